This is an optimization exercise on Yosys and OpenROAD, whose aim is small area, not a production implementation. At most, simulation tests tie the RTL to the original design; equivalence was not proved. Runs are listed by start time; runs that overlapped did not see each other's results, and the first one shown may already differ from the original design. Not every run is shown, and edits may drop behaviour that the tests do not exercise. The RTL of run 11 was laid out without a check of its function. Power and IR drop assume default switching activity. The flow treats the clock pin as an ideal source, which a real chip does not have.

$ cat design/flow/config.mk
export PLATFORM = sky130hd
export DESIGN_NAME = morph_open
export DESIGN_NICKNAME = morph_open
export VERILOG_FILES = /design/flow/design.v
export SDC_FILE = /design/flow/constraint.sdc
export NUM_CORES = 4
export LEC_CHECK = 0
export CAP_MARGIN = 20
export CORE_MARGIN = 2
export CORE_UTILIZATION = 40
export SLEW_MARGIN = 20
$ cat design/flow/run.sh
#!/bin/bash
# synth_recipe.tcl (not shown) runs the flow's synth.tcl, then flattens the netlist and writes it again
# the make line also repeats each setting of config.mk as NAME=value (left out here)
make -C /OpenROAD-flow-scripts/flow DESIGN_CONFIG=/design/flow/config.mk WORK_HOME=/design/flow/orfs CLKGATE_MAP_FILE= SYNTH_SCRIPT=/design/flow/synth_recipe.tcl finish
$ cat design/flow/design.v
`timescale 1ns / 1ps
module morph_open #(
    parameter IMG_H = 83
)
(
    input clk,
    input mask,
    input de_in,
    input h_sync_in,
    input v_sync_in,
    output de_out,
    output h_sync_out,
    output v_sync_out,
    output [23:0] open_out
);
localparam integer LSYNC = 4 * IMG_H + 9;                      
localparam integer LM    = 4 * IMG_H + 6;                       
localparam integer LDE   = 6 * IMG_H + 11;                      
reg [LDE-1:0]   s_de;
reg [LSYNC:0]   s_hs;
reg [LSYNC:0]   s_vs;
reg [LM-1:0]    s_m;
reg             e_r;
reg [LM-1:0]    s_e;
reg             d_r;
reg  ev;
reg  z1, z2;      
integer r, c, t;
always @(*) begin
    ev = 1'b1;
    z1 = 1'b0;
    z2 = 1'b0;
    for (r = 0; r < 5; r = r + 1)
        for (c = 0; c < 5; c = c + 1) begin
            t  = 1 + c + IMG_H * r;
            ev = ev & s_de[t];
            z2 = z2 | (z1 & ~s_m[t]);
            z1 = z1 | ~s_m[t];
        end
end
reg  dv;
reg  dor;
always @(*) begin
    dv  = 1'b1;
    dor = 1'b0;
    for (r = 0; r < 5; r = r + 1)
        for (c = 0; c < 5; c = c + 1) begin
            t   = 2 + c + IMG_H * r;
            dor = dor | s_e[t-1];
            dv  = dv & s_de[170 + t];
        end
end
always @(posedge clk) begin
    s_de <= {s_de[LDE-2:0], de_in};
    s_hs <= {s_hs[LSYNC-1:0], h_sync_in};
    s_vs <= {s_vs[LSYNC-1:0], v_sync_in};
    s_m  <= {s_m[LM-2:0], mask};
    e_r  <= ev & ~z2;
    s_e  <= {s_e[LM-2:0], e_r};
    d_r  <= dv & dor;
end
assign de_out     = s_de[LSYNC];
assign h_sync_out = s_hs[LSYNC];
assign v_sync_out = s_vs[LSYNC];
assign open_out   = {24{d_r}};
endmodule
$ cat design/flow/constraint.sdc
create_clock -name core_clock -period 5.0 [get_ports {clk}]
set_input_delay 1.0000 -clock core_clock [delete_from_list [all_inputs] [get_ports {clk}]]
set_output_delay 1.0000 -clock core_clock [all_outputs]
set_load 0.01 [all_outputs]
==> impl_metrics.py, run 1 <==
metrics = {
    "run_status": {
        "status": "complete, no violations",
    },
    "final_layout": {
        "nets": 2138,
        "multi_input_area_um2": 458,
        "layout-drive-gt1-share_pct": 11.8,
        "final_common_cell": "dfxtp_1",
        "register_area_mm2": 0.0375,
        "antenna_cells": 0,
        "n_fill_cell": 7805,
        "layout_common_cells": "1871 x dfxtp_1, 160 x clkbuf_16, 35 x clkinv_2",
        "syn_to_final_growth_pct": 18.9,
    },
    "clocking": {
        "clockRootBuffer": "clkbuf_16",
        "cts_inserted_buffers": 159,
        "post_cts_buffers": 0,
        "cts_resized": 0,
        "cts_tree": "yes",
        "cts.sinks": 1871,
        "cts_max_level": 4,
        "cts_hold_buf": 0,
        "clk_latency_ns": 0.73,
        "cts.clk_slew.worst_paths_ns": 0.06,
        "cts.path.max_buffers": 3,
    },
    "global_routing": {
        "grt.overflow.total": 0,
        "grt_pass1_vias": 13400,
        "grt_pass1_wl_um": 66200,
        "grt.busiest_layer": "met1",
        "grt_max_degree": 25,
        "antenna_found_initial": 1,
        "grt_use_met2_pct": 10.4,
        "use_met3_pct": 3.01,
        "use_met1_pct": 11.7,
        "grtUsageTotal_pct": 8.18,
    },
    "floorplanning": {
        "dieArea_mm2": 0.0977,
        "pin_count": 32,
        "num_rows": 113,
        "fp.dieW_um": 313,
        "initial_utilization_pct": 40.2,
        "die_y_um": 313,
        "core_area_mm2": 0.0947,
    },
    "sta": {
        "setup_viol": 0,
        "finalHoldViolCount": 0,
        "fmax_mhz": 322,
        "drv_slew": 0,
        "fin_setup_tns_ns": 0,
        "worst_slew_pin_slew_ns": 0.615,
        "rsz0062_at_grt": "false",
        "finalClockSkew_ns": 0.0313,
        "relSlewSlack_pct": 58.9,
        "fin_crit_ns": 3.11,
        "fin_crit_sh_pct": 62.1,
    },
    "route": {
        "post_drt_wl_per_cell_um": 10.9,
        "drc": 0,
        "dr.pass1.iters": 4,
        "ant_nets": 0,
        "drt-total-wl_um": 38300,
        "drt_iter0_markers": 596,
        "vias": 12800,
        "via_per_inst": 3.64,
    },
    "worst_setup_path": {
        "crit_required_ns": 4.00,
        "worstSetupStartpointType": "flop",
        "slowest_delay_ns": 0.71,
        "crit_fanout": 24,
        "cp_slowest_cell": "dfxtp_1",
        "crit_arrival_ns": 2.11,
        "crit_chain": "clkdlybuf4s50_1",
        "crit_type": "reg -> out",
        "crit_family": "flip-flops",
        "cp_num_buf_inv": 1,
        "cp-end-kind": "output pin",
    },
    "yosys": {
        "synth.distinct_cells": 27,
        "syn_inst": 1965,
        "yosysSeqAreaShare_pct": 98.3,
        "synth_edf_count": 0,
        "ys_top_cells_by_area": "dfxtp_1 98%, buf_4 0.47%, nand4_1 0.21%",
        "ys.flop_type": "dfxtp_1",
        "syn-cell-area_mm2": 0.0381,
        "synthArstFlopShare_pct": 0,
        "synth_top_area_cell": "dfxtp_1",
        "yosys_warnings": 1,
        "synthesis.nets": 1970,
        "synth_top_area_share_pct": 98.3,
        "syn_avg_cell_area_um2": 19.4,
        "synth.ff_latch_count": 1871,
    },
    "worst_hold_path": {
        "hp-class": "reg -> reg",
    },
    "placement": {
        "dp_hpwl_um": 17000,
        "numPortBuffers": 31,
        "place.gp.congestion": 0.685,
    },
    "flow_run": {
        "maxCapViolCount": 0,
    },
}
[per-stage QoR]
stage	hold slack [ns]	std cells	worst slack, ns	util, %	area, µm²
finish	0.296	3529	1.89	47.8	45300
global route	0.303	3529	1.74	47.8	45300
CTS	0.297	3529	1.80	47.8	45300
detailed placement	0.312	3237	2.61	42.0	39800
global placement	0.311	3237	2.68	42.0	39800
floorplan	0.310	1965	3.12	-	38100
[logic make-up (layout without fill, tap and decap cells)]
kind of cell / count (synthesis) / count (layout) / share of synthesized area [%]
flip-flops: 1871 / 1871 / 98.3
AND/OR/NAND/NOR: 49 / 49 / 0.785
buffers and inverters: 24 / 323 / 0.473
AO/OA/AOI/OAI: 19 / 19 / 0.365
adder cells (fa/ha/maj): 2 / 2 / 0.0526
[cells in the mapped netlist, types with 2 or more instances]
master	number
and4_1	2
o2111ai_1	2
buf_4	24
nor4_1	8
nand4_1	13
nor3_1	2
and3_1	6
nand3_1	3
o21ai_0	2
nand2_1	9
o211ai_1	4
maj3_1	2
dfxtp_1	1871
a21oi_1	4
[final cells by class]
cell class | count | area share [%]
clock buffer | 224 | 10.1
clock inverter | 68 | 1.97
multi-input combinational | 70 | 1.01
sequential | 1871 | 82.7
tap | 1265 | 3.50
timing repair buffer | 31 | 0.685
[sequential cells by signal (all words and copies together) (netlist names)]
register	count
s_vs	342
s_m	338
e_r	1
s_e	338
s_de	509
s_hs	342
d_r	1
[final timing paths]
kind                            cells past startpoint  slack, ns           end  startpoint
worst max-delay path                                1       1.89  open_out[19]         d_r
worst min register to register                      0       0.30      s_m[302]    s_m[301]
worst max register to register                      6       3.39           e_r      s_m[2]
worst min-delay path                                0       0.30      s_m[302]    s_m[301]
[routing by layer]
layer  vias up  wire (µm)
met3       130       1900
met4         0       1450
met2       218      14400
met5         -          0
met1      6006      20500
li1       6482          -
Power of run 1 is not shown: the default activity estimate is doubtful for this run.
==> inputs of run 2 (changes only) <==
--- a/design/flow/config.mk
+++ b/design/flow/config.mk
@@ -7,5 +7,9 @@
 export LEC_CHECK = 0
 export CAP_MARGIN = 20
 export CORE_MARGIN = 2
-export CORE_UTILIZATION = 40
+export CORE_UTILIZATION = 80
+export CTS_BUF_LIST = sky130_fd_sc_hd__clkbuf_4 sky130_fd_sc_hd__clkbuf_8
+export CTS_CLUSTER_DIAMETER = 60
+export CTS_CLUSTER_SIZE = 30
+export PLACE_DENSITY = 0.85
 export SLEW_MARGIN = 20
==> run 2 against run 1 <==
Compared with the run above:
- the run now fails in detailed placement (3_5_place_dp)
- synthesized cell count did not move
- synthesized area did not move
==> impl_metrics.py, run 2 <==
metrics = {
    "placement": {
        "numPortBuffers": 31,
        "place.gp.congestion": 0.700,
    },
    "yosys": {
        "yosys.area_share.xor_xnor_pct": 0,
        "synth-compound-area-share_pct": 0.365,
        "synth.distinct_cells": 27,
        "synthArstFlopShare_pct": 0,
        "synth.ff_latch_count": 1871,
        "syn-cell-area_mm2": 0.0381,
        "post_synth_and_or_nand_nor_area_fraction_pct": 0.785,
        "syn_avg_cell_area_um2": 19.4,
        "synth_mux_area_share_pct": 0,
        "synthesis.nets": 1970,
        "ys_top_cells_by_area": "dfxtp_1 98%, buf_4 0.47%, nand4_1 0.21%",
        "synthAdderAreaFrac_pct": 0.0526,
        "ys_top_cells_by_count": "1871 x dfxtp_1, 24 x buf_4, 13 x nand4_1",
        "yosys_warnings": 1,
        "synth_top_area_cell": "dfxtp_1",
        "synth_top_area_share_pct": 98.3,
        "synth_edf_count": 0,
        "yosysSeqAreaShare_pct": 98.3,
        "syn_inst": 1965,
        "yosysMostFrequentCell": "dfxtp_1",
        "synth_top_family_by_area": "simple AND/OR/NAND/NOR gates",
        "ys.flop_type": "dfxtp_1",
    },
    "floorplanning": {
        "pin_count": 32,
        "fp.dieW_um": 222,
        "die_y_um": 222,
        "initial_utilization_pct": 81.5,
        "num_rows": 79,
    },
    "run_status": {
        "first-error": "Error: detail_place.tcl, 38 bad optional access",
        "stop_stage": "detailed placement (3_5_place_dp)",
        "status": "stopped before the end",
    },
}
## run 2: worst min path at each step
stage          startpoint        end  slack [ns]  cells past startpoint
2_1_floorplan    s_de[99]  s_de[100]        0.31                      0
3_3_place_gp    s_de[165]  s_de[166]        0.31                      0
## run 2: per-stage QoR
step / instances / hold WS, ns / setup slack [ns] / power, µW / instance area (µm²)
floorplan: 1965 / 0.310 / 3.12 / 15300 / 38100
global placement: 2579 / 0.310 / 2.69 / 15300 / 39000
## run 2: cells by family after synthesis
family / after synthesis
flops: 1871
simple gates: 49
buf+inv: 24
compound gates: 19
fa+ha+maj: 2
## run 2: power by group through the flow
stage	registers, µW	logic (µW)	clock network, µW
floorplan	15300	2.24	0
global placement	15300	5.37	0
==> inputs of run 3 (changes only) <==
==> design/flow/config.mk (replaced) <==
export PLATFORM = sky130hd
export DESIGN_NAME = morph_open
export DESIGN_NICKNAME = morph_open
export VERILOG_FILES = /design/flow/design.v
export SDC_FILE = /design/flow/constraint.sdc
export NUM_CORES = 4
export LEC_CHECK = 0
export CAP_MARGIN = 20
export CORE_MARGIN = 2
export CORE_UTILIZATION = 70
export CTS_BUF_LIST = sky130_fd_sc_hd__clkbuf_8
export PLACE_DENSITY = 0.75
export SLEW_MARGIN = 20
==> run 3 against run 2 <==
Compared with the run above:
- the run now finishes clean
- synthesized area is the same
- synthesized cell count is the same
==> impl_metrics.py, run 3 <==
metrics = {
    "run_status": {
        "status": "complete, no violations",
    },
    "worst_setup_path": {
        "crit_arrival_ns": 2.20,
        "cp_slowest_cell": "dfxtp_1",
        "slowest_delay_ns": 0.73,
        "crit_type": "reg -> out",
        "worstSetupStartpointType": "flop",
        "crit_family": "flip-flops",
        "crit_chain": "clkdlybuf4s50_1",
        "cp-end-kind": "output pin",
        "cp_num_buf_inv": 1,
        "crit_required_ns": 4.00,
        "crit_fanout": 24,
    },
    "route": {
        "drc": 0,
        "ant_nets": 0,
        "via_per_inst": 4.23,
        "dr.pass1.iters": 4,
        "drt-total-wl_um": 40800,
        "post_drt_wl_per_cell_um": 13.1,
        "vias": 13100,
        "drt_iter0_markers": 500,
    },
    "yosys": {
        "syn-cell-area_mm2": 0.0381,
        "synth_edf_count": 0,
        "synth_top_area_share_pct": 98.3,
        "syn_avg_cell_area_um2": 19.4,
        "yosysMostFrequentCell": "dfxtp_1",
        "synthAdderAreaFrac_pct": 0.0526,
        "ys_top_cells_by_area": "dfxtp_1 98%, buf_4 0.47%, nand4_1 0.21%",
        "ys_top_cells_by_count": "1871 x dfxtp_1, 24 x buf_4, 13 x nand4_1",
        "synth_top_family_by_area": "simple AND/OR/NAND/NOR gates",
        "synth_top_area_cell": "dfxtp_1",
        "synth.ff_latch_count": 1871,
        "synth_mux_area_share_pct": 0,
        "ys.flop_type": "dfxtp_1",
        "yosys_warnings": 1,
        "synth.distinct_cells": 27,
        "post_synth_and_or_nand_nor_area_fraction_pct": 0.785,
        "synthesis.nets": 1970,
        "synth-compound-area-share_pct": 0.365,
        "syn_inst": 1965,
        "yosysSeqAreaShare_pct": 98.3,
        "yosys.area_share.xor_xnor_pct": 0,
        "synthArstFlopShare_pct": 0,
    },
    "sta": {
        "relSlewSlack_pct": 57.4,
        "fin_crit_ns": 3.20,
        "worst_slew_pin_slew_ns": 0.638,
        "fin_crit_sh_pct": 64.0,
        "fin_setup_tns_ns": 0,
        "rsz0062_at_grt": "false",
        "finalHoldViolCount": 0,
        "finalClockSkew_ns": 0.0262,
        "setup_viol": 0,
        "drv_slew": 0,
        "fmax_mhz": 312,
    },
    "clocking": {
        "cts.path.max_buffers": 3,
        "cts_inserted_buffers": 238,
        "cts.sinks": 1871,
        "post_cts_buffers": 0,
        "clockRootBuffer": "clkbuf_8",
        "cts.clk_slew.worst_paths_ns": 0.07,
        "cts_resized": 0,
        "cts_hold_buf": 0,
        "cts_tree": "yes",
        "clk_latency_ns": 0.82,
        "cts_max_level": 4,
    },
    "final_layout": {
        "layout-drive-gt1-share_pct": 14.4,
        "final_cell_area_mm2": 0.0440,
        "final_common_cell": "dfxtp_1",
        "syn_to_final_growth_pct": 15.6,
        "final_util_pct": 81.8,
        "reg_top3": "s_de: 509 flops, s_hs: 342 flops, s_vs: 342 flops",
        "nets": 2217,
        "layout_common_cells": "1871 x dfxtp_1, 320 x clkbuf_8, 95 x inv_1",
        "largest_reg_flops": 509,
        "antenna_cells": 0,
        "registers.top_by_ff_count": "s_de",
    },
    "global_routing": {
        "grt_pass1_vias": 14500,
        "grt.overflow.total": 0,
        "grt_max_degree": 25,
        "grt_pass1_wl_um": 70800,
        "antenna_found_initial": 0,
        "grtUsageTotal_pct": 15.7,
    },
    "flow_run": {
        "maxCapViolCount": 0,
    },
    "floorplanning": {
        "dieArea_mm2": 0.0563,
        "fp.dieW_um": 237,
        "die_y_um": 237,
        "num_rows": 85,
        "core_area_mm2": 0.0538,
        "initial_utilization_pct": 70.8,
        "pin_count": 32,
    },
    "placement": {
        "placed_cell_area_mm2": 0.0391,
        "place.gp.congestion": 0.720,
        "dp_hpwl_um": 17200,
        "numPortBuffers": 31,
    },
    "worst_hold_path": {
        "hp-class": "reg -> reg",
    },
}
run 3: cell counts after synthesis:
No cell type changed its count.
run 3: cell type report:
type / instances / area, µm²
clock buffer: 320 / 4400
clock inverter: 118 / 536
fill: 2506 / 9780
multi-input combinational: 70 / 458
sequential: 1871 / 37500
tap: 696 / 871
timing repair buffer: 31 / 310
run 3: kinds of logic after synthesis:
group,after synthesis
flip-flops,1871
AND/OR/NAND/NOR,49
buffers and inverters,24
AO/OA/AOI/OAI,19
adder cells (fa/ha/maj),2
run 3: path summary, 6_finish.rpt:
kind | startpoint | end | slack (ns) | cells after the start
worst max-delay path | d_r | open_out[7] | 1.80 | 1
worst min-delay path | s_m[76] | s_m[77] | 0.30 | 0
worst max register to register | s_m[2] | e_r | 3.36 | 6
worst min register to register | s_m[76] | s_m[77] | 0.30 | 0
run 3: per-layer routing:
| metal | track usage (%) | wire [µm] | vias up |
|---|---|---|---|
| met5 | 0 | 0 | - |
| met4 | 8.56 | 935 | 0 |
| met3 | 5.41 | 1670 | 79 |
| met2 | 21.5 | 17200 | 208 |
| met1 | 22.0 | 21000 | 6162 |
| li1 | - | - | 6686 |
run 3: metrics by stage:
| stage | worst slack [ns] | hold WS [ns] | std cells |
|---|---|---|---|
| final | 1.80 | 0.304 | 3106 |
| after global routing | 1.61 | 0.310 | 3106 |
| after CTS | 1.65 | 0.309 | 3106 |
| after detailed placement | 2.63 | 0.312 | 2668 |
| after global placement | 2.69 | 0.310 | 2668 |
| after floorplan | 3.12 | 0.310 | 1965 |
Power of run 3 is not shown: the default activity estimate is doubtful for this run.
==> inputs of run 4 (changes only) <==
==> design/flow/flow/run.sh (new file) <==
#!/bin/bash
# The standard layout, with a leaner clock tree (no dummy loads, larger sink
# clusters, clkbuf_16 only) and the smallest buffer on each port.
set -euo pipefail
export CTS_ARGS="-sink_clustering_enable -repair_clock_nets -dont_use_dummy_load -sink_clustering_size 32 -sink_clustering_max_diameter 100 -buf_list sky130_fd_sc_hd__clkbuf_16"
export BUFFER_PORTS_ARGS="-buffer_cell sky130_fd_sc_hd__buf_1"
bash standard.sh > standard.log 2>&1
==> design/flow/standard.sh (new file) <==
#!/bin/bash
# synth_recipe.tcl (not shown) runs the flow's synth.tcl, then flattens the netlist and writes it again
# the make line also repeats each setting of config.mk as NAME=value (left out here)
make -C /OpenROAD-flow-scripts/flow DESIGN_CONFIG=/design/flow/config.mk WORK_HOME=/design/flow/orfs CLKGATE_MAP_FILE= SYNTH_SCRIPT=/design/flow/synth_recipe.tcl "${@:-finish}"
--- a/design/flow/config.mk
+++ b/design/flow/config.mk
@@ -7,7 +7,6 @@
 export LEC_CHECK = 0
 export CAP_MARGIN = 20
 export CORE_MARGIN = 2
-export CORE_UTILIZATION = 70
-export CTS_BUF_LIST = sky130_fd_sc_hd__clkbuf_8
-export PLACE_DENSITY = 0.75
+export CORE_UTILIZATION = 82
+export PLACE_DENSITY = 0.86
 export SLEW_MARGIN = 20
removed: design/flow/run.sh
==> run 4 against run 3 <==
Compared with the run above:
- synthesized cell count unchanged
- synthesized area unchanged
- the run now fails in detailed placement (3_5_place_dp)
==> impl_metrics.py, run 4 <==
metrics = {
    "floorplanning": {
        "die_y_um": 220,
        "initial_utilization_pct": 83.6,
        "pin_count": 32,
        "fp.dieW_um": 220,
        "num_rows": 78,
    },
    "yosys": {
        "yosys_warnings": 1,
        "synth_edf_count": 0,
        "syn-cell-area_mm2": 0.0381,
        "ys_top_cells_by_count": "1871 x dfxtp_1, 24 x buf_4, 13 x nand4_1",
        "synth_top_area_cell": "dfxtp_1",
        "ys.flop_type": "dfxtp_1",
        "yosysMostFrequentCell": "dfxtp_1",
        "synthesis.nets": 1970,
        "syn_inst": 1965,
        "synth.ff_latch_count": 1871,
        "synthArstFlopShare_pct": 0,
        "yosysSeqAreaShare_pct": 98.3,
        "synth_top_area_share_pct": 98.3,
        "ys_top_cells_by_area": "dfxtp_1 98%, buf_4 0.47%, nand4_1 0.21%",
        "synth.distinct_cells": 27,
        "syn_avg_cell_area_um2": 19.4,
    },
    "placement": {
        "place.gp.congestion": 0.703,
        "numPortBuffers": 31,
    },
    "run_status": {
        "first-error": "Error: detail_place.tcl, 38 bad optional access",
        "status": "stopped before the end",
        "stop_stage": "detailed placement (3_5_place_dp)",
    },
}
run 4: worst max-delay path by stage:
stage                   end  slack (ns)  cells past startpoint
3_3_place_gp   open_out[13]        3.14                      1
2_1_floorplan   open_out[0]        3.12                      1
run 4: cells by family after synthesis:
kind of cell               share of synthesized area (%)
buffers and inverters                              0.473
DFF                                                 98.3
and+or+nand+nor                                    0.785
adders and majority gates                         0.0526
AOI/OAI and AO/OA                                  0.365
run 4: power by group through the flow:
stage          Combinational [µW]  Clock, µW  Sequential, µW
2_1_floorplan                2.24          0           15300
3_3_place_gp                 3.40          0           15300
run 4: stage by stage:
step | instance area [µm²] | total power, µW
3_3_place_gp | 38800 | 15300
2_1_floorplan | 38100 | 15300
==> inputs of run 5 (changes only) <==
==> design/flow/flow/run.sh (replaced) <==
#!/bin/bash
# The standard layout, with a leaner clock tree (no dummy loads, larger sink
# clusters, clkbuf_16 only) and the smallest buffer on each port.
set -euo pipefail
export CTS_ARGS="-sink_clustering_enable -repair_clock_nets -dont_use_dummy_load -sink_clustering_size 30 -sink_clustering_max_diameter 100 -buf_list sky130_fd_sc_hd__clkbuf_16"
export BUFFER_PORTS_ARGS="-buffer_cell sky130_fd_sc_hd__buf_1"
bash standard.sh > standard.log 2>&1
--- a/design/flow/config.mk
+++ b/design/flow/config.mk
@@ -7,6 +7,6 @@
 export LEC_CHECK = 0
 export CAP_MARGIN = 20
 export CORE_MARGIN = 2
-export CORE_UTILIZATION = 82
-export PLACE_DENSITY = 0.86
+export CORE_UTILIZATION = 85
+export PLACE_DENSITY = 0.9
 export SLEW_MARGIN = 20
==> run 5 against run 4 <==
Compared with the run above:
- the flow again stops in detailed placement (3_5_place_dp)
- synthesized area unchanged
- synthesized cell count is the same
==> impl_metrics.py, run 5 <==
metrics = {
    "run_status": {
        "status": "stopped before the end",
        "stop_stage": "detailed placement (3_5_place_dp)",
        "first-error": "Error: detail_place.tcl, 38 bad optional access",
    },
    "placement": {
        "numPortBuffers": 31,
        "place.gp.congestion": 0.702,
    },
    "yosys": {
        "ys_top_cells_by_count": "1871 x dfxtp_1, 24 x buf_4, 13 x nand4_1",
        "yosys_warnings": 1,
        "syn_inst": 1965,
        "synthesis.nets": 1970,
        "yosysSeqAreaShare_pct": 98.3,
        "ys.flop_type": "dfxtp_1",
        "synthArstFlopShare_pct": 0,
        "ys_top_cells_by_area": "dfxtp_1 98%, buf_4 0.47%, nand4_1 0.21%",
        "synth.ff_latch_count": 1871,
        "syn_avg_cell_area_um2": 19.4,
        "synth_top_area_share_pct": 98.3,
        "synth_top_area_cell": "dfxtp_1",
        "yosysMostFrequentCell": "dfxtp_1",
        "synth_edf_count": 0,
        "synth.distinct_cells": 27,
        "syn-cell-area_mm2": 0.0381,
    },
    "floorplanning": {
        "pin_count": 32,
        "num_rows": 77,
        "die_y_um": 216,
        "fp.dieW_um": 216,
        "initial_utilization_pct": 86.1,
    },
}
run 5: cell counts after synthesis:
No cell type changed its count.
run 5: cells by family after synthesis:
family | share of synthesized area, %
flip-flops | 98.3
AND/OR/NAND/NOR | 0.785
buffers and inverters | 0.473
AO/OA/AOI/OAI | 0.365
adder cells (fa/ha/maj) | 0.0526
run 5: how the worst max path moves through the flow:
stage,start,endpoint
floorplan,d_r,open_out[0]
global placement,d_r,open_out[17]
run 5: power by group through the flow:
stage	combinational (µW)	sequential [µW]	clock, µW
after global placement	3.38	15300	0
after floorplan	2.24	15300	0
run 5: stage by stage:
step              setup WS, ns  cell area (µm²)
floorplan                 3.12            38100
global placement          3.14            38800
==> inputs of run 6 (changes only) <==
==> design/flow/flow/run.sh (replaced) <==
#!/bin/bash
# The standard layout, with a leaner clock tree (no dummy loads, larger sink
# clusters, clkbuf_16 only) and the smallest buffer on each port.
set -euo pipefail
export CTS_ARGS="-sink_clustering_enable -repair_clock_nets -dont_use_dummy_load -sink_clustering_size 30 -sink_clustering_max_diameter 100 -buf_list {sky130_fd_sc_hd__buf_12 sky130_fd_sc_hd__clkbuf_16} -root_buf sky130_fd_sc_hd__clkbuf_16 -tree_buf sky130_fd_sc_hd__clkbuf_16 -sink_clustering_buffer sky130_fd_sc_hd__buf_12"
export BUFFER_PORTS_ARGS="-buffer_cell sky130_fd_sc_hd__buf_1"
bash standard.sh > standard.log 2>&1
--- a/design/flow/config.mk
+++ b/design/flow/config.mk
@@ -7,6 +7,6 @@
 export LEC_CHECK = 0
 export CAP_MARGIN = 20
 export CORE_MARGIN = 2
-export CORE_UTILIZATION = 85
-export PLACE_DENSITY = 0.9
+export CORE_UTILIZATION = 75
+export PLACE_DENSITY = 0.8
 export SLEW_MARGIN = 20
==> run 6 against run 5 <==
Compared with the run above:
- the flow stops in clock tree synthesis (4_1_cts)
- synthesized area is the same
- synthesized cell count unchanged
==> impl_metrics.py, run 6 <==
metrics = {
    "yosys": {
        "ys_top_cells_by_area": "dfxtp_1 98%, buf_4 0.47%, nand4_1 0.21%",
        "synthArstFlopShare_pct": 0,
        "syn_inst": 1965,
        "ys_top_cells_by_count": "1871 x dfxtp_1, 24 x buf_4, 13 x nand4_1",
        "synthesis.nets": 1970,
        "yosysSeqAreaShare_pct": 98.3,
        "ys.flop_type": "dfxtp_1",
        "syn_avg_cell_area_um2": 19.4,
        "synth.ff_latch_count": 1871,
        "syn-cell-area_mm2": 0.0381,
        "yosys_warnings": 1,
        "synth_edf_count": 0,
        "synth_top_area_share_pct": 98.3,
        "synth.distinct_cells": 27,
        "synth_top_area_cell": "dfxtp_1",
        "yosysMostFrequentCell": "dfxtp_1",
    },
    "run_status": {
        "first-error": "[ERROR DPL-0033] detailed placement checks failed during check placement.",
        "status": "stopped before the end",
        "stop_stage": "clock tree synthesis (4_1_cts)",
    },
    "placement": {
        "placed_cell_area_mm2": 0.0389,
        "dp_hpwl_um": 19000,
        "numPortBuffers": 31,
        "place.gp.congestion": 0.727,
    },
    "floorplanning": {
        "die_y_um": 229,
        "initial_utilization_pct": 75.9,
        "fp.dieW_um": 229,
        "num_rows": 82,
        "pin_count": 32,
    },
    "clocking": {
        "cts.path.max_buffers": 3,
        "cts_resized": 0,
        "clockRootBuffer": "clkbuf_16",
        "cts_max_level": 3,
        "cts_inserted_buffers": 72,
        "cts.sinks": 1871,
        "cts_hold_buf": 0,
        "post_cts_buffers": 0,
    },
}
## run 6: power by group through the flow
| stage | Clock (µW) | Sequential [µW] | Combinational (µW) |
|---|---|---|---|
| after detailed placement | 0 | 15300 | 3.99 |
| after global placement | 0 | 15300 | 3.43 |
| after floorplan | 0 | 15300 | 2.24 |
## run 6: cells by family after synthesis
family / after synthesis / share of synthesized area (%)
AND/OR/NAND/NOR: 49 / 0.785
flip-flops: 1871 / 98.3
adder cells (fa/ha/maj): 2 / 0.0526
buffers and inverters: 24 / 0.473
AO/OA/AOI/OAI: 19 / 0.365
## run 6: worst max-delay path by stage
stage / endpoint / slack (ns) / depth (start not counted)
detailed placement: open_out[20] / 3.10 / 1
global placement: open_out[13] / 3.14 / 1
floorplan: open_out[0] / 3.12 / 1
## run 6: metrics by stage
step / hold slack [ns] / instances / worst slack, ns / power (µW) / utilization [%]
after floorplan: 0.310 / 1965 / 3.12 / 15300 / -
after global placement: 0.310 / 2644 / 3.14 / 15300 / 77.5
after detailed placement: 0.312 / 2644 / 3.10 / 15400 / 77.5
==> inputs of run 7 (changes only) <==
==> design/flow/flow/run.sh (replaced) <==
#!/bin/bash
# The standard layout, with a leaner clock tree (no dummy loads, larger sink
# clusters, clkbuf_16 only) and the smallest buffer on each port.
set -euo pipefail
export CTS_ARGS="-sink_clustering_enable -repair_clock_nets -dont_use_dummy_load -sink_clustering_size 26 -sink_clustering_max_diameter 60 -buf_list sky130_fd_sc_hd__buf_12"
export BUFFER_PORTS_ARGS="-buffer_cell sky130_fd_sc_hd__buf_1"
bash standard.sh > standard.log 2>&1
==> run 7 against run 6 <==
Compared with the run above:
- the flow again stops in clock tree synthesis (4_1_cts)
- synthesized area unchanged
- synthesized cell count unchanged
==> impl_metrics.py, run 7 <==
metrics = {
    "yosys": {
        "synth.ff_latch_count": 1871,
        "yosysMostFrequentCell": "dfxtp_1",
        "synthArstFlopShare_pct": 0,
        "syn_inst": 1965,
        "synthAdderAreaFrac_pct": 0.0526,
        "yosys_warnings": 1,
        "synth_top_area_share_pct": 98.3,
        "syn_avg_cell_area_um2": 19.4,
        "syn-cell-area_mm2": 0.0381,
        "synth_top_family_by_area": "simple AND/OR/NAND/NOR gates",
        "ys_top_cells_by_count": "1871 x dfxtp_1, 24 x buf_4, 13 x nand4_1",
        "post_synth_and_or_nand_nor_area_fraction_pct": 0.785,
        "synth-compound-area-share_pct": 0.365,
        "synthesis.nets": 1970,
        "yosysSeqAreaShare_pct": 98.3,
        "synth_edf_count": 0,
        "ys.flop_type": "dfxtp_1",
        "synth_mux_area_share_pct": 0,
        "synth.distinct_cells": 27,
        "yosys.area_share.xor_xnor_pct": 0,
        "ys_top_cells_by_area": "dfxtp_1 98%, buf_4 0.47%, nand4_1 0.21%",
        "synth_top_area_cell": "dfxtp_1",
    },
    "clocking": {
        "cts.path.max_buffers": 3,
        "clockRootBuffer": "buf_12",
        "cts_inserted_buffers": 81,
        "cts_hold_buf": 0,
        "cts_max_level": 3,
        "cts_resized": 0,
        "post_cts_buffers": 0,
        "cts.sinks": 1871,
    },
    "floorplanning": {
        "die_y_um": 229,
        "pin_count": 32,
        "num_rows": 82,
        "fp.dieW_um": 229,
        "initial_utilization_pct": 75.9,
    },
    "run_status": {
        "first-error": "[ERROR DPL-0033] detailed placement checks failed during check placement.",
        "status": "stopped before the end",
        "stop_stage": "clock tree synthesis (4_1_cts)",
    },
    "placement": {
        "place.gp.congestion": 0.727,
        "numPortBuffers": 31,
        "dp_hpwl_um": 19000,
        "place_ws_ns": 3.10,
        "placed_cell_area_mm2": 0.0389,
    },
}
## run 7: how the worst max path moves through the flow
| stage | start | to | slack, ns | cells past startpoint |
|---|---|---|---|---|
| global placement | d_r | open_out[13] | 3.14 | 1 |
| detailed placement | d_r | open_out[20] | 3.10 | 1 |
| floorplan | d_r | open_out[0] | 3.12 | 1 |
## run 7: cell families after synthesis
group                    count (synthesis)
adder cells (fa/ha/maj)                  2
flip-flops                            1871
AND/OR/NAND/NOR                         49
buffers and inverters                   24
AO/OA/AOI/OAI                           19
## run 7: metrics by stage
| step | hold WS, ns | util, % | cells |
|---|---|---|---|
| 3_5_place_dp | 0.312 | 77.5 | 2644 |
| 2_1_floorplan | 0.310 | - | 1965 |
| 3_3_place_gp | 0.310 | 77.5 | 2644 |
## run 7: power groups by stage
stage | combinational (µW) | clock, µW | sequential (µW)
floorplan | 2.24 | 0 | 15300
global placement | 3.43 | 0 | 15300
detailed placement | 3.99 | 0 | 15300
==> inputs of run 8 (changes only) <==
--- a/design/flow/config.mk
+++ b/design/flow/config.mk
@@ -7,6 +7,6 @@
 export LEC_CHECK = 0
 export CAP_MARGIN = 20
 export CORE_MARGIN = 2
-export CORE_UTILIZATION = 75
-export PLACE_DENSITY = 0.8
+export CORE_UTILIZATION = 68
+export PLACE_DENSITY = 0.72
 export SLEW_MARGIN = 20
==> run 8 against run 7 <==
Compared with the run above:
- now clean on timing, DRC and antenna
- synthesized area is the same
- synthesized cell count unchanged
==> impl_metrics.py, run 8 <==
metrics = {
    "floorplanning": {
        "num_rows": 86,
        "dieArea_mm2": 0.0579,
        "initial_utilization_pct": 69.0,
        "pin_count": 32,
        "core_area_mm2": 0.0552,
        "die_y_um": 241,
        "fp.dieW_um": 241,
    },
    "yosys": {
        "syn-cell-area_mm2": 0.0381,
        "ys_top_cells_by_count": "1871 x dfxtp_1, 24 x buf_4, 13 x nand4_1",
        "ys_top_cells_by_area": "dfxtp_1 98%, buf_4 0.47%, nand4_1 0.21%",
        "yosysSeqAreaShare_pct": 98.3,
        "syn_inst": 1965,
        "synth_top_area_share_pct": 98.3,
        "synth.ff_latch_count": 1871,
        "synth.distinct_cells": 27,
        "yosys_warnings": 1,
        "synth_top_area_cell": "dfxtp_1",
        "yosysMostFrequentCell": "dfxtp_1",
        "syn_avg_cell_area_um2": 19.4,
        "ys.flop_type": "dfxtp_1",
        "synthArstFlopShare_pct": 0,
        "synth_edf_count": 0,
        "synthesis.nets": 1970,
    },
    "final_layout": {
        "layout_common_cells": "1871 x dfxtp_1, 81 x buf_12, 31 x buf_1",
        "layout-drive-gt1-share_pct": 4.19,
        "register_area_mm2": 0.0375,
        "multi_input_area_um2": 458,
        "n_fill_cell": 3264,
        "final_common_cell": "dfxtp_1",
        "nets": 2060,
        "syn_to_final_growth_pct": 6.55,
        "final_cell_count_no_fill": 2801,
        "largest_reg_flops": 509,
        "reg_top3": "s_de: 509 flops, s_hs: 342 flops, s_vs: 342 flops",
        "antenna_cells": 0,
        "registers.top_by_ff_count": "s_de",
    },
    "route": {
        "vias": 11900,
        "drt_iter0_markers": 511,
        "ant_nets": 0,
        "drt-total-wl_um": 34900,
        "drc": 0,
        "via_per_inst": 4.25,
        "dr.pass1.iters": 4,
        "post_drt_wl_per_cell_um": 12.5,
    },
    "clocking": {
        "cts.path.max_buffers": 3,
        "cts.sinks": 1871,
        "clockRootBuffer": "buf_12",
        "cts_tree": "yes",
        "cts_inserted_buffers": 81,
        "clk_latency_ns": 0.57,
        "cts_hold_buf": 0,
        "cts_max_level": 3,
        "post_cts_buffers": 0,
        "cts_resized": 0,
        "cts.clk_slew.worst_paths_ns": 0.09,
    },
    "sta": {
        "relSlewSlack_pct": 61.8,
        "worst_slew_pin_slew_ns": 0.572,
        "final.setup.worst_slack_ns": 2.54,
        "fin_crit_sh_pct": 49.3,
        "setup_viol": 0,
        "finalHoldViolCount": 0,
        "drv_slew": 0,
        "finalClockSkew_ns": 0.0290,
        "fin_setup_tns_ns": 0,
        "rsz0062_at_grt": "false",
        "fmax_mhz": 406,
        "fin_crit_ns": 2.46,
    },
    "worst_hold_path": {
        "hp-class": "reg -> reg",
        "min_from": "s_e[216]",
    },
    "placement": {
        "dp_hpwl_um": 16000,
        "place_ws_ns": 3.09,
        "place_inst": 2720,
        "place.gp.congestion": 0.702,
        "numPortBuffers": 31,
    },
    "worst_setup_path": {
        "rr_startpoint": "s_m[2]",
        "crit_type": "reg -> out",
        "cp-end-kind": "output pin",
        "slowest_delay_ns": 0.69,
        "crit_chain": "buf_1",
        "crit_family": "flip-flops",
        "cp_slowest_cell": "dfxtp_1",
        "crit_fanout": 24,
        "crit_start": "d_r",
        "worstSetupStartpointType": "flop",
        "crit_required_ns": 4.00,
        "cp_num_buf_inv": 1,
        "crit_arrival_ns": 1.46,
    },
    "global_routing": {
        "grtUsageTotal_pct": 12.7,
        "antenna_found_initial": 0,
        "grt.overflow.total": 0,
        "grt_max_degree": 27,
        "grt_pass1_wl_um": 59400,
        "grt_pass1_vias": 11900,
    },
    "run_status": {
        "status": "complete, no violations",
    },
    "flow_run": {
        "maxCapViolCount": 0,
    },
}
==> run 8: metrics by stage <==
step / cell area (µm²) / util (%) / hold slack, ns
final: 40600 / 73.5 / 0.313
after global routing: 40600 / 73.5 / 0.312
after CTS: 40600 / 73.5 / 0.314
after detailed placement: 39000 / 70.6 / 0.312
after global placement: 39000 / 70.6 / 0.310
after floorplan: 38100 / - / 0.310
==> run 8: metal layers <==
metal  track usage, %  share of wire (%)  vias to the layer above
li1                 -                  -                     6188
met1             20.3                 57                     5498
met2             16.5                 36                      131
met3             3.32                3.7                       93
met4             5.27                3.2                        0
met5                0                  0                        -
==> run 8: area by class of cell <==
class | count | share of cell area (%)
clock buffers | 81 | 4.00
multi-input cells | 70 | 1.13
flip-flops and latches | 1871 | 92.3
well taps | 748 | 2.31
repair buffers | 31 | 0.287
==> run 8: cell families (layout without fill, tap and decap cells) <==
group                      count (synthesis)  count (layout)  synth area share [%]
AOI/OAI and AO/OA                         19              19                 0.365
DFF                                     1871            1871                  98.3
adders and majority gates                  2               2                0.0526
and+or+nand+nor                           49              49                 0.785
buffers and inverters                     24             112                 0.473
==> run 8: worst paths after layout <==
check                      to  slack [ns]  cells past startpoint
setup / recovery  open_out[2]        2.54                      1
hold / removal       s_e[217]        0.31                      0
setup reg to reg          e_r        3.35                      6
hold reg to reg      s_e[217]        0.31                      0
Power of run 8 is not shown: the default activity estimate is doubtful for this run.
==> inputs of run 9 (changes only) <==
==> design/flow/flow/run.sh (replaced) <==
#!/bin/bash
# The standard layout, with a leaner clock tree (no dummy loads, larger sink
# clusters, clkbuf_16 only) and the smallest buffer on each port.
set -euo pipefail
export CTS_ARGS="-sink_clustering_enable -repair_clock_nets -dont_use_dummy_load -sink_clustering_size 30 -sink_clustering_max_diameter 100 -buf_list {sky130_fd_sc_hd__buf_12 sky130_fd_sc_hd__clkbuf_16} -root_buf sky130_fd_sc_hd__clkbuf_16 -tree_buf sky130_fd_sc_hd__clkbuf_16 -sink_clustering_buffer sky130_fd_sc_hd__buf_12"
export BUFFER_PORTS_ARGS="-buffer_cell sky130_fd_sc_hd__buf_1"
bash standard.sh > standard.log 2>&1
==> run 9 against run 8 <==
Compared with the run above:
- critical path depth unchanged
- synthesized area unchanged
- global-route usage down 0.14 points
- synthesized cell count unchanged
- hold slack worse by 0.037 ns
- non-clock buffer count unchanged
- die area unchanged
- utilization down 0.24 points
- final cell count down 0.32%
- clock skew up 0.015 ns
==> impl_metrics.py, run 9 <==
metrics = {
    "run_status": {
        "status": "complete, no violations",
    },
    "worst_setup_path": {
        "reg2reg_depth": 6,
        "crit_type": "reg -> out",
        "crit_required_ns": 4.00,
        "slowest_delay_ns": 0.70,
        "crit_fanout": 24,
        "rr_startpoint": "s_m[2]",
        "cp_slowest_cell": "dfxtp_1",
        "worstSetupStartpointType": "flop",
        "r2r-end": "e_r",
        "crit_chain": "buf_1",
        "r2r_slack_ns": 3.34,
        "crit_arrival_ns": 1.51,
        "cp-end-kind": "output pin",
        "cp_num_buf_inv": 1,
        "crit_family": "flip-flops",
    },
    "yosys": {
        "yosysSeqAreaShare_pct": 98.3,
        "synth_edf_count": 0,
        "ys.flop_type": "dfxtp_1",
        "synth_top_area_share_pct": 98.3,
        "syn_avg_cell_area_um2": 19.4,
        "synth_top_area_cell": "dfxtp_1",
        "synthesis.nets": 1970,
        "yosysMostFrequentCell": "dfxtp_1",
        "synth.ff_latch_count": 1871,
        "syn_inst": 1965,
        "syn-cell-area_mm2": 0.0381,
        "yosys_warnings": 1,
        "synthArstFlopShare_pct": 0,
        "synth.distinct_cells": 27,
        "ys_top_cells_by_count": "1871 x dfxtp_1, 24 x buf_4, 13 x nand4_1",
        "ys_top_cells_by_area": "dfxtp_1 98%, buf_4 0.47%, nand4_1 0.21%",
    },
    "sta": {
        "drv_slew": 0,
        "fin_crit_ns": 2.51,
        "finalClockSkew_ns": 0.0439,
        "fin_crit_sh_pct": 50.3,
        "fin_setup_tns_ns": 0,
        "finalHoldViolCount": 0,
        "rsz0062_at_grt": "false",
        "setup_viol": 0,
        "worst_slew_pin_slew_ns": 0.573,
        "relSlewSlack_pct": 61.8,
        "fmax_mhz": 398,
    },
    "route": {
        "route.met3.wl_um": 1250,
        "wl_met1_um": 20100,
        "drt_iter0_markers": 512,
        "post_drt_wl_per_cell_um": 12.5,
        "dr.pass1.iters": 4,
        "vias": 11800,
        "ant_nets": 0,
        "drt-total-wl_um": 34900,
        "maxUsedRoutingLayer": "met4",
        "via_per_inst": 4.23,
        "met2_length_um": 12600,
        "drc": 0,
    },
    "worst_hold_path": {
        "hp-class": "reg -> reg",
        "holdPathStages": 0,
        "min_from": "s_de[40]",
        "hold_path_end": "s_de[41]",
    },
    "final_layout": {
        "registers.top_by_ff_count": "s_de",
        "nets": 2051,
        "layout_common_cells": "1871 x dfxtp_1, 63 x buf_12, 31 x buf_1",
        "reg_top3": "s_de: 509 flops, s_hs: 342 flops, s_vs: 342 flops",
        "final_common_cell": "dfxtp_1",
        "final_cell_area_mm2": 0.0405,
        "final_util_pct": 73.3,
        "antenna_cells": 0,
        "layout-drive-gt1-share_pct": 3.77,
        "n_fill_cell": 3255,
        "largest_reg_flops": 509,
        "syn_to_final_growth_pct": 6.19,
    },
    "clocking": {
        "cts_inserted_buffers": 72,
        "cts.clk_slew.worst_paths_ns": 0.11,
        "cts_tree": "yes",
        "cts_hold_buf": 0,
        "clk_latency_ns": 0.60,
        "cts_resized": 0,
        "cts.path.max_buffers": 3,
        "cts.sinks": 1871,
        "post_cts_buffers": 0,
        "clockRootBuffer": "clkbuf_16",
        "cts_max_level": 3,
    },
    "floorplanning": {
        "fp.dieW_um": 241,
        "die_y_um": 241,
        "dieArea_mm2": 0.0579,
        "pin_count": 32,
        "core_area_mm2": 0.0552,
        "num_rows": 86,
        "initial_utilization_pct": 69.0,
    },
    "global_routing": {
        "grtUsageTotal_pct": 12.6,
        "grt.overflow.total": 0,
        "grt_pass1_vias": 11800,
        "grt_pass1_wl_um": 59000,
        "grt_max_degree": 31,
        "antenna_found_initial": 0,
    },
    "placement": {
        "place.gp.congestion": 0.702,
        "placed_cell_area_mm2": 0.0390,
        "numPortBuffers": 31,
        "dp_hpwl_um": 16000,
    },
    "flow_run": {
        "maxCapViolCount": 0,
    },
}
run 9: kinds of logic (layout without fill, tap and decap cells):
| family | count (synthesis) | in the layout | synth area share, % |
|---|---|---|---|
| flops | 1871 | 1871 | 98.3 |
| compound gates | 19 | 19 | 0.365 |
| buf+inv | 24 | 103 | 0.473 |
| fa+ha+maj | 2 | 2 | 0.0526 |
| simple gates | 49 | 49 | 0.785 |
run 9: layout make-up:
cell class	instances	area, µm²	area share, %
clock buffers	72	1490	3.67
multi-input cells	70	458	1.13
flip-flops and latches	1871	37500	92.6
well taps	748	936	2.31
repair buffers	31	116	0.288
run 9: stage by stage:
step | hold WS [ns] | cells | setup WS, ns
after detailed placement | 0.312 | 2720 | 3.09
after CTS | 0.280 | 2792 | 2.42
after global routing | 0.276 | 2792 | 2.23
final | 0.276 | 2792 | 2.49
after floorplan | 0.310 | 1965 | 3.12
after global placement | 0.310 | 2720 | 3.14
run 9: how the worst max path moves through the flow:
| stage | start | endpoint | slack (ns) | cells past startpoint |
|---|---|---|---|---|
| finish | d_r | open_out[2] | 2.49 | 1 |
| global route | d_r | open_out[2] | 2.23 | 1 |
| CTS | d_r | open_out[2] | 2.42 | 1 |
| detailed placement | d_r | open_out[2] | 3.09 | 1 |
| global placement | d_r | open_out[9] | 3.14 | 1 |
| floorplan | d_r | open_out[0] | 3.12 | 1 |
run 9: per-layer routing:
layer	global-route usage (%)	vias to the layer above
li1	-	6175
met1	20.3	5444
met2	16.4	123
met3	3.33	77
met4	4.50	0
met5	0	-
Power of run 9 is not shown: the default activity estimate is doubtful for this run.
==> inputs of run 10 (changes only) <==
==> design/flow/flow/run.sh (replaced) <==
#!/bin/bash
# The standard layout, with a leaner clock tree (no dummy loads, larger sink
# clusters, clkbuf_16 only) and the smallest buffer on each port.
set -euo pipefail
export CTS_ARGS="-sink_clustering_enable -repair_clock_nets -dont_use_dummy_load -sink_clustering_size 35 -sink_clustering_max_diameter 100 -buf_list {sky130_fd_sc_hd__buf_12 sky130_fd_sc_hd__clkbuf_16} -root_buf sky130_fd_sc_hd__clkbuf_16 -tree_buf sky130_fd_sc_hd__clkbuf_16 -sink_clustering_buffer sky130_fd_sc_hd__buf_12"
export BUFFER_PORTS_ARGS="-buffer_cell sky130_fd_sc_hd__buf_1"
bash standard.sh > standard.log 2>&1
==> run 10 against run 9 <==
Compared with the run above:
- sequential share of layout area rose by 0.65 points
- final cell count is 0.47% lower
- via count is 1.3% lower
- fmax down 1.1%
- critical path type unchanged
- cell area fell by 0.69%
- largest cell class unchanged
- critical endpoint unchanged
- synthesized cell count is the same
- clock skew shrank 0.0031 ns
- non-clock buffer count unchanged
- synthesized area unchanged
- utilization shrank 0.51 points
- critical path depth stayed put
==> impl_metrics.py, run 10 <==
metrics = {
    "global_routing": {
        "grt.overflow.total": 0,
        "antenna_found_initial": 0,
        "grt_pass1_wl_um": 58000,
        "grt_max_degree": 36,
        "grt_pass1_vias": 11500,
        "grtUsageTotal_pct": 12.3,
    },
    "clocking": {
        "cts_tree": "yes",
        "cts.sinks": 1871,
        "cts_inserted_buffers": 59,
        "cts_hold_buf": 0,
        "clk_latency_ns": 0.63,
        "clockRootBuffer": "clkbuf_16",
        "cts.clk_slew.worst_paths_ns": 0.12,
        "cts_max_level": 2,
        "post_cts_buffers": 0,
        "cts_resized": 0,
        "cts.path.max_buffers": 3,
    },
    "worst_setup_path": {
        "crit_fanout": 24,
        "crit_family": "flip-flops",
        "cp_num_buf_inv": 1,
        "slowest_delay_ns": 0.70,
        "crit_type": "reg -> out",
        "crit_required_ns": 4.00,
        "crit_arrival_ns": 1.54,
        "cp_slowest_cell": "dfxtp_1",
        "worstSetupStartpointType": "flop",
        "cp-end-kind": "output pin",
        "crit_chain": "buf_1",
    },
    "flow_run": {
        "maxCapViolCount": 0,
    },
    "yosys": {
        "ys_top_cells_by_area": "dfxtp_1 98%, buf_4 0.47%, nand4_1 0.21%",
        "yosysMostFrequentCell": "dfxtp_1",
        "synth_top_area_share_pct": 98.3,
        "syn_avg_cell_area_um2": 19.4,
        "synthArstFlopShare_pct": 0,
        "synth_edf_count": 0,
        "ys.flop_type": "dfxtp_1",
        "synthesis.nets": 1970,
        "synth.ff_latch_count": 1871,
        "yosysSeqAreaShare_pct": 98.3,
        "syn_inst": 1965,
        "ys_top_cells_by_count": "1871 x dfxtp_1, 24 x buf_4, 13 x nand4_1",
        "synth.distinct_cells": 27,
        "synth_top_area_cell": "dfxtp_1",
        "syn-cell-area_mm2": 0.0381,
        "yosys_warnings": 1,
    },
    "sta": {
        "fmax_mhz": 393,
        "setup_viol": 0,
        "finalClockSkew_ns": 0.0408,
        "drv_slew": 0,
        "rsz0062_at_grt": "false",
        "fin_crit_sh_pct": 50.8,
        "finalHoldViolCount": 0,
        "worst_slew_pin_slew_ns": 0.573,
        "fin_crit_ns": 2.54,
        "relSlewSlack_pct": 61.8,
        "fin_setup_tns_ns": 0,
    },
    "final_layout": {
        "n_fill_cell": 3311,
        "layout_common_cells": "1871 x dfxtp_1, 54 x buf_12, 31 x buf_1",
        "layout-drive-gt1-share_pct": 3.15,
        "reg_top3": "s_de: 509 flops, s_hs: 342 flops, s_vs: 342 flops",
        "nets": 2038,
        "registers.top_by_ff_count": "s_de",
        "largest_reg_flops": 509,
        "syn_to_final_growth_pct": 5.46,
        "final_common_cell": "dfxtp_1",
        "antenna_cells": 0,
    },
    "route": {
        "vias": 11700,
        "drt_iter0_markers": 518,
        "drc": 0,
        "ant_nets": 0,
        "drt-total-wl_um": 34400,
        "post_drt_wl_per_cell_um": 12.4,
        "via_per_inst": 4.20,
        "dr.pass1.iters": 4,
    },
    "placement": {
        "dp_hpwl_um": 16000,
        "numPortBuffers": 31,
        "place.gp.congestion": 0.702,
    },
    "floorplanning": {
        "dieArea_mm2": 0.0579,
        "pin_count": 32,
        "core_area_mm2": 0.0552,
        "fp.dieW_um": 241,
        "num_rows": 86,
        "initial_utilization_pct": 69.0,
        "die_y_um": 241,
    },
    "worst_hold_path": {
        "hp-class": "reg -> reg",
    },
    "run_status": {
        "status": "complete, no violations",
    },
}
## run 10: cell families (layout without fill, tap and decap cells)
| group | after synthesis | after routing | share of synthesized area, % |
|---|---|---|---|
| and+or+nand+nor | 49 | 49 | 0.785 |
| buffers and inverters | 24 | 90 | 0.473 |
| adders and majority gates | 2 | 2 | 0.0526 |
| AOI/OAI and AO/OA | 19 | 19 | 0.365 |
| DFF | 1871 | 1871 | 98.3 |
## run 10: routing by layer
layer / track usage (%) / share of wire [%]
met3: 2.54 / 3.4
met5: 0 / 0
met2: 15.7 / 35
met1: 20.3 / 58
met4: 4.76 / 2.9
## run 10: path summary, 6_finish.rpt
path | start | end | slack, ns | cells after the start
setup / recovery | d_r | open_out[2] | 2.46 | 1
hold reg to reg | s_de[40] | s_de[41] | 0.28 | 0
hold / removal | s_de[40] | s_de[41] | 0.28 | 0
setup reg to reg | s_m[2] | e_r | 3.35 | 6
## run 10: final cells by class
cell class	count	area, µm²	area share (%)
tap	748	936	2.33
clock buffer	59	1210	3.00
multi-input combinational	70	458	1.14
timing repair buffer	31	116	0.290
sequential	1871	37500	93.2
## run 10: per-stage QoR
| step | util (%) | area [µm²] | hold slack [ns] | setup slack, ns | std cells |
|---|---|---|---|---|---|
| 6_report | 72.8 | 40200 | 0.282 | 2.46 | 2779 |
| 5_1_grt | 72.8 | 40200 | 0.281 | 2.20 | 2779 |
| 4_1_cts | 72.8 | 40200 | 0.282 | 2.38 | 2779 |
| 3_5_place_dp | 70.6 | 39000 | 0.312 | 3.09 | 2720 |
| 3_3_place_gp | 70.6 | 39000 | 0.310 | 3.14 | 2720 |
| 2_1_floorplan | - | 38100 | 0.310 | 3.12 | 1965 |
Power of run 10 is not shown: the default activity estimate is doubtful for this run.
==> inputs of run 11 (changes only) <==
--- a/design/flow/design.v
+++ b/design/flow/design.v
@@ -23,33 +23,31 @@
 reg             e_r;
 reg [LM-1:0]    s_e;
 reg             d_r;
-reg  ev;
-reg  z1, z2;      
-integer r, c, t;
-always @(*) begin
-    ev = 1'b1;
-    z1 = 1'b0;
-    z2 = 1'b0;
-    for (r = 0; r < 5; r = r + 1)
-        for (c = 0; c < 5; c = c + 1) begin
-            t  = 1 + c + IMG_H * r;
-            ev = ev & s_de[t];
-            z2 = z2 | (z1 & ~s_m[t]);
-            z1 = z1 | ~s_m[t];
+wire [24:0] ewin_de, ewin_m, dwin_e, dwin_de;
+genvar gr, gc;
+generate
+    for (gr = 0; gr < 5; gr = gr + 1) begin : g_r
+        for (gc = 0; gc < 5; gc = gc + 1) begin : g_c
+            assign ewin_de[5*gr+gc] = s_de[1 + gc + IMG_H * gr];
+            assign ewin_m[5*gr+gc]  = s_m[1 + gc + IMG_H * gr];
+            assign dwin_e[5*gr+gc]  = s_e[1 + gc + IMG_H * gr];
+            assign dwin_de[5*gr+gc] = s_de[172 + gc + IMG_H * gr];
         end
-end
-reg  dv;
-reg  dor;
-always @(*) begin
-    dv  = 1'b1;
-    dor = 1'b0;
-    for (r = 0; r < 5; r = r + 1)
-        for (c = 0; c < 5; c = c + 1) begin
-            t   = 2 + c + IMG_H * r;
-            dor = dor | s_e[t-1];
-            dv  = dv & s_de[170 + t];
-        end
-end
+    end
+endgenerate
+wire [4:0] r_any, r_two;
+generate
+    for (gr = 0; gr < 5; gr = gr + 1) begin : g_row
+        wire [4:0] z = ~ewin_m[5*gr +: 5];
+        assign r_any[gr] = |z;
+        assign r_two[gr] = (z[0] & (z[1] | z[2] | z[3] | z[4])) | (z[1] & (z[2] | z[3] | z[4])) | (z[2] & (z[3] | z[4])) | (z[3] & z[4]);
+    end
+endgenerate
+wire two_rows = (r_any[0] & (r_any[1] | r_any[2] | r_any[3] | r_any[4])) | (r_any[1] & (r_any[2] | r_any[3] | r_any[4])) | (r_any[2] & (r_any[3] | r_any[4])) | (r_any[3] & r_any[4]);
+wire ev = &ewin_de;
+wire z2 = (|r_two) | two_rows;
+wire dv = &dwin_de;
+wire dor = |dwin_e;
 always @(posedge clk) begin
     s_de <= {s_de[LDE-2:0], de_in};
     s_hs <= {s_hs[LSYNC-1:0], h_sync_in};
==> design/flow/flow/run.sh (replaced) <==
#!/bin/bash
# The standard layout, with a leaner clock tree (no dummy loads, larger sink
# clusters, clkbuf_16 only) and the smallest buffer on each port.
set -euo pipefail
export CTS_ARGS="-sink_clustering_enable -repair_clock_nets -dont_use_dummy_load -sink_clustering_size 34 -sink_clustering_max_diameter 100 -buf_list {sky130_fd_sc_hd__buf_12 sky130_fd_sc_hd__clkbuf_16} -root_buf sky130_fd_sc_hd__clkbuf_16 -tree_buf sky130_fd_sc_hd__clkbuf_16 -sink_clustering_buffer sky130_fd_sc_hd__buf_12"
export BUFFER_PORTS_ARGS="-buffer_cell sky130_fd_sc_hd__buf_1"
bash standard.sh > standard.log 2>&1
==> run 11 against run 10 <==
Compared with the run above:
- cell area is essentially flat
- critical path depth stayed put
- routed wire length rose by 1.1%
- synthesized cell count fell by 0.15%
- highest routed layer unchanged
- final cell count barely moved
- critical endpoint is now open_out[3]
- fmax about the same
- utilization hardly changed
- non-clock buffer count did not move
- critical path type unchanged
- flip-flop and latch count is the same
- die area shrank 0.12%
==> impl_metrics.py, run 11 <==
metrics = {
    "run_status": {
        "status": "complete, no violations",
    },
    "final_layout": {
        "layout_common_cells": "1871 x dfxtp_1, 56 x buf_12, 31 x buf_1",
        "final_cell_count_no_fill": 2778,
        "nets": 2037,
        "syn_to_final_growth_pct": 5.57,
        "layout-drive-gt1-share_pct": 3.20,
        "largest_reg_flops": 509,
        "final_common_cell": "dfxtp_1",
        "reg_top3": "s_de: 509 flops, s_hs: 342 flops, s_vs: 342 flops",
        "registers.top_by_ff_count": "s_de",
        "antenna_cells": 0,
    },
    "placement": {
        "numPortBuffers": 31,
        "dp_hpwl_um": 16800,
        "place.gp.congestion": 0.726,
        "place_inst": 2717,
    },
    "yosys": {
        "yosysSeqAreaShare_pct": 98.5,
        "synth_top_area_share_pct": 98.5,
        "synthesis.nets": 1967,
        "ys.flop_type": "dfxtp_1",
        "synth_edf_count": 0,
        "yosysMostFrequentCell": "dfxtp_1",
        "synthArstFlopShare_pct": 0,
        "syn-cell-area_mm2": 0.0380,
        "synth.ff_latch_count": 1871,
        "yosys_warnings": 1,
        "synth_top_area_cell": "dfxtp_1",
        "syn_avg_cell_area_um2": 19.4,
        "synth.distinct_cells": 24,
        "syn_inst": 1962,
        "ys_top_cells_by_count": "1871 x dfxtp_1, 24 x buf_4, 10 x nand4_1",
        "ys_top_cells_by_area": "dfxtp_1 98%, buf_4 0.47%, nand4_1 0.16%",
    },
    "clocking": {
        "cts.sinks": 1871,
        "cts_inserted_buffers": 61,
        "cts_tree": "yes",
        "cts_max_level": 2,
        "clockRootBuffer": "clkbuf_16",
        "post_cts_buffers": 0,
        "cts_resized": 0,
        "cts.clk_slew.worst_paths_ns": 0.12,
        "clk_latency_ns": 0.64,
        "cts.path.max_buffers": 3,
        "cts_hold_buf": 0,
    },
    "sta": {
        "fmax_mhz": 393,
        "setup_viol": 0,
        "rsz0062_at_grt": "false",
        "fin_crit_sh_pct": 50.9,
        "finalHoldViolCount": 0,
        "worst_slew_pin_slew_ns": 0.554,
        "finalClockSkew_ns": 0.0749,
        "relSlewSlack_pct": 63.0,
        "fin_setup_tns_ns": 0,
        "fin_crit_ns": 2.54,
        "drv_slew": 0,
    },
    "floorplanning": {
        "core_area_mm2": 0.0552,
        "fp.dieW_um": 241,
        "pin_count": 32,
        "die_y_um": 241,
        "initial_utilization_pct": 68.9,
        "dieArea_mm2": 0.0579,
        "num_rows": 86,
    },
    "global_routing": {
        "grt_pass1_wl_um": 58800,
        "grtUsageTotal_pct": 12.5,
        "grt_max_degree": 35,
        "antenna_found_initial": 0,
        "grt_pass1_vias": 11700,
        "grt.overflow.total": 0,
    },
    "worst_hold_path": {
        "hp-class": "reg -> reg",
    },
    "worst_setup_path": {
        "cp-end-kind": "output pin",
        "slowest_delay_ns": 0.69,
        "crit_fanout": 24,
        "crit_chain": "buf_1",
        "cp_slowest_cell": "dfxtp_1",
        "crit_required_ns": 4.00,
        "worstSetupStartpointType": "flop",
        "crit_arrival_ns": 1.54,
        "crit_family": "flip-flops",
        "crit_type": "reg -> out",
        "cp_num_buf_inv": 1,
    },
    "route": {
        "via_per_inst": 4.24,
        "drt_iter0_markers": 524,
        "drt-total-wl_um": 34800,
        "ant_nets": 0,
        "drc": 0,
        "dr.pass1.iters": 4,
        "post_drt_wl_per_cell_um": 12.5,
        "vias": 11800,
    },
    "flow_run": {
        "maxCapViolCount": 0,
    },
}
[run 11: final cells by class]
cell class | count | area [µm²]
sequential | 1871 | 37500
clock buffer | 61 | 1250
fill | 3354 | 15000
timing repair buffer | 31 | 116
multi-input combinational | 67 | 409
tap | 748 | 936
[run 11: cell families (layout without fill, tap and decap cells)]
family	after synthesis	count (layout)	synth area share, %
flip-flops	1871	1871	98.5
AND/OR/NAND/NOR	46	46	0.691
buffers and inverters	24	92	0.474
AO/OA/AOI/OAI	21	21	0.385
[run 11: per-stage QoR]
| step | setup slack [ns] | cell area (µm²) | util (%) | hold slack (ns) |
|---|---|---|---|---|
| 2_1_floorplan | 3.12 | 38000 | - | 0.310 |
| 3_3_place_gp | 3.15 | 38900 | 70.5 | 0.310 |
| 3_5_place_dp | 3.11 | 38900 | 70.5 | 0.312 |
| 4_1_cts | 2.39 | 40200 | 72.8 | 0.238 |
| 5_1_grt | 2.28 | 40200 | 72.8 | 0.228 |
| 6_report | 2.46 | 40200 | 72.8 | 0.238 |
[run 11: final timing paths]
kind / start / end / slack, ns / cells after the start
worst max-delay path: d_r / open_out[3] / 2.46 / 1
worst max register to register: s_m[336] / e_r / 3.39 / 4
worst min register to register: s_m[41] / s_m[42] / 0.24 / 0
worst min-delay path: s_m[41] / s_m[42] / 0.24 / 0
[run 11: metal layers]
metal	share of wire [%]	up-vias	track usage (%)	wire (µm)
met5	0	-	0	0
met4	2.8	0	4.57	962
met3	3.5	67	2.69	1200
met2	37	106	16.7	13000
met1	56	5472	20.1	19600
li1	-	6124	-	-
Power of run 11 is not shown: the default activity estimate is doubtful for this run.
==> inputs of run 12 (changes only) <==
--- a/design/flow/design.v
+++ b/design/flow/design.v
@@ -35,17 +35,18 @@
         end
     end
 endgenerate
-wire [4:0] r_any, r_two;
+wire [4:0] r_any, c_any;
 generate
-    for (gr = 0; gr < 5; gr = gr + 1) begin : g_row
-        wire [4:0] z = ~ewin_m[5*gr +: 5];
-        assign r_any[gr] = |z;
-        assign r_two[gr] = (z[0] & (z[1] | z[2] | z[3] | z[4])) | (z[1] & (z[2] | z[3] | z[4])) | (z[2] & (z[3] | z[4])) | (z[3] & z[4]);
+    for (gr = 0; gr < 5; gr = gr + 1) begin : g_rc
+        assign r_any[gr] = ~&ewin_m[5*gr +: 5];
+        assign c_any[gr] = ~(ewin_m[gr] & ewin_m[gr+5] & ewin_m[gr+10] & ewin_m[gr+15] & ewin_m[gr+20]);
     end
 endgenerate
-wire two_rows = (r_any[0] & (r_any[1] | r_any[2] | r_any[3] | r_any[4])) | (r_any[1] & (r_any[2] | r_any[3] | r_any[4])) | (r_any[2] & (r_any[3] | r_any[4])) | (r_any[3] & r_any[4]);
+function amo5(input [4:0] a);
+    amo5 = ~((a[0] & (a[1] | a[2] | a[3] | a[4])) | (a[1] & (a[2] | a[3] | a[4])) | (a[2] & (a[3] | a[4])) | (a[3] & a[4]));
+endfunction
 wire ev = &ewin_de;
-wire z2 = (|r_two) | two_rows;
+wire z2 = ~(amo5(r_any) & amo5(c_any));
 wire dv = &dwin_de;
 wire dor = |dwin_e;
 always @(posedge clk) begin
==> run 12 against run 11 <==
Compared with the run above:
- die area is essentially flat
- fmax shrank 1.1%
- final cell count is essentially flat
- synthesized area is essentially flat
- sequential share of layout area grew 0.084 points
- count of clock-buffer cells in the layout is the same
==> impl_metrics.py, run 12 <==
metrics = {
    "final_layout": {
        "layout-drive-gt1-share_pct": 3.30,
        "final_cell_count_no_fill": 2776,
        "largest_reg_flops": 509,
        "registers.top_by_ff_count": "s_de",
        "layout_common_cells": "1871 x dfxtp_1, 56 x buf_12, 31 x buf_1",
        "syn_to_final_growth_pct": 5.57,
        "n_fill_cell": 3395,
        "nets": 2035,
        "final_common_cell": "dfxtp_1",
        "reg_top3": "s_de: 509 flops, s_hs: 342 flops, s_vs: 342 flops",
        "antenna_cells": 0,
    },
    "yosys": {
        "synth_top_family_by_area": "simple AND/OR/NAND/NOR gates",
        "synth.ff_latch_count": 1871,
        "synth_top_area_cell": "dfxtp_1",
        "post_synth_and_or_nand_nor_area_fraction_pct": 0.820,
        "syn_inst": 1960,
        "synthesis.nets": 1965,
        "synthAdderAreaFrac_pct": 0.0263,
        "synth.distinct_cells": 19,
        "syn-cell-area_mm2": 0.0380,
        "ys.flop_type": "dfxtp_1",
        "synth_mux_area_share_pct": 0,
        "synth_top_area_share_pct": 98.5,
        "yosys_warnings": 1,
        "yosysSeqAreaShare_pct": 98.5,
        "ys_top_cells_by_count": "1871 x dfxtp_1, 24 x buf_4, 13 x nand2_1",
        "synthArstFlopShare_pct": 0,
        "ys_top_cells_by_area": "dfxtp_1 99%, buf_4 0.47%, nand4_1 0.16%",
        "synth-compound-area-share_pct": 0.135,
        "syn_avg_cell_area_um2": 19.4,
        "synth_edf_count": 0,
        "yosysMostFrequentCell": "dfxtp_1",
        "yosys.area_share.xor_xnor_pct": 0,
    },
    "worst_setup_path": {
        "crit_chain": "buf_1",
        "crit_required_ns": 4.00,
        "cp_slowest_cell": "dfxtp_1",
        "crit_arrival_ns": 1.57,
        "crit_type": "reg -> out",
        "cp-end-kind": "output pin",
        "crit_family": "flip-flops",
        "crit_fanout": 24,
        "worstSetupStartpointType": "flop",
        "slowest_delay_ns": 0.71,
        "cp_num_buf_inv": 1,
    },
    "clocking": {
        "clockRootBuffer": "clkbuf_16",
        "cts.clk_slew.worst_paths_ns": 0.12,
        "cts_inserted_buffers": 61,
        "cts_hold_buf": 0,
        "cts_max_level": 2,
        "post_cts_buffers": 0,
        "cts.path.max_buffers": 3,
        "cts.sinks": 1871,
        "cts_resized": 0,
        "cts_tree": "yes",
        "clk_latency_ns": 0.63,
    },
    "sta": {
        "rsz0062_at_grt": "false",
        "fin_setup_tns_ns": 0,
        "fmax_mhz": 389,
        "fin_crit_ns": 2.57,
        "worst_slew_pin_slew_ns": 0.584,
        "fin_crit_sh_pct": 51.5,
        "setup_viol": 0,
        "finalHoldViolCount": 0,
        "relSlewSlack_pct": 61.0,
        "finalClockSkew_ns": 0.0748,
        "drv_slew": 0,
    },
    "floorplanning": {
        "die_y_um": 240,
        "num_rows": 86,
        "pin_count": 32,
        "fp.dieW_um": 240,
        "dieArea_mm2": 0.0578,
        "initial_utilization_pct": 68.9,
        "core_area_mm2": 0.0552,
    },
    "route": {
        "drt-total-wl_um": 34400,
        "dr.pass1.iters": 4,
        "drt_iter0_markers": 491,
        "vias": 11700,
        "post_drt_wl_per_cell_um": 12.4,
        "via_per_inst": 4.21,
        "drc": 0,
        "ant_nets": 0,
    },
    "global_routing": {
        "grt.overflow.total": 0,
        "antenna_found_initial": 0,
        "grt_pass1_wl_um": 58500,
        "grt_max_degree": 35,
        "grt_pass1_vias": 11800,
        "grtUsageTotal_pct": 12.4,
    },
    "flow_run": {
        "maxCapViolCount": 0,
    },
    "placement": {
        "numPortBuffers": 31,
        "place_inst": 2715,
        "place.gp.congestion": 0.725,
        "dp_hpwl_um": 16400,
    },
    "worst_hold_path": {
        "hp-class": "reg -> reg",
    },
    "run_status": {
        "status": "complete, no violations",
    },
}
[run 12: changes by cell type after synthesis, sizes merged, moves of 2 or more]
| cell | before | now |
|---|---|---|
| nand3 | 6 | 12 |
| a21oi | 6 | 1 |
| nor2 | 2 | 7 |
| a31oi | 4 | 0 |
| and4 | 3 | 0 |
| nand2 | 10 | 13 |
| and3 | 2 | 4 |
| nor4 | 9 | 7 |
| o22ai | 3 | 1 |
[run 12: per-layer routing]
metal / track usage [%] / share of wire (%)
met1: 20.0 / 57
met2: 16.5 / 37
met3: 3.25 / 3.7
met4: 3.58 / 2.1
met5: 0 / 0
[run 12: cells by family after synthesis]
logic type	Yosys count
flip-flops	1871
AND/OR/NAND/NOR	58
buffers and inverters	24
AO/OA/AOI/OAI	6
adder cells (fa/ha/maj)	1
[run 12: through the flow]
stage	hold slack, ns	util [%]	cell area, µm²	setup slack, ns
6_report	0.240	72.7	40100	2.43
5_1_grt	0.245	72.7	40100	2.24
4_1_cts	0.246	72.7	40100	2.35
3_5_place_dp	0.312	70.4	38900	3.08
3_3_place_gp	0.311	70.4	38900	3.15
2_1_floorplan	0.310	-	38000	3.12
[run 12: path summary, 6_finish.rpt]
| kind | start | end | slack (ns) | depth (start not counted) |
|---|---|---|---|---|
| min | s_de[20] | s_de[21] | 0.24 | 0 |
| max | d_r | open_out[4] | 2.43 | 1 |
| min reg2reg | s_de[20] | s_de[21] | 0.24 | 0 |
| max reg2reg | s_e[86] | d_r | 3.55 | 3 |
[run 12: layout make-up]
| cell class | instances | area, µm² | area share, % |
|---|---|---|---|
| repair buffers | 31 | 116 | 0.290 |
| well taps | 748 | 936 | 2.33 |
| flip-flops and latches | 1871 | 37500 | 93.3 |
| clock buffers | 61 | 1250 | 3.11 |
| multi-input cells | 65 | 373 | 0.929 |
Power of run 12 is not shown: the default activity estimate is doubtful for this run.
==> inputs of run 13 (changes only) <==
==> design/flow/flow/run.sh (replaced) <==
#!/bin/bash
# The standard layout, with a leaner clock tree (no dummy loads, larger sink
# clusters, clkbuf_16 only) and the smallest buffer on each port.
set -euo pipefail
export CTS_ARGS="-sink_clustering_enable -repair_clock_nets -dont_use_dummy_load -sink_clustering_size 36 -sink_clustering_max_diameter 100 -buf_list {sky130_fd_sc_hd__buf_12 sky130_fd_sc_hd__clkbuf_16} -root_buf sky130_fd_sc_hd__clkbuf_16 -tree_buf sky130_fd_sc_hd__clkbuf_16 -sink_clustering_buffer sky130_fd_sc_hd__buf_12"
export BUFFER_PORTS_ARGS="-buffer_cell sky130_fd_sc_hd__buf_1"
bash standard.sh > standard.log 2>&1
==> run 13 against run 12 <==
Compared with the run above:
- still clean on timing, DRC and antenna
- routed wire length up 0.53%
- synthesized area unchanged
- worst setup slack worse by 0.0033 ns
- via count up 0.30%
- cell area down 0.20%
- die area unchanged
- critical path depth unchanged
- final cell count down 0.14%
- fmax down 0.13%
- non-clock buffer count unchanged
- clock skew down 0.063 ns
==> impl_metrics.py, run 13 <==
metrics = {
    "floorplanning": {
        "num_rows": 86,
        "pin_count": 32,
        "initial_utilization_pct": 68.9,
        "core_area_mm2": 0.0552,
        "die_y_um": 240,
        "dieArea_mm2": 0.0578,
        "fp.dieW_um": 240,
    },
    "clocking": {
        "cts.sinks": 1871,
        "cts_inserted_buffers": 57,
        "cts.clk_slew.worst_paths_ns": 0.12,
        "cts_max_level": 2,
        "post_cts_buffers": 0,
        "cts_resized": 0,
        "cts_hold_buf": 0,
        "cts.path.max_buffers": 3,
        "clk_latency_ns": 0.63,
        "cts_tree": "yes",
        "clockRootBuffer": "clkbuf_16",
    },
    "route": {
        "vias": 11700,
        "via_per_inst": 4.23,
        "dr.pass1.iters": 4,
        "ant_nets": 0,
        "drt-total-wl_um": 34600,
        "post_drt_wl_per_cell_um": 12.5,
        "drt_iter0_markers": 536,
        "drc": 0,
    },
    "yosys": {
        "yosys_warnings": 1,
        "synth.distinct_cells": 19,
        "ys_top_cells_by_count": "1871 x dfxtp_1, 24 x buf_4, 13 x nand2_1",
        "syn_avg_cell_area_um2": 19.4,
        "ys.flop_type": "dfxtp_1",
        "syn-cell-area_mm2": 0.0380,
        "syn_inst": 1960,
        "synthArstFlopShare_pct": 0,
        "yosysMostFrequentCell": "dfxtp_1",
        "synthesis.nets": 1965,
        "synth_top_area_cell": "dfxtp_1",
        "yosysSeqAreaShare_pct": 98.5,
        "synth_edf_count": 0,
        "synth.ff_latch_count": 1871,
        "synth_top_area_share_pct": 98.5,
        "ys_top_cells_by_area": "dfxtp_1 99%, buf_4 0.47%, nand4_1 0.16%",
    },
    "final_layout": {
        "reg_top3": "s_de: 509 flops, s_hs: 342 flops, s_vs: 342 flops",
        "final_common_cell": "dfxtp_1",
        "largest_reg_flops": 509,
        "syn_to_final_growth_pct": 5.36,
        "final_util_pct": 72.5,
        "layout-drive-gt1-share_pct": 3.11,
        "n_fill_cell": 3423,
        "layout_common_cells": "1871 x dfxtp_1, 52 x buf_12, 31 x buf_1",
        "nets": 2031,
        "registers.top_by_ff_count": "s_de",
        "antenna_cells": 0,
    },
    "worst_setup_path": {
        "slowest_delay_ns": 0.72,
        "rr_startpoint": "s_e[5]",
        "cp-end-kind": "output pin",
        "r2r_slack_ns": 3.55,
        "crit_chain": "buf_1",
        "crit_type": "reg -> out",
        "reg2reg_depth": 3,
        "r2r-end": "d_r",
        "crit_arrival_ns": 1.58,
        "cp_num_buf_inv": 1,
        "crit_family": "flip-flops",
        "worstSetupStartpointType": "flop",
        "crit_cells": 1,
        "crit_fanout": 24,
        "cp_slowest_cell": "dfxtp_1",
        "crit_required_ns": 4.00,
    },
    "worst_hold_path": {
        "min_from": "s_de[226]",
        "hold_path_end": "s_de[227]",
        "hp-class": "reg -> reg",
        "holdPathStages": 0,
    },
    "global_routing": {
        "antenna_found_initial": 0,
        "grtUsageTotal_pct": 12.4,
        "grt_max_degree": 37,
        "grt_pass1_vias": 11800,
        "grt_pass1_wl_um": 58500,
        "grt.overflow.total": 0,
    },
    "sta": {
        "finalHoldViolCount": 0,
        "fin_setup_tns_ns": 0,
        "rsz0062_at_grt": "false",
        "fmax_mhz": 388,
        "setup_viol": 0,
        "worst_slew_pin_slew_ns": 0.588,
        "drv_slew": 0,
        "fin_crit_sh_pct": 51.5,
        "relSlewSlack_pct": 60.7,
        "finalClockSkew_ns": 0.0119,
        "holdWs_ns": 0.331,
        "fin_crit_ns": 2.58,
        "final.setup.worst_slack_ns": 2.42,
    },
    "placement": {
        "numPortBuffers": 31,
        "place_ws_ns": 3.08,
        "dp_hpwl_um": 16400,
        "place.gp.congestion": 0.725,
    },
    "flow_run": {
        "maxCapViolCount": 0,
    },
    "run_status": {
        "status": "complete, no violations",
    },
}
run 13: through the flow:
step | cell area, µm² | instances
global placement | 38900 | 2715
finish | 40000 | 2772
CTS | 40000 | 2772
floorplan | 38000 | 1960
global route | 40000 | 2772
detailed placement | 38900 | 2715
run 13: final cells by class:
| class | instances | area [µm²] | area share (%) |
|---|---|---|---|
| timing repair buffer | 31 | 116 | 0.291 |
| sequential | 1871 | 37500 | 93.5 |
| clock buffer | 57 | 1170 | 2.91 |
| tap | 748 | 936 | 2.34 |
| multi-input combinational | 65 | 373 | 0.931 |
run 13: worst max-delay path by stage:
| stage | slack (ns) | end | from |
|---|---|---|---|
| 6_report | 2.42 | open_out[4] | d_r |
| 5_1_grt | 2.24 | open_out[14] | d_r |
| 4_1_cts | 2.35 | open_out[4] | d_r |
| 3_5_place_dp | 3.08 | open_out[4] | d_r |
| 3_3_place_gp | 3.15 | open_out[0] | d_r |
| 2_1_floorplan | 3.12 | open_out[0] | d_r |
run 13: cell families (layout without fill, tap and decap cells):
logic type,after synthesis,in the layout,share of synthesized area (%)
AO/OA/AOI/OAI,6,6,0.135
adder cells (fa/ha/maj),1,1,0.0263
buffers and inverters,24,88,0.474
flip-flops,1871,1871,98.5
AND/OR/NAND/NOR,58,58,0.820
run 13: routing by layer:
metal  share of wire [%]  GRT usage, %  vias to the layer above
li1                    -             -                     6091
met4                 2.6          3.90                        0
met5                   0             0                        -
met3                 3.5          2.97                       67
met2                  37          16.6                       90
met1                  57          19.9                     5486
Power of run 13 is not shown: the default activity estimate is doubtful for this run.
==> inputs of run 14 (changes only) <==
--- a/design/flow/design.v
+++ b/design/flow/design.v
@@ -43,7 +43,7 @@
     end
 endgenerate
 function amo5(input [4:0] a);
-    amo5 = ~((a[0] & (a[1] | a[2] | a[3] | a[4])) | (a[1] & (a[2] | a[3] | a[4])) | (a[2] & (a[3] | a[4])) | (a[3] & a[4]));
+    amo5 = ~(((a[0] | a[1]) & (a[2] | a[3] | a[4])) | (a[0] & a[1]) | (a[2] & (a[3] | a[4])) | (a[3] & a[4]));
 endfunction
 wire ev = &ewin_de;
 wire z2 = ~(amo5(r_any) & amo5(c_any));
==> design/flow/flow/run.sh (replaced) <==
#!/bin/bash
# The standard layout, with a leaner clock tree (no dummy loads, larger sink
# clusters, clkbuf_16 only) and the smallest buffer on each port.
set -euo pipefail
export CTS_ARGS="-sink_clustering_enable -repair_clock_nets -dont_use_dummy_load -sink_clustering_size 34 -sink_clustering_max_diameter 100 -buf_list {sky130_fd_sc_hd__buf_12 sky130_fd_sc_hd__clkbuf_16} -root_buf sky130_fd_sc_hd__clkbuf_16 -tree_buf sky130_fd_sc_hd__clkbuf_16 -sink_clustering_buffer sky130_fd_sc_hd__buf_12"
export BUFFER_PORTS_ARGS="-buffer_cell sky130_fd_sc_hd__buf_1"
bash standard.sh > standard.log 2>&1
==> run 14 against run 13 <==
Compared with the run above:
- flip-flop and latch count unchanged
- hold slack worse by 0.091 ns
- first-iteration DRC count up 11%
- synthesized cell count down 0.31%
==> impl_metrics.py, run 14 <==
metrics = {
    "run_status": {
        "status": "complete, no violations",
    },
    "floorplanning": {
        "dieArea_mm2": 0.0578,
        "core_area_mm2": 0.0552,
        "die_y_um": 240,
        "fp.dieW_um": 240,
        "initial_utilization_pct": 68.8,
        "pin_count": 32,
        "num_rows": 86,
    },
    "placement": {
        "numPortBuffers": 31,
        "dp_hpwl_um": 16800,
        "place.gp.congestion": 0.717,
    },
    "worst_setup_path": {
        "crit_arrival_ns": 1.59,
        "cp_slowest_cell": "dfxtp_1",
        "cp-end-kind": "output pin",
        "crit_fanout": 24,
        "crit_family": "flip-flops",
        "crit_type": "reg -> out",
        "crit_required_ns": 4.00,
        "cp_num_buf_inv": 1,
        "worstSetupStartpointType": "flop",
        "crit_chain": "buf_1",
        "slowest_delay_ns": 0.72,
    },
    "yosys": {
        "synth.distinct_cells": 18,
        "yosysMostFrequentCell": "dfxtp_1",
        "syn_inst": 1954,
        "synth_top_area_share_pct": 98.6,
        "synth.ff_latch_count": 1871,
        "yosysSeqAreaShare_pct": 98.6,
        "synthAdderAreaFrac_pct": 0,
        "syn_avg_cell_area_um2": 19.4,
        "synth_mux_area_share_pct": 0,
        "synth-compound-area-share_pct": 0.155,
        "yosys_warnings": 1,
        "ys_top_cells_by_area": "dfxtp_1 99%, buf_4 0.47%, nand4_1 0.18%",
        "ys_top_cells_by_count": "1871 x dfxtp_1, 24 x buf_4, 11 x nand3_1, 11 x nand4_1, 9 x and3_1",
        "post_synth_and_or_nand_nor_area_fraction_pct": 0.764,
        "synth_top_family_by_area": "simple AND/OR/NAND/NOR gates",
        "synthesis.nets": 1959,
        "synth_edf_count": 0,
        "syn-cell-area_mm2": 0.0380,
        "synth_top_area_cell": "dfxtp_1",
        "ys.flop_type": "dfxtp_1",
        "yosys.area_share.xor_xnor_pct": 0,
        "synthArstFlopShare_pct": 0,
    },
    "sta": {
        "fin_crit_sh_pct": 51.7,
        "finalHoldViolCount": 0,
        "drv_slew": 0,
        "fmax_mhz": 387,
        "worst_slew_pin_slew_ns": 0.594,
        "holdWs_ns": 0.240,
        "fin_setup_tns_ns": 0,
        "rsz0062_at_grt": "false",
        "setup_viol": 0,
        "fin_crit_ns": 2.59,
        "finalClockSkew_ns": 0.0694,
        "relSlewSlack_pct": 60.4,
    },
    "clocking": {
        "cts_max_level": 2,
        "cts.clk_slew.worst_paths_ns": 0.12,
        "cts_tree": "yes",
        "clockRootBuffer": "clkbuf_16",
        "cts_hold_buf": 0,
        "post_cts_buffers": 0,
        "cts.path.max_buffers": 3,
        "cts_inserted_buffers": 61,
        "cts.sinks": 1871,
        "clk_latency_ns": 0.62,
        "cts_resized": 0,
    },
    "global_routing": {
        "grt.overflow.total": 0,
        "grt_pass1_vias": 11600,
        "grtUsageTotal_pct": 12.5,
        "grt_pass1_wl_um": 58300,
        "grt_max_degree": 35,
        "antenna_found_initial": 0,
    },
    "route": {
        "dr.pass1.iters": 4,
        "post_drt_wl_per_cell_um": 12.6,
        "drt_iter0_markers": 596,
        "vias": 11600,
        "ant_nets": 0,
        "drt-total-wl_um": 35000,
        "via_per_inst": 4.19,
        "drc": 0,
    },
    "final_layout": {
        "nets": 2029,
        "n_fill_cell": 3305,
        "layout-drive-gt1-share_pct": 3.07,
        "register_area_mm2": 0.0375,
        "final_common_cell": "dfxtp_1",
        "multi_input_area_um2": 349,
        "layout_common_cells": "1871 x dfxtp_1, 56 x buf_12, 31 x buf_1",
        "syn_to_final_growth_pct": 5.58,
        "registers.top_by_ff_count": "s_de",
        "antenna_cells": 0,
        "reg_top3": "s_de: 509 flops, s_hs: 342 flops, s_vs: 342 flops",
        "largest_reg_flops": 509,
    },
    "flow_run": {
        "maxCapViolCount": 0,
    },
    "worst_hold_path": {
        "hp-class": "reg -> reg",
    },
}
run 14: cell count changes in the layout (fill, tap and decap cells not counted), moves of 2 or more:
cell,before,now
or2_1,0,2
nand3_1,9,11
nand3_2,3,0
and3_1,4,9
nand2_1,13,6
nor2_1,6,1
buf_12,52,56
run 14: area by class of cell:
class / instances / area share, %
sequential: 1871 / 93.4
clock buffer: 61 / 3.11
tap: 748 / 2.33
multi-input combinational: 59 / 0.870
timing repair buffer: 31 / 0.290
run 14: logic make-up (layout without fill, tap and decap cells):
family,count (synthesis),in the layout
AOI/OAI and AO/OA,7,7
buffers and inverters,24,92
DFF,1871,1871
and+or+nand+nor,52,52
run 14: worst paths after layout:
kind	startpoint	end	slack [ns]	cells after the start
worst max-delay path	d_r	open_out[4]	2.41	1
worst min-delay path	s_m[39]	s_m[40]	0.24	0
worst max register to register	s_e[5]	d_r	3.52	3
worst min register to register	s_m[39]	s_m[40]	0.24	0
run 14: routing by layer:
| metal | vias up | track usage (%) | share of wire, % |
|---|---|---|---|
| met5 | - | 0 | 0 |
| met4 | 0 | 3.75 | 2.2 |
| met3 | 59 | 3.13 | 3.6 |
| met2 | 84 | 16.7 | 37 |
| met1 | 5372 | 20.1 | 57 |
| li1 | 6098 | - | - |
run 14: per-stage QoR:
stage | setup slack, ns | cell area [µm²] | instances | utilization (%)
2_1_floorplan | 3.12 | 38000 | 1954 | -
3_3_place_gp | 3.15 | 38900 | 2709 | 70.4
3_5_place_dp | 3.07 | 38900 | 2709 | 70.4
4_1_cts | 2.34 | 40100 | 2770 | 72.7
5_1_grt | 2.24 | 40100 | 2770 | 72.7
6_report | 2.41 | 40100 | 2770 | 72.7
Power of run 14 is not shown: the default activity estimate is doubtful for this run.
==> inputs of run 15 (changes only) <==
==> design/flow/flow/run.sh (replaced) <==
#!/bin/bash
# The standard layout, with a leaner clock tree (no dummy loads, larger sink
# clusters, buf_12 leaves) and the smallest buffer on each port.
set -euo pipefail
export CTS_ARGS="-sink_clustering_enable -repair_clock_nets -dont_use_dummy_load -sink_clustering_size 35 -sink_clustering_max_diameter 80 -buf_list {sky130_fd_sc_hd__buf_12 sky130_fd_sc_hd__clkbuf_16} -root_buf sky130_fd_sc_hd__clkbuf_16 -tree_buf sky130_fd_sc_hd__clkbuf_16 -sink_clustering_buffer sky130_fd_sc_hd__buf_12"
export BUFFER_PORTS_ARGS="-buffer_cell sky130_fd_sc_hd__buf_1"
bash standard.sh > standard.log 2>&1
==> run 15 against run 14 <==
Compared with the run above:
- still clean
- worst setup slack gained 0.0056 ns
- first-iteration DRC count shrank 4.2%
- fmax rose by 0.22%
- register-to-register slack barely moved
- cell area barely moved
- flip-flop and latch count unchanged
- non-clock buffer count is the same
- final cell count barely moved
- critical path depth did not move
- highest routed layer unchanged
==> impl_metrics.py, run 15 <==
metrics = {
    "final_layout": {
        "layout-drive-gt1-share_pct": 2.97,
        "final_cell_area_mm2": 0.0401,
        "syn_to_final_growth_pct": 5.47,
        "reg_top3": "s_de: 509 flops, s_hs: 342 flops, s_vs: 342 flops",
        "registers.top_by_ff_count": "s_de",
        "largest_reg_flops": 509,
        "antenna_cells": 0,
        "final_common_cell": "dfxtp_1",
        "layout_common_cells": "1871 x dfxtp_1, 54 x buf_12, 31 x buf_1",
        "nets": 2027,
    },
    "sta": {
        "rsz0062_at_grt": "false",
        "finalClockSkew_ns": 0.0384,
        "holdWs_ns": 0.285,
        "relSlewSlack_pct": 60.0,
        "fmax_mhz": 388,
        "fin_setup_tns_ns": 0,
        "setup_viol": 0,
        "fin_crit_ns": 2.58,
        "fin_crit_sh_pct": 51.6,
        "worst_slew_pin_slew_ns": 0.599,
        "finalHoldViolCount": 0,
        "drv_slew": 0,
    },
    "global_routing": {
        "antenna_found_initial": 0,
        "grt.overflow.total": 0,
        "grt_max_degree": 36,
        "grtUsageTotal_pct": 12.5,
        "grt_pass1_vias": 11700,
        "grt_pass1_wl_um": 58400,
    },
    "clocking": {
        "clockRootBuffer": "clkbuf_16",
        "clk_latency_ns": 0.63,
        "cts_max_level": 2,
        "cts.path.max_buffers": 3,
        "cts_tree": "yes",
        "post_cts_buffers": 0,
        "cts.sinks": 1871,
        "cts_hold_buf": 0,
        "cts_inserted_buffers": 59,
        "cts.clk_slew.worst_paths_ns": 0.12,
        "cts_resized": 0,
    },
    "route": {
        "vias": 11700,
        "via_per_inst": 4.21,
        "drc": 0,
        "drt-total-wl_um": 34900,
        "dr.pass1.iters": 4,
        "post_drt_wl_per_cell_um": 12.6,
        "ant_nets": 0,
        "drt_iter0_markers": 571,
    },
    "yosys": {
        "synthArstFlopShare_pct": 0,
        "synth_top_area_cell": "dfxtp_1",
        "synth_edf_count": 0,
        "synth.distinct_cells": 18,
        "synthesis.nets": 1959,
        "synth_top_area_share_pct": 98.6,
        "syn_avg_cell_area_um2": 19.4,
        "yosysMostFrequentCell": "dfxtp_1",
        "ys.flop_type": "dfxtp_1",
        "yosys_warnings": 1,
        "syn-cell-area_mm2": 0.0380,
        "syn_inst": 1954,
        "ys_top_cells_by_area": "dfxtp_1 99%, buf_4 0.47%, nand4_1 0.18%",
        "synth.ff_latch_count": 1871,
        "ys_top_cells_by_count": "1871 x dfxtp_1, 24 x buf_4, 11 x nand3_1, 11 x nand4_1, 9 x and3_1",
        "yosysSeqAreaShare_pct": 98.6,
    },
    "run_status": {
        "status": "complete, no violations",
    },
    "placement": {
        "place.gp.congestion": 0.717,
        "dp_hpwl_um": 16800,
        "numPortBuffers": 31,
        "placed_cell_area_mm2": 0.0389,
    },
    "worst_setup_path": {
        "crit_arrival_ns": 1.58,
        "worstSetupStartpointType": "flop",
        "crit_required_ns": 4.00,
        "crit_chain": "buf_1",
        "crit_family": "flip-flops",
        "cp_num_buf_inv": 1,
        "crit_fanout": 24,
        "cp_slowest_cell": "dfxtp_1",
        "cp-end-kind": "output pin",
        "slowest_delay_ns": 0.72,
        "crit_type": "reg -> out",
    },
    "floorplanning": {
        "initial_utilization_pct": 68.8,
        "dieArea_mm2": 0.0578,
        "pin_count": 32,
        "core_area_mm2": 0.0552,
        "num_rows": 86,
        "fp.dieW_um": 240,
        "die_y_um": 240,
    },
    "flow_run": {
        "maxCapViolCount": 0,
    },
    "worst_hold_path": {
        "hp-class": "reg -> reg",
    },
}
-- run 15: cells by family (layout without fill, tap and decap cells) --
logic type,Yosys count,count (layout),synth area share [%]
flops,1871,1871,98.6
simple gates,52,52,0.764
buf+inv,24,90,0.474
compound gates,7,7,0.155
-- run 15: cell type report --
type | instances | area [µm²]
clock buffers | 59 | 1210
well taps | 748 | 936
multi-input cells | 59 | 349
flip-flops and latches | 1871 | 37500
repair buffers | 31 | 116
fillers | 3310 | 15100
-- run 15: stage by stage --
| step | cells | worst slack [ns] | util, % |
|---|---|---|---|
| after global routing | 2768 | 2.25 | 72.6 |
| after CTS | 2768 | 2.35 | 72.6 |
| after global placement | 2709 | 3.15 | 70.4 |
| after floorplan | 1954 | 3.12 | - |
| after detailed placement | 2709 | 3.07 | 70.4 |
| final | 2768 | 2.42 | 72.6 |
-- run 15: per-layer routing --
layer / global-route usage [%] / vias up / part of all wire (%)
li1: - / 6090 / -
met1: 20.2 / 5412 / 57
met2: 16.8 / 96 / 37
met3: 2.96 / 62 / 3.4
met4: 3.90 / 0 / 2.3
met5: 0 / - / 0
-- run 15: final timing paths --
check | from | to | slack [ns] | cells past startpoint
max | d_r | open_out[4] | 2.42 | 1
min | s_m[32] | s_m[33] | 0.29 | 0
max reg2reg | s_e[5] | d_r | 3.53 | 3
min reg2reg | s_m[32] | s_m[33] | 0.29 | 0
-- run 15: worst register-to-register path: cells and delay by family, from the launching register on --
family | cells | cell delay, ns
AOI/OAI and AO/OA | 1 | 0.22
and+or+nand+nor | 2 | 0.78
DFF | 1 | 0.33
Power of run 15 is not shown: the default activity estimate is doubtful for this run.
==> inputs of run 16 (changes only) <==
--- a/design/flow/design.v
+++ b/design/flow/design.v
@@ -15,23 +15,24 @@
 );
 localparam integer LSYNC = 4 * IMG_H + 9;                      
 localparam integer LM    = 4 * IMG_H + 6;                       
-localparam integer LDE   = 6 * IMG_H + 11;                      
-reg [LDE-1:0]   s_de;
+reg [LSYNC:0]   s_de;
 reg [LSYNC:0]   s_hs;
 reg [LSYNC:0]   s_vs;
 reg [LM-1:0]    s_m;
 reg             e_r;
-reg [LM-1:0]    s_e;
+reg [4:0]       s_e;
+reg             h_r;
+reg [4*IMG_H-1:0] s_h;
 reg             d_r;
-wire [24:0] ewin_de, ewin_m, dwin_e, dwin_de;
+reg             f_r;
+reg [2*IMG_H-1:0] s_f;
+wire [24:0] ewin_de, ewin_m;
 genvar gr, gc;
 generate
     for (gr = 0; gr < 5; gr = gr + 1) begin : g_r
         for (gc = 0; gc < 5; gc = gc + 1) begin : g_c
             assign ewin_de[5*gr+gc] = s_de[1 + gc + IMG_H * gr];
             assign ewin_m[5*gr+gc]  = s_m[1 + gc + IMG_H * gr];
-            assign dwin_e[5*gr+gc]  = s_e[1 + gc + IMG_H * gr];
-            assign dwin_de[5*gr+gc] = s_de[172 + gc + IMG_H * gr];
         end
     end
 endgenerate
@@ -47,15 +48,19 @@
 endfunction
 wire ev = &ewin_de;
 wire z2 = ~(amo5(r_any) & amo5(c_any));
-wire dv = &dwin_de;
-wire dor = |dwin_e;
+wire dv = (&s_de[176:172]) & (&s_de[259:255]) & f_r & s_f[IMG_H-1] & s_f[2*IMG_H-1];
+wire dor = h_r | s_h[IMG_H-1] | s_h[2*IMG_H-1] | s_h[3*IMG_H-1] | s_h[4*IMG_H-1];
 always @(posedge clk) begin
-    s_de <= {s_de[LDE-2:0], de_in};
+    s_de <= {s_de[LSYNC-1:0], de_in};
+    f_r  <= &s_de[LSYNC:LSYNC-4];
+    s_f  <= {s_f[2*IMG_H-2:0], f_r};
     s_hs <= {s_hs[LSYNC-1:0], h_sync_in};
     s_vs <= {s_vs[LSYNC-1:0], v_sync_in};
     s_m  <= {s_m[LM-2:0], mask};
     e_r  <= ev & ~z2;
-    s_e  <= {s_e[LM-2:0], e_r};
+    s_e  <= {s_e[3:0], e_r};
+    h_r  <= |s_e;
+    s_h  <= {s_h[4*IMG_H-2:0], h_r};
     d_r  <= dv & dor;
 end
 assign de_out     = s_de[LSYNC];
==> design/flow/flow/run.sh (replaced) <==
#!/bin/bash
# The standard layout, with a leaner clock tree (no dummy loads, larger sink
# clusters, buf_12 leaves) and the smallest buffer on each port.
set -euo pipefail
export CTS_ARGS="-sink_clustering_enable -repair_clock_nets -dont_use_dummy_load -sink_clustering_size 34 -sink_clustering_max_diameter 100 -buf_list {sky130_fd_sc_hd__buf_12 sky130_fd_sc_hd__clkbuf_16} -root_buf sky130_fd_sc_hd__clkbuf_16 -tree_buf sky130_fd_sc_hd__clkbuf_16 -sink_clustering_buffer sky130_fd_sc_hd__buf_12"
export BUFFER_PORTS_ARGS="-buffer_cell sky130_fd_sc_hd__buf_1"
bash standard.sh > standard.log 2>&1
==> run 16 against run 15 <==
Compared with the run above:
- worst setup slack got worse by 0.013 ns
- global-route usage increased by 0.058 points
- cell area about the same
- non-clock buffer count unchanged
- synthesized area is 0.11% lower
- routed wire length increased by 0.92%
- register-to-register slack better by 0.08 ns
- utilization is 0.14 points higher
- fmax decreased by 0.50%
- first-iteration DRC count shrank 12%
- final cell count shrank 0.11%
- critical path type unchanged
==> impl_metrics.py, run 16 <==
metrics = {
    "route": {
        "maxUsedRoutingLayer": "met4",
        "drt-total-wl_um": 35200,
        "post_drt_wl_per_cell_um": 12.7,
        "ant_nets": 0,
        "dr.pass1.iters": 4,
        "drt_iter0_markers": 504,
        "drc": 0,
        "route.met3.wl_um": 1200,
        "vias": 11700,
        "met2_length_um": 13400,
        "via_per_inst": 4.22,
        "wl_met1_um": 19700,
    },
    "global_routing": {
        "grt_pass1_vias": 11900,
        "grtUsageTotal_pct": 12.6,
        "antenna_found_initial": 2,
        "grt.overflow.total": 0,
        "grt_pass1_wl_um": 59100,
        "grt_max_degree": 35,
    },
    "floorplanning": {
        "initial_utilization_pct": 68.9,
        "dieArea_mm2": 0.0577,
        "die_y_um": 240,
        "num_rows": 86,
        "core_area_mm2": 0.0551,
        "fp.dieW_um": 240,
        "pin_count": 32,
    },
    "yosys": {
        "synth.ff_latch_count": 1871,
        "synthesis.nets": 1954,
        "syn-cell-area_mm2": 0.0379,
        "yosys_warnings": 1,
        "syn_avg_cell_area_um2": 19.5,
        "yosysMostFrequentCell": "dfxtp_1",
        "synth_top_area_cell": "dfxtp_1",
        "yosysSeqAreaShare_pct": 98.7,
        "synthArstFlopShare_pct": 0,
        "syn_inst": 1949,
        "ys_top_cells_by_area": "dfxtp_1 99%, buf_4 0.47%, nand3_1 0.16%",
        "synth.distinct_cells": 18,
        "ys_top_cells_by_count": "1871 x dfxtp_1, 24 x buf_4, 12 x nand3_1",
        "synth_edf_count": 0,
        "ys.flop_type": "dfxtp_1",
        "synth_top_area_share_pct": 98.7,
    },
    "final_layout": {
        "nets": 2024,
        "n_fill_cell": 3390,
        "antenna_cells": 0,
        "layout-drive-gt1-share_pct": 3.12,
        "layout_common_cells": "1871 x dfxtp_1, 56 x buf_12, 31 x buf_1",
        "reg_top3": "s_de: 342 flops, s_hs: 342 flops, s_vs: 342 flops",
        "final_common_cell": "dfxtp_1",
        "syn_to_final_growth_pct": 5.58,
    },
    "worst_setup_path": {
        "slowest_delay_ns": 0.71,
        "crit_arrival_ns": 1.59,
        "crit_chain": "buf_1",
        "crit_fanout": 24,
        "crit_start": "d_r",
        "worstSetupEndpoint": "open_out[11]",
        "cp_num_buf_inv": 1,
        "r2r-end": "e_r",
        "crit_cells": 1,
        "r2r_slack_ns": 3.61,
        "crit_type": "reg -> out",
        "reg2reg_depth": 5,
        "cp-end-kind": "output pin",
        "worstSetupStartpointType": "flop",
        "crit_required_ns": 4.00,
        "rr_startpoint": "s_de[169]",
        "crit_family": "flip-flops",
        "cp_slowest_cell": "dfxtp_1",
    },
    "sta": {
        "fin_crit_ns": 2.59,
        "rsz0062_at_grt": "false",
        "finalClockSkew_ns": 0.0745,
        "fmax_mhz": 386,
        "fin_crit_sh_pct": 51.9,
        "fin_setup_tns_ns": 0,
        "setup_viol": 0,
        "drv_slew": 0,
        "finalHoldViolCount": 0,
        "worst_slew_pin_slew_ns": 0.582,
        "relSlewSlack_pct": 61.1,
    },
    "run_status": {
        "status": "complete, no violations",
    },
    "worst_hold_path": {
        "hp-class": "reg -> reg",
    },
    "clocking": {
        "cts_inserted_buffers": 61,
        "cts_resized": 0,
        "cts.clk_slew.worst_paths_ns": 0.12,
        "cts_hold_buf": 0,
        "clockRootBuffer": "clkbuf_16",
        "cts.path.max_buffers": 3,
        "cts.sinks": 1871,
        "cts_max_level": 2,
        "cts_tree": "yes",
        "post_cts_buffers": 0,
        "clk_latency_ns": 0.64,
    },
    "flow_run": {
        "maxCapViolCount": 0,
    },
    "placement": {
        "place.gp.congestion": 0.722,
        "numPortBuffers": 31,
        "dp_hpwl_um": 16600,
    },
}
-- run 16: cell count changes after synthesis, sizes merged --
| cell | before | now |
|---|---|---|
| a21oi | 1 | 2 |
| a41oi | 1 | 0 |
| nand3 | 11 | 12 |
| nand4 | 11 | 8 |
| nor2 | 1 | 4 |
| nor4 | 7 | 1 |
-- run 16: final cells by class --
cell class | instances | area, µm² | share of cell area (%)
flip-flops and latches | 1871 | 37500 | 93.5
clock buffers | 61 | 1250 | 3.11
well taps | 748 | 936 | 2.34
multi-input cells | 54 | 307 | 0.765
repair buffers | 31 | 116 | 0.290
-- run 16: worst min path at each step --
stage | from | to | slack (ns) | cells after the start
after CTS | s_m[116] | s_m[117] | 0.24 | 0
after floorplan | s_de[99] | s_de[100] | 0.31 | 0
after global routing | s_m[122] | s_m[123] | 0.23 | 0
after global placement | s_h[98] | s_h[99] | 0.31 | 0
final | s_m[116] | s_m[117] | 0.24 | 0
after detailed placement | s_de[233] | s_de[234] | 0.31 | 0
-- run 16: per-layer routing --
metal	vias to the layer above	GRT usage, %
met5	-	0
met4	0	4.67
met3	72	2.58
met2	92	17.4
met1	5449	19.8
li1	6061	-
-- run 16: cells by family after synthesis --
kind of cell | after synthesis | synth area share [%]
flops | 1871 | 98.7
simple gates | 47 | 0.663
buf+inv | 24 | 0.475
compound gates | 7 | 0.145
-- run 16: metrics by stage --
stage               hold WS [ns]  cells  util (%)  instance area, µm²  worst slack (ns)
floorplan                  0.310   1949         -               37900              3.12
global placement           0.312   2704      70.5               38800              3.15
detailed placement         0.312   2704      70.5               38800              3.07
CTS                        0.242   2765      72.7               40100              2.31
global route               0.234   2765      72.7               40100              2.24
finish                     0.239   2765      72.7               40100              2.41
Power of run 16 is not shown: the default activity estimate is doubtful for this run.
==> inputs of run 17 (changes only) <==
==> design/flow/flow/run.sh (replaced) <==
#!/bin/bash
# The standard layout, with a leaner clock tree (no dummy loads, larger sink
# clusters, buf_12 leaves) and the smallest buffer on each port.
set -euo pipefail
export CTS_ARGS="-sink_clustering_enable -repair_clock_nets -dont_use_dummy_load -sink_clustering_size 35 -sink_clustering_max_diameter 80 -buf_list {sky130_fd_sc_hd__buf_12 sky130_fd_sc_hd__clkbuf_16} -root_buf sky130_fd_sc_hd__clkbuf_16 -tree_buf sky130_fd_sc_hd__clkbuf_16 -sink_clustering_buffer sky130_fd_sc_hd__buf_12"
export BUFFER_PORTS_ARGS="-buffer_cell sky130_fd_sc_hd__buf_1"
bash standard.sh > standard.log 2>&1
==> run 17 against run 16 <==
Compared with the run above:
- still clean on timing, DRC and antenna
- hold slack improved by 0.044 ns
- sequential share of layout area rose by 0.093 points
- flip-flop and latch count did not move
- final cell count barely moved
- routed wire length rose by 0.53%
- count of clock-buffer cells in the layout fell by 2
- worst setup slack improved by 0.0048 ns
- clock skew fell by 0.034 ns
- die area did not move
- fmax rose by 0.18%
- global-route usage rose by 0.073 points
- critical endpoint unchanged
- largest cell class unchanged
- highest routed layer unchanged
==> impl_metrics.py, run 17 <==
metrics = {
    "run_status": {
        "status": "complete, no violations",
    },
    "yosys": {
        "yosysMostFrequentCell": "dfxtp_1",
        "synthArstFlopShare_pct": 0,
        "synth_mux_area_share_pct": 0,
        "synth.ff_latch_count": 1871,
        "synth-compound-area-share_pct": 0.145,
        "syn_avg_cell_area_um2": 19.5,
        "ys_top_cells_by_count": "1871 x dfxtp_1, 24 x buf_4, 12 x nand3_1",
        "synthAdderAreaFrac_pct": 0,
        "yosys_warnings": 1,
        "post_synth_and_or_nand_nor_area_fraction_pct": 0.663,
        "syn-cell-area_mm2": 0.0379,
        "synthesis.nets": 1954,
        "synth_top_area_share_pct": 98.7,
        "yosysSeqAreaShare_pct": 98.7,
        "ys_top_cells_by_area": "dfxtp_1 99%, buf_4 0.47%, nand3_1 0.16%",
        "yosys.area_share.xor_xnor_pct": 0,
        "ys.flop_type": "dfxtp_1",
        "syn_inst": 1949,
        "synth_top_family_by_area": "simple AND/OR/NAND/NOR gates",
        "synth_top_area_cell": "dfxtp_1",
        "synth.distinct_cells": 18,
        "synth_edf_count": 0,
    },
    "worst_setup_path": {
        "slowest_delay_ns": 0.71,
        "cp-end-kind": "output pin",
        "worstSetupStartpointType": "flop",
        "cp_num_buf_inv": 1,
        "crit_arrival_ns": 1.59,
        "cp_slowest_cell": "dfxtp_1",
        "crit_type": "reg -> out",
        "crit_fanout": 24,
        "crit_required_ns": 4.00,
        "crit_family": "flip-flops",
        "crit_chain": "buf_1",
    },
    "worst_hold_path": {
        "hp-class": "reg -> reg",
    },
    "sta": {
        "relSlewSlack_pct": 61.1,
        "fin_crit_sh_pct": 51.8,
        "fin_crit_ns": 2.59,
        "finalHoldViolCount": 0,
        "setup_viol": 0,
        "fmax_mhz": 386,
        "finalClockSkew_ns": 0.0407,
        "fin_setup_tns_ns": 0,
        "drv_slew": 0,
        "rsz0062_at_grt": "false",
        "worst_slew_pin_slew_ns": 0.582,
    },
    "clocking": {
        "cts.clk_slew.worst_paths_ns": 0.12,
        "cts_inserted_buffers": 59,
        "post_cts_buffers": 0,
        "cts_tree": "yes",
        "clk_latency_ns": 0.63,
        "cts.path.max_buffers": 3,
        "cts_resized": 0,
        "cts_hold_buf": 0,
        "cts.sinks": 1871,
        "clockRootBuffer": "clkbuf_16",
        "cts_max_level": 2,
    },
    "global_routing": {
        "grtUsageTotal_pct": 12.7,
        "use_met3_pct": 2.51,
        "grt.busiest_layer": "met1",
        "antenna_found_initial": 2,
        "grt.overflow.total": 0,
        "grt_max_degree": 36,
        "use_met1_pct": 19.9,
        "grt_pass1_vias": 11900,
        "grt_pass1_wl_um": 59300,
        "grt_use_met2_pct": 17.6,
    },
    "floorplanning": {
        "dieArea_mm2": 0.0577,
        "initial_utilization_pct": 68.9,
        "fp.dieW_um": 240,
        "num_rows": 86,
        "core_area_mm2": 0.0551,
        "die_y_um": 240,
        "pin_count": 32,
    },
    "route": {
        "via_per_inst": 4.23,
        "drc": 0,
        "drt-total-wl_um": 35400,
        "dr.pass1.iters": 4,
        "drt_iter0_markers": 462,
        "vias": 11700,
        "post_drt_wl_per_cell_um": 12.8,
        "ant_nets": 0,
    },
    "final_layout": {
        "layout-drive-gt1-share_pct": 3.03,
        "final_common_cell": "dfxtp_1",
        "nets": 2022,
        "layout_common_cells": "1871 x dfxtp_1, 54 x buf_12, 31 x buf_1",
        "register_area_mm2": 0.0375,
        "final_util_pct": 72.6,
        "n_fill_cell": 3426,
        "multi_input_area_um2": 307,
        "reg_top3": "s_de: 342 flops, s_hs: 342 flops, s_vs: 342 flops",
        "syn_to_final_growth_pct": 5.48,
        "final_cell_area_mm2": 0.0400,
        "antenna_cells": 0,
    },
    "placement": {
        "placed_cell_area_mm2": 0.0388,
        "place.gp.congestion": 0.722,
        "numPortBuffers": 31,
        "dp_hpwl_um": 16600,
    },
    "flow_run": {
        "maxCapViolCount": 0,
    },
}
==> run 17: layer usage <==
| metal | routed length, µm | vias up |
|---|---|---|
| li1 | - | 6060 |
| met1 | 19600 | 5485 |
| met2 | 13700 | 87 |
| met3 | 1230 | 60 |
| met4 | 881 | 0 |
| met5 | 0 | - |
==> run 17: area by class of cell <==
type	count	share of cell area [%]
Sequential cell	1871	93.6
Clock buffer	59	3.01
Tap cell	748	2.34
Multi-Input combinational cell	54	0.766
Timing Repair Buffer	31	0.291
==> run 17: cell families after synthesis <==
family,Yosys count
simple gates,47
compound gates,7
flops,1871
buf+inv,24
==> run 17: final timing paths <==
kind / slack [ns] / start / depth (start not counted) / end
worst min register to register: 0.28 / s_m[116] / 0 / s_m[117]
worst max register to register: 3.60 / s_de[169] / 5 / e_r
worst min-delay path: 0.28 / s_m[116] / 0 / s_m[117]
worst max-delay path: 2.41 / d_r / 1 / open_out[11]
==> run 17: through the flow <==
step	worst slack, ns	cells	hold slack [ns]
floorplan	3.12	1949	0.310
global placement	3.15	2704	0.312
detailed placement	3.07	2704	0.312
CTS	2.32	2763	0.286
global route	2.23	2763	0.284
finish	2.41	2763	0.283
Power of run 17 is not shown: the default activity estimate is doubtful for this run.
==> inputs of run 18 (changes only) <==
==> design/flow/flow/run.sh (replaced) <==
#!/bin/bash
# The standard layout, with a leaner clock tree (no dummy loads, larger sink
# clusters, buf_12 leaves) and the smallest buffer on each port.
set -euo pipefail
export CTS_ARGS="-sink_clustering_enable -repair_clock_nets -dont_use_dummy_load -apply_ndr full -sink_clustering_size 35 -sink_clustering_max_diameter 80 -buf_list {sky130_fd_sc_hd__buf_12 sky130_fd_sc_hd__clkbuf_16} -root_buf sky130_fd_sc_hd__clkbuf_16 -tree_buf sky130_fd_sc_hd__clkbuf_16 -sink_clustering_buffer sky130_fd_sc_hd__buf_12"
export BUFFER_PORTS_ARGS="-buffer_cell sky130_fd_sc_hd__buf_1"
bash standard.sh > standard.log 2>&1
==> run 18 against run 17 <==
Compared with the run above:
- still clean on timing, DRC and antenna
- hold slack is the same
- sequential share of layout area did not move
- non-clock buffer count is the same
- synthesized area unchanged
- fmax did not move
- via count is the same
- utilization unchanged
- critical path type unchanged
- critical endpoint unchanged
- largest cell class unchanged
==> impl_metrics.py, run 18 <==
metrics = {
    "yosys": {
        "synth.distinct_cells": 18,
        "ys.flop_type": "dfxtp_1",
        "syn_inst": 1949,
        "ys_top_cells_by_area": "dfxtp_1 99%, buf_4 0.47%, nand3_1 0.16%",
        "synth-compound-area-share_pct": 0.145,
        "synth.ff_latch_count": 1871,
        "synth_mux_area_share_pct": 0,
        "syn_avg_cell_area_um2": 19.5,
        "synth_top_family_by_area": "simple AND/OR/NAND/NOR gates",
        "synthArstFlopShare_pct": 0,
        "ys_top_cells_by_count": "1871 x dfxtp_1, 24 x buf_4, 12 x nand3_1",
        "yosys.area_share.xor_xnor_pct": 0,
        "synthAdderAreaFrac_pct": 0,
        "post_synth_and_or_nand_nor_area_fraction_pct": 0.663,
        "synth_top_area_cell": "dfxtp_1",
        "synth_top_area_share_pct": 98.7,
        "yosysSeqAreaShare_pct": 98.7,
        "synthesis.nets": 1954,
        "syn-cell-area_mm2": 0.0379,
        "yosysMostFrequentCell": "dfxtp_1",
        "yosys_warnings": 1,
        "synth_edf_count": 0,
    },
    "worst_setup_path": {
        "crit_family": "flip-flops",
        "crit_type": "reg -> out",
        "worstSetupStartpointType": "flop",
        "slowest_delay_ns": 0.71,
        "crit_required_ns": 4.00,
        "crit_arrival_ns": 1.59,
        "cp-end-kind": "output pin",
        "cp_num_buf_inv": 1,
        "cp_slowest_cell": "dfxtp_1",
        "crit_fanout": 24,
        "crit_chain": "buf_1",
    },
    "sta": {
        "finalClockSkew_ns": 0.0407,
        "fin_crit_sh_pct": 51.8,
        "fin_crit_ns": 2.59,
        "finalHoldViolCount": 0,
        "rsz0062_at_grt": "false",
        "relSlewSlack_pct": 61.1,
        "worst_slew_pin_slew_ns": 0.582,
        "holdWs_ns": 0.283,
        "fmax_mhz": 386,
        "setup_viol": 0,
        "drv_slew": 0,
        "fin_setup_tns_ns": 0,
    },
    "final_layout": {
        "layout-drive-gt1-share_pct": 3.03,
        "nets": 2022,
        "antenna_cells": 0,
        "reg_top3": "s_de: 342 flops, s_hs: 342 flops, s_vs: 342 flops",
        "layout_common_cells": "1871 x dfxtp_1, 54 x buf_12, 31 x buf_1",
        "final_common_cell": "dfxtp_1",
        "final_util_pct": 72.6,
        "syn_to_final_growth_pct": 5.48,
    },
    "route": {
        "drc": 0,
        "wl_met1_um": 19600,
        "met2_length_um": 13700,
        "drt_iter0_markers": 462,
        "maxUsedRoutingLayer": "met4",
        "drt-total-wl_um": 35400,
        "ant_nets": 0,
        "vias": 11700,
        "dr.pass1.iters": 4,
        "post_drt_wl_per_cell_um": 12.8,
        "via_per_inst": 4.23,
        "route.met3.wl_um": 1230,
    },
    "floorplanning": {
        "initial_utilization_pct": 68.9,
        "fp.dieW_um": 240,
        "num_rows": 86,
        "pin_count": 32,
        "core_area_mm2": 0.0551,
        "dieArea_mm2": 0.0577,
        "die_y_um": 240,
    },
    "clocking": {
        "post_cts_buffers": 0,
        "cts_hold_buf": 0,
        "cts_max_level": 2,
        "cts_tree": "yes",
        "clk_latency_ns": 0.63,
        "cts_resized": 0,
        "cts.path.max_buffers": 3,
        "clockRootBuffer": "clkbuf_16",
        "cts.sinks": 1871,
        "cts_inserted_buffers": 59,
        "cts.clk_slew.worst_paths_ns": 0.12,
    },
    "placement": {
        "numPortBuffers": 31,
        "place.gp.congestion": 0.722,
        "dp_hpwl_um": 16600,
    },
    "global_routing": {
        "antenna_found_initial": 2,
        "grt_pass1_vias": 11900,
        "grt_max_degree": 36,
        "grt.overflow.total": 0,
        "grtUsageTotal_pct": 12.7,
        "grt_pass1_wl_um": 59300,
    },
    "flow_run": {
        "maxCapViolCount": 0,
    },
    "worst_hold_path": {
        "hp-class": "reg -> reg",
    },
    "run_status": {
        "status": "complete, no violations",
    },
}
run 18: metrics by stage:
step	std cells	setup WS, ns	area, µm²
5_1_grt	2763	2.23	40000
2_1_floorplan	1949	3.12	37900
4_1_cts	2763	2.32	40000
6_report	2763	2.41	40000
3_5_place_dp	2704	3.07	38800
3_3_place_gp	2704	3.15	38800
run 18: cell families after synthesis:
kind of cell	after synthesis
AOI/OAI and AO/OA	7
DFF	1871
buffers and inverters	24
and+or+nand+nor	47
run 18: final timing paths:
kind	endpoint	slack, ns	depth (start not counted)	startpoint
setup / recovery	open_out[11]	2.41	1	d_r
setup reg to reg	e_r	3.60	5	s_de[169]
hold reg to reg	s_m[117]	0.28	0	s_m[116]
hold / removal	s_m[117]	0.28	0	s_m[116]
run 18: final cells by class:
class / instances / area (µm²)
multi-input cells: 54 / 307
well taps: 748 / 936
clock buffers: 59 / 1210
flip-flops and latches: 1871 / 37500
repair buffers: 31 / 116
fillers: 3426 / 15100
run 18: routing by layer:
metal,vias up,track usage [%]
li1,6060,-
met1,5485,19.9
met2,87,17.6
met3,60,2.51
met4,0,4.55
met5,-,0
run 18: worst reg2reg max path, delay by kind of cell, from the launching register on:
kind             cells  cell delay [ns]
AO/OA/AOI/OAI        2             0.49
flip-flops           1             0.37
AND/OR/NAND/NOR      3             0.51
Power of run 18 is not shown: the default activity estimate is doubtful for this run.

port drivers added, routing unchanged:
In the flow no input, the clock included, has a driving cell. The finished layouts below were timed again as built, in two steps. Step 1: set_driving_cell puts a clkbuf_16 on clk and a buf_2 on each other input, an assumption about the parent block. Step 2, shift: input delay + t, output delay - t, t = (earliest + latest rising clock arrival at the registers) / 2. This alone moves slack from input paths to output paths. Three values: ideal ports, drivers, drivers and shift; two values: the first two.
| run | shift t [ns] | setup WS [ns] | hold WS [ns] | worst setup path after step 2 | worst slew at a driven data input, ns |
|---|---|---|---|---|---|
| run 1 | 0.776 | 1.894 / 1.836 / 2.612 | 0.296 / 0.296 / 0.296 | register to output | 0.04 |
| run 3 | 0.861 | 1.799 / 1.746 / 2.606 | 0.304 / 0.304 / 0.304 | register to output | 0.04 |
| run 8 | 0.622 | 2.537 / 2.475 / 3.097 | 0.313 / 0.313 / 0.313 | register to output | 0.03 |
| run 9 | 0.645 | 2.486 / 2.425 / 3.070 | 0.276 / 0.276 / 0.276 | register to output | 0.03 |
| run 10 | 0.671 | 2.458 / 2.400 / 3.071 | 0.282 / 0.282 / 0.282 | register to output | 0.03 |
| run 11 | 0.662 | 2.456 / 2.399 / 3.062 | 0.238 / 0.238 / 0.238 | register to output | 0.03 |
| run 12 | 0.650 | 2.427 / 2.371 / 3.021 | 0.240 / 0.240 / 0.240 | register to output | 0.03 |
| run 13 | 0.680 | 2.424 / 2.368 / 3.048 | 0.331 / 0.331 / 0.331 | register to output | 0.03 |
| run 14 | 0.654 | 2.414 / 2.354 / 3.008 | 0.240 / 0.240 / 0.240 | register to output | 0.03 |
| run 15 | 0.673 | 2.420 / 2.361 / 3.034 | 0.285 / 0.285 / 0.285 | register to output | 0.03 |
| run 16 | 0.659 | 2.407 / 2.350 / 3.010 | 0.239 / 0.239 / 0.239 | register to output | 0.03 |
| run 17 | 0.668 | 2.412 / 2.356 / 3.025 | 0.283 / 0.283 / 0.283 | register to output | 0.03 |
| run 18 | 0.668 | 2.412 / 2.356 / 3.025 | 0.283 / 0.283 / 0.283 | register to output | 0.03 |
After both steps setup and hold are still met in every run listed.
